Source: an optimization exercise on an open RTL-to-GDS flow (aim: small area). Production flows keep margins and buffers that such runs may drop. In this exercise RTL edits were held to simulation tests only and were not proved equivalent to the original. Order is by start time. A run may have started before the one above it ended, and the first run may already hold edits. Some runs may be left out. An edit can pass the tests and still lose a function that they never use. In runs 4 to 8 the design's own scripts or RTL, not TritonCTS, make the clock network. No driver is modelled on the clock port, so clock power and skew are understated where the tree is cut down; a real chip needs a root buffer or a tree. Power figures rest on the tool's default switching activity, not on a simulated workload.

==> flow/design.v <==
`timescale 1ns / 1ps
module clock_divider(
    input wire clk,
    input wire rst,
    output reg clkTime,
    output reg clkAdj,
    output reg clkLED,
    output reg clkDis,
    output wire tickTime,
    output wire tickAdj,
    output wire tickLED,
    output wire tickDis
    );
    reg [31:0] countTime;
    reg [31:0] countAdj;
    reg [31:0] countLED;
    reg [31:0] countDis;
    assign tickDis  = (countDis  == 10)   & ~clkDis;
    assign tickLED  = (countLED  == 1000) & ~clkLED;
    assign tickAdj  = (countAdj  == 2500) & ~clkAdj;
    assign tickTime = (countTime == 5000) & ~clkTime;
    always@(posedge clk)
    begin
        if (rst)
        begin
            countTime <= 0;
            countAdj <= 0;
            countLED <= 0;
            countDis <= 0;
            clkTime <= 0;
            clkAdj <= 0;
            clkLED <= 0;
            clkDis <= 0;
        end
        else
        begin
        if (countDis == 10)
        begin
            clkDis <= ~clkDis;
            countDis <= 0;
        end
        else
        begin
            countDis <= countDis + 1;
        end
        if (countLED == 1000)
        begin
            clkLED <= ~clkLED;
            countLED <= 0;
        end
        else
        begin
            countLED <= countLED + 1;
        end
        if (countAdj == 2500)
        begin
            clkAdj <= ~clkAdj;
            countAdj <= 0;
        end
        else
        begin
            countAdj <= countAdj + 1;
        end
        if (countTime == 5000)
        begin
            clkTime <= ~clkTime;
            countTime <= 0;
        end
        else
        begin
            countTime <= countTime + 1;           
        end
        end
    end
endmodule
`timescale 1ns / 1ps
module adjust_led(
    input wire clk,
    input wire rst,
    input wire tickLED,
    input wire adj,
    output reg adjLED
    );
    always @(posedge clk) begin
        if (rst)
        begin
            adjLED <= 0;
        end
        else if (tickLED)
        begin
        if(adj)
        begin
            adjLED <= ~adjLED;
        end
        else
        begin
            adjLED <= 0;
        end
        end
    end
endmodule
`timescale 1ns / 1ps
module counter(
    input wire clk,
    input wire sys_rst,
    input wire tickAdj,  
    output reg pause,
    output reg reset,
    input wire sel,
    input wire adj,
    input wire tickDis,  
    input wire rstB,    
    input wire pauseB,  
    output reg [2:0] m10,
    output reg [3:0] m1,
    output reg [2:0] s10,
    output reg [3:0] s1
    );
    reg clk1;
    reg rst;
    reg [2:0] stepRst, stepPause;
    reg pauseFlip;
    always @(posedge clk) 
    begin
    if (sys_rst)
    begin
        m10 <= 3'b000;
        m1 <= 4'b0000;
        s10 <= 3'b000;
        s1 <= 4'b0000;
        clk1 <= 1'b1;
    end
    else if (tickAdj)
    begin
        if(pause)
        begin
        end
        else if(reset) 
        begin
             m10 <= 3'b000;
             m1 <= 4'b0000;
             s10 <= 3'b000;
             s1 <= 4'b0000;
        end
        else if(adj)
        begin
            if(sel)  
            begin
                s1 <= s1 +1;
                if(s1 == 9)
                begin
                    s10 <= s10+1;
                    s1 <= 0;
                    if(s10 == 5)
                    begin
                        s10 <= 0;
                    end
                end
            end 
            else
            begin
                m1 <= m1 +1;
                if(m1 == 9)
                begin
                    m10 <= m10+1;
                    m1 <= 0;
                    if(m10 == 5)
                    begin
                        m10 <= 0;
                    end
                end
            end
        end
        else if (clk1)
        begin
            s1 <= s1 + 1;
            if (s1 == 9)
            begin
                s10 <= s10 + 1;
                s1 <= 0;
                if (s10 == 5)
                begin
                    m1 <= m1 + 1;
                    s10 <= 0;
                    if (m1 == 9)
                    begin
                        m10 <= m10 + 1;
                        m1 <= 0;
                        if (m10 == 5)
                        begin
                            m10 <= 0;
                        end
                    end
                end
            end
        end 
        clk1 <= ~clk1;
    end
    end
    always @(posedge clk)
    begin
        if (sys_rst)
        begin
            stepRst   <= 3'b000;
            stepPause <= 3'b000;
            reset <= 1'b0;
        end
        else if (tickDis)
        begin
        if (rst) 
        begin
            stepRst   <= 3'b000;
            stepPause <= 3'b000;
        end
        else 
        begin
            stepRst   <= {rstB, stepRst[2:1]};
            reset <= rstB;
            stepPause <= {pauseB, stepPause[2:1]};
        end
        end
    end
    always @(posedge clk)
    begin
        if (sys_rst)
        begin
            rst   <= 1'b0;
            pause <= 1'b0;
            pauseFlip <= 1'b0;
        end
        else if (tickDis)
        begin
        if (rst == 1) 
        begin
            rst   <= 1'b0;
            pause <= 1'b0;
            pauseFlip <= 0;
        end 
        else if (pauseFlip)
        begin
            pause <= ~pause;
            pauseFlip <= 1'b0;
        end
        else 
        begin
            rst   <= ~stepRst[0]   & stepRst[1];
            pauseFlip <= ~stepPause[0] & stepPause[1];
        end
        end
    end
endmodule
`timescale 1ns / 1ps
module display(
    input wire clk,
    input wire rst,
    input wire tickDis,  
    input wire clkAdj,
    input wire [2:0] m10,
    input wire [3:0] m1,
    input wire [2:0] s10,
    input wire [3:0] s1,
    input wire adj,
    input wire sel,
    output reg [6:0] seg,
    output reg [3:0] an
);
    reg [1:0] digit_select;   
    reg [8:0] blink_counter;   
    reg blink_state;   
    always @(posedge clk) begin
        if (rst) begin
            blink_counter <= 0;
            blink_state <= 0;
        end else if (tickDis) begin
        blink_counter <= blink_counter + 1;   
        if (blink_counter == 125) begin
            blink_counter <= 0;   
            blink_state <= ~blink_state;   
        end
        end
    end
    always @(posedge clk) begin
        if (rst) begin
            seg <= 7'b1111111;
            an <= 4'b1111;
            digit_select <= 2'b00;
        end else if (tickDis) begin
        case (digit_select)
            2'b00: begin
                an <= 4'b0111;   
                if (adj && ~sel) begin
                    if (~blink_state) begin
                        seg <= 7'b1111111;   
                    end else begin
                        case (m10)
                            3'b000: seg <= 7'b1000000;
                            3'b001: seg <= 7'b1111001;
                            3'b010: seg <= 7'b0100100;
                            3'b011: seg <= 7'b0110000;
                            3'b100: seg <= 7'b0011001;
                            3'b101: seg <= 7'b0010010;
                            default: seg <= 7'b1111111;  
                        endcase
                    end
                end else begin
                    case (m10)
                        3'b000: seg <= 7'b1000000;
                        3'b001: seg <= 7'b1111001;
                        3'b010: seg <= 7'b0100100;
                        3'b011: seg <= 7'b0110000;
                        3'b100: seg <= 7'b0011001;
                        3'b101: seg <= 7'b0010010;
                        default: seg <= 7'b1111111;  
                    endcase   
                end
            end
            2'b01: begin
                an <= 4'b1011;   
                if (adj && ~sel) begin
                    if (~blink_state) begin
                        seg <= 7'b1111111;   
                    end else begin
                        case (m1)
                            4'b0000: seg <= 7'b1000000;
                            4'b0001: seg <= 7'b1111001;
                            4'b0010: seg <= 7'b0100100;
                            4'b0011: seg <= 7'b0110000;
                            4'b0100: seg <= 7'b0011001;
                            4'b0101: seg <= 7'b0010010;
                            4'b0110: seg <= 7'b0000010;
                            4'b0111: seg <= 7'b1111000;
                            4'b1000: seg <= 7'b0000000;
                            4'b1001: seg <= 7'b0010000;
                            default: seg <= 7'b1111111;  
                        endcase
                    end
                end else begin
                    case (m1)
                        4'b0000: seg <= 7'b1000000;
                        4'b0001: seg <= 7'b1111001;
                        4'b0010: seg <= 7'b0100100;
                        4'b0011: seg <= 7'b0110000;
                        4'b0100: seg <= 7'b0011001;
                        4'b0101: seg <= 7'b0010010;
                        4'b0110: seg <= 7'b0000010;
                        4'b0111: seg <= 7'b1111000;
                        4'b1000: seg <= 7'b0000000;
                        4'b1001: seg <= 7'b0010000;
                        default: seg <= 7'b1111111;  
                    endcase   
                end
            end
            2'b10: begin
                an <= 4'b1101;   
                if (adj && sel) begin
                    if (~blink_state) begin
                        seg <= 7'b1111111;   
                    end else begin
                        case (s10)
                            3'b000: seg <= 7'b1000000;
                            3'b001: seg <= 7'b1111001;
                            3'b010: seg <= 7'b0100100;
                            3'b011: seg <= 7'b0110000;
                            3'b100: seg <= 7'b0011001;
                            3'b101: seg <= 7'b0010010;
                            default: seg <= 7'b1111111;  
                        endcase
                    end
                end else begin
                    case (s10)
                        3'b000: seg <= 7'b1000000;
                        3'b001: seg <= 7'b1111001;
                        3'b010: seg <= 7'b0100100;
                        3'b011: seg <= 7'b0110000;
                        3'b100: seg <= 7'b0011001;
                        3'b101: seg <= 7'b0010010;
                        default: seg <= 7'b1111111;  
                    endcase   
                end
            end
            2'b11: begin
                an <= 4'b1110;   
                if (adj && sel) begin
                    if (~blink_state) begin
                        seg <= 7'b1111111;   
                    end else begin
                        case (s1)
                            4'b0000: seg <= 7'b1000000;
                            4'b0001: seg <= 7'b1111001;
                            4'b0010: seg <= 7'b0100100;
                            4'b0011: seg <= 7'b0110000;
                            4'b0100: seg <= 7'b0011001;
                            4'b0101: seg <= 7'b0010010;
                            4'b0110: seg <= 7'b0000010;
                            4'b0111: seg <= 7'b1111000;
                            4'b1000: seg <= 7'b0000000;
                            4'b1001: seg <= 7'b0010000;
                            default: seg <= 7'b1111111;  
                        endcase
                    end
                end else begin
                    case (s1)
                        4'b0000: seg <= 7'b1000000;
                        4'b0001: seg <= 7'b1111001;
                        4'b0010: seg <= 7'b0100100;
                        4'b0011: seg <= 7'b0110000;
                        4'b0100: seg <= 7'b0011001;
                        4'b0101: seg <= 7'b0010010;
                        4'b0110: seg <= 7'b0000010;
                        4'b0111: seg <= 7'b1111000;
                        4'b1000: seg <= 7'b0000000;
                        4'b1001: seg <= 7'b0010000;
                        default: seg <= 7'b1111111;  
                    endcase    
                end
            end
        endcase
        digit_select <= digit_select + 1;
        if (digit_select > 2'b11) digit_select <= 2'b00;   
        end
    end
endmodule
`timescale 1ns / 1ps
module main(
    input clk,
    input rst,
    input btnR,
    input btnC,
    input selSwitch,
    input adjSwitch,
    output adjLED,
    output pauseLED,
    output rstLED,
    output [6:0] seg,
    output [3:0] an
);
    wire clkTime;
    wire clkAdj;
    wire clkLED;
    wire clkDis;
    wire tickTime;
    wire tickAdj;
    wire tickLED;
    wire tickDis;
    wire [2:0] m10;
    wire [3:0] m1;
    wire [2:0] s10;
    wire [3:0] s1;
    wire reset;
    wire pause;
    assign pauseLED = pause;
    assign rstLED = reset;
    clock_divider my_cd(clk, rst, clkTime, clkAdj, clkLED, clkDis, tickTime, tickAdj, tickLED, tickDis);
    adjust_led my_adjust_led(clk, rst, tickLED, adjSwitch, adjLED);
    counter my_counter(clk, rst, tickAdj, pause, reset, selSwitch, adjSwitch, tickDis, btnR, btnC, m10, m1, s10, s1);
    display my_display(clk, rst, tickDis, clkAdj, m10, m1, s10, s1, adjSwitch, selSwitch, seg, an);
endmodule
==> flow/run.sh <==
#!/bin/bash
# synth_recipe.tcl (not shown) runs the flow's synth.tcl, then flattens the netlist and writes it again
# the make line also repeats each setting of config.mk as NAME=value (left out here)
make -C /OpenROAD-flow-scripts/flow DESIGN_CONFIG=/design/flow/config.mk WORK_HOME=/design/flow/orfs CLKGATE_MAP_FILE= SYNTH_SCRIPT=/design/flow/synth_recipe.tcl finish
==> flow/config.mk <==
export PLATFORM = sky130hd
export DESIGN_NAME = main
export DESIGN_NICKNAME = main
export VERILOG_FILES = /design/flow/design.v
export SDC_FILE = /design/flow/constraint.sdc
export NUM_CORES = 4
export LEC_CHECK = 0
export CAP_MARGIN = 20
export CORE_MARGIN = 2
export CORE_UTILIZATION = 40
export SLEW_MARGIN = 20
==> flow/constraint.sdc <==
create_clock -name core_clock -period 10.0 [get_ports {clk}]
set_input_delay 2.0000 -clock core_clock [delete_from_list [all_inputs] [get_ports {clk}]]
set_output_delay 2.0000 -clock core_clock [all_outputs]
set_load 0.01 [all_outputs]
==> summary.txt, run 1 <==
Placement
  – Routability Congestion: about 0.84
  – # port buffers: 19
  – Hpwl dp: ~11000 um
  – Placed Cells: between 1000 and 1500

Pwr
  – Power Dens Cells: about 150 nW/um2
  – Combinational share of power: 2.7%
  – Peak supply drop: 0.109 mV
  – Leakage: 3.28 nW
  – Clock power share: between 40% and 50%
  – Internal: 1.05 mW
  – Seq pwr share: about half
  – Switching Fraction: a little over a fifth
  – Switch Pwr: 0.297 mW

Cells and area
  – Layout cells sized above 1: under 10%
  – Ant. Diodes: 0
  – Nets: between 900 and 1000
  – P&R area growth vs syn: 12.4%
  – Commonest non-fill, non-tap cells in the layout: 162 x dfxtp_1, 135 x nor2_1, 73 x nand2_1
  – Layout Cells excl Fill: 1217
  – Commonest non-fill, non-tap cell in the layout: dfxtp_1

Die
  – Die Ht: between 100 and 150 um
  – Die ar.: roughly 21000 um2
  – IO Count: 20
  – Initial Util: around 40%
  – Total core area: 19500 um2
  – Die Wd: around 150 um
  – Num rows: between 50 and 60

Flow run
  – Max Cap Violations: 0

Clock tree
  – Number of buffers created by CTS: 17
  – Root Driver: clkbuf_16
  – CTS tree: done
  – Clock-pin slew on the worst setup and hold paths: 70 ps
  – H-Tree Depth: 4
  – Setup Buffers After CTS: 0
  – Clk buf depth: 2
  – Clock latency (worst-skew pair): between 400 and 500 ps
  – Sink Count: approximately 160
  – Hold_buf cts: 0
  – Post-CTS sizing: 0

Worst setup path
  – R2R Path Start: my_counter.reset
  – Reg2Reg Setup Slack: 6550 ps
  – Critical-path maximum fanout: 6
  – Required @ worst endpoint: approximately 10000 ps
  – R2r worst-path depth: 9
  – Crit path kind: input port to flop
  – Critical Path Source Type: input port
  – Crit path DAT: ~5000 ps
  – CP Launch Point: adjSwitch
  – Endpoint type of the worst setup path: flop

STA
  – Setup violators final: 0
  – Final hold viol count: 0
  – Crit path time final: about 4700 ps
  – Final max-slew violation count: 0
  – Worst rel slew slack: ~36%
  – Actual transition at the worst max-transition pin: ~960 ps
  – Setup TNS: 0 ps
  – RSZ-0062 raised after global routing: false
  – Max Clk Rate: around 210 MHz
  – Share of the clock period used by the worst path: a little under half
  – Worst Skew: about 11 ps

GRT
  – Gr ovfl total: 0
  – Met2 Use GR: ~24%
  – Vias in the first global route: between 5000 and 6000
  – First-pass GRT wire length: between 20000 and 30000 um
  – GR Util All Layers: between 10% and 20%
  – Met1 Use GR: about a fifth
  – Largest net degree at the start of global routing: 43
  – Busiest metal layer after global routing: met2
  – Antenna violations before repair: 1
  – M3 GR Usage: 3.99%

Yosys
  – Cell variety after synth: between 60 and 70
  – Syn. warnings: 4
  – Mean Syn Cell Area: ~8.5 um2
  – Ys async rst share: 0%
  – Synthesized flop and latch total: around 160
  – Sequential share of the synthesized area: between 40% and 50%
  – Syn Inst Count: 940
  – Synth Flop Type: dfxtp_1
  – Post-Syn Area: 7950 um2
  – Post-synth EDFFs: 0
  – Syn nets: between 900 and 1000

Outcome
  – Status: timing/DRC/antenna clean

Drt
  – Total routed wirelength: 15900 um
  – DR vias/cell: 5.15
  – Drt drc: 0
  – Initial DRC count: 388
  – DRT antenna net count: 0
  – Wire length per cell: 13.1 um
  – Vias: between 6000 and 7000
  – First-pass DRT Iterations: 5

Min path
  – Hold Path Origin: my_counter.stepPause[2]
  – Hold WC Path Type: flop to flop
  – Cell depth of the worst hold path: 2
layout make-up:
class,instances,area (um2)
clock inverter,13,161
timing repair buffer,22,205
fill,1911,10500
sequential,162,3240
inverter,42,158
clock buffer,18,429
tap,265,332
multi-input combinational,695,4410
through the flow:
stage,util (%),power (mW),hold WS [ps],cell area (um2),setup WS (ps)
after floorplan,-,0.693,432,7950,5830
after global routing,45.9,1.40,472,8940,4980
after detailed placement,42.8,0.704,446,8330,4870
after global placement,42.8,0.704,441,8330,4950
final,45.9,1.35,452,8940,5260
after CTS,45.8,1.36,455,8920,5320
sequential cells by signal, summed over array words and instances (netlist names), 3 cells and up, named ones only:
register                  cells
my_cd.countAdj               32
my_counter.stepRst            3
my_counter.s1                 4
my_display.seg                7
my_counter.stepPause          3
my_counter.s10                3
my_cd.countLED               32
my_display.an                 4
my_display.blink_counter      9
my_counter.m10                3
my_counter.m1                 4
my_cd.countDis               32
critical path: stages:
cell,delay [ps]
clkdlybuf4s50_1,560
nor3_1,100
or2_0,330
nor4_2,700
mux2i_1,290
nor2_1,240
inv_1,130
ha_1,210
a221oi_1,350
a22oi_1,120
routing by layer:
metal | wire [um] | up-vias
met1 | 8150 | 2906
li1 | - | 3278
met2 | 7130 | 68
met3 | 471 | 17
met4 | 142 | 2
met5 | 13 | -
power groups by stage:
stage / clock network (mW) / logic [mW] / registers [mW]
global route: 0.704 / 0.0412 / 0.653
CTS: 0.675 / 0.0370 / 0.653
floorplan: 0 / 0.0260 / 0.667
detailed placement: 0 / 0.0367 / 0.668
finish: 0.660 / 0.0364 / 0.653
global placement: 0 / 0.0366 / 0.668
logic make-up (layout without fill, tap and decap cells):
logic type / Yosys count / in the layout / synth area share, %
simple gates: 423 / 423 / 27.2
flops: 162 / 162 / 40.8
compound gates: 132 / 132 / 10.9
xor+xnor: 96 / 96 / 10.6
buf+inv: 83 / 95 / 4.07
fa+ha+maj: 31 / 31 / 4.88
mux: 13 / 13 / 1.67
worst min-delay path by stage:
stage	to
after floorplan	my_counter.stepPause[0]
after global placement	my_counter.stepRst[0]
after detailed placement	my_counter.stepRst[2]
after CTS	my_counter.stepRst[2]
after global routing	my_counter.stepPause[0]
final	my_counter.stepPause[2]
cells in the mapped netlist (8+ instances only):
master | number | area (um2)
nand2_1 | 73 | 274
nor3_1 | 22 | 110
o21ai_0 | 38 | 190
xor2_1 | 60 | 526
a21oi_1 | 35 | 175
nor4_1 | 24 | 150
xnor2_1 | 36 | 315
ha_1 | 31 | 388
clkbuf_1 | 36 | 135
nand4_1 | 25 | 156
or3_1 | 15 | 93.8
mux2i_1 | 11 | 110
dfxtp_1 | 162 | 3240
nor2b_1 | 8 | 50.1
nand3_1 | 45 | 225
nor2_1 | 135 | 507
and2_1 | 8 | 50.1
and4_1 | 12 | 105
and3_1 | 16 | 100
a22oi_1 | 8 | 60.1
inv_1 | 41 | 154
nor4b_1 | 8 | 70.1
==> inputs of run 2 (changes only) <==
==> flow/design.v (replaced) <==
`timescale 1ns / 1ps
module clock_divider(
    input wire clk,
    input wire rst,
    output wire tickDis,
    output wire tickAdj,
    output wire tickLED,
    output wire d7b,       
    output wire d9         
    );
    reg p;               
    reg [3:0] r11;
    reg [11:0] r2501;
    reg [2:0] r7;
    reg [3:0] r9;
    reg [3:0] r13;
    wire [3:0] c11    = r11   ^ 4'h5;    
    wire [11:0] c2501 = r2501 ^ 12'h555;  
    wire [2:0] c7     = r7    ^ 3'h5;    
    wire [3:0] c9     = r9    ^ 4'h5;    
    wire [3:0] c13    = r13   ^ 4'h5;    
    wire w11   = (c11 & 4'h3) == 4'h0;            
    wire w2501 = (c2501 & 12'h7b3) == 12'h400;    
    wire w9    = (c9 & 4'h9) == 4'h0;             
    wire w13   = (c13 & 4'hd) == 4'h0;            
    wire w7    = (c7 & 3'h3) == 3'h0;             
    assign tickDis = ~p & w11;
    assign tickAdj = ~p & w2501;
    assign tickLED = tickDis & w7 & w13;
    assign d7b = (c7 == 3'h7);
    assign d9 = (c9 & 4'ha) == 4'h0;
    always @(posedge clk) begin
        p     <= ~rst & ~p;
        r11   <= 4'h5   ^ ((rst | w11)   ? 4'h1    : {c11[2:0], c11[3] ^ c11[0]});
        r2501 <= 12'h555 ^ ((rst | w2501) ? 12'he59 : {c2501[10:0], c2501[11] ^ c2501[10]});
        r7    <= 3'h5   ^ (rst           ? 3'h1    : {c7[1:0], c7[2] ^ c7[0]});
        r9    <= 4'h5   ^ ((rst | w9)    ? 4'h3    : {c9[2:0], c9[3] ^ c9[0]});
        r13   <= 4'h5   ^ ((rst | w13)   ? 4'h1    : {c13[2:0], c13[3] ^ c13[0]});
    end
endmodule
`timescale 1ns / 1ps
module adjust_led(
    input wire clk,
    input wire rst,
    input wire tickLED,
    input wire adj,
    output reg adjLED
    );
    always @(posedge clk) begin
        if (rst)
            adjLED <= 0;
        else if (tickLED)
            adjLED <= adj & ~adjLED;
    end
endmodule
`timescale 1ns / 1ps
module counter(
    input wire clk,
    input wire sys_rst,
    input wire tickAdj,
    output reg pause,
    output reg reset,
    input wire sel,
    input wire adj,
    input wire tickDis,
    input wire rstB,
    input wire pauseB,
    output reg [2:0] m10,
    output reg [3:0] m1,
    output reg [2:0] s10,
    output reg [3:0] s1
    );
    reg clk1;
    reg rst;
    reg [2:0] stepRst, stepPause;
    reg pauseFlip;
    wire s1w  = (s1 == 9);
    wire s10w = (s10 == 5);
    wire m1w  = (m1 == 9);
    wire m10w = (m10 == 5);
    wire run  = tickAdj & ~pause & ~reset;
    wire clr  = tickAdj & ~pause & reset;
    wire incS = run & (adj ? sel : clk1);
    wire incM = run & (adj ? ~sel : (clk1 & s1w & s10w));
    always @(posedge clk) begin
        if (sys_rst | clr) begin
            s1 <= 0; s10 <= 0;
        end else if (incS) begin
            s1 <= s1w ? 4'd0 : s1 + 1;
            if (s1w) s10 <= s10w ? 3'd0 : s10 + 1;
        end
        if (sys_rst | clr) begin
            m1 <= 0; m10 <= 0;
        end else if (incM) begin
            m1 <= m1w ? 4'd0 : m1 + 1;
            if (m1w) m10 <= m10w ? 3'd0 : m10 + 1;
        end
        if (sys_rst)
            clk1 <= 1'b1;
        else if (tickAdj)
            clk1 <= ~clk1;
    end
    always @(posedge clk) begin
        if (sys_rst) begin
            stepRst   <= 3'b000;
            stepPause <= 3'b000;
            reset <= 1'b0;
        end else if (tickDis) begin
            if (rst) begin
                stepRst   <= 3'b000;
                stepPause <= 3'b000;
            end else begin
                stepRst   <= {rstB, stepRst[2:1]};
                reset <= rstB;
                stepPause <= {pauseB, stepPause[2:1]};
            end
        end
    end
    always @(posedge clk) begin
        if (sys_rst) begin
            rst   <= 1'b0;
            pause <= 1'b0;
            pauseFlip <= 1'b0;
        end else if (tickDis) begin
            if (rst) begin
                rst   <= 1'b0;
                pause <= 1'b0;
                pauseFlip <= 1'b0;
            end else if (pauseFlip) begin
                pause <= ~pause;
                pauseFlip <= 1'b0;
            end else begin
                rst   <= ~stepRst[0] & stepRst[1];
                pauseFlip <= ~stepPause[0] & stepPause[1];
            end
        end
    end
endmodule
`timescale 1ns / 1ps
module display(
    input wire clk,
    input wire rst,
    input wire tickDis,
    input wire d7b,
    input wire d9,
    input wire [2:0] m10,
    input wire [3:0] m1,
    input wire [2:0] s10,
    input wire [3:0] s1,
    input wire adj,
    input wire sel,
    output reg [6:0] seg,
    output reg [3:0] an
);
    reg blink_state;
    reg [3:0] code;
    wire selM10 = an[3] & an[2] & an[1];
    wire selMin = an[2] & an[1];
    wire even = ~an[3] | ~an[1];
    wire [3:0] digit = selM10 ? {1'b0, m10} :
                       ~an[3] ? m1 :
                       ~an[2] ? {1'b0, s10} : s1;
    wire blank = adj & (sel ^ selMin) & ~blink_state;
    always @(posedge clk) begin
        if (rst) begin
            blink_state <= 0;
            code <= 4'hf;
            an <= 4'b1111;
        end else if (tickDis) begin
            if (even & d7b & d9) blink_state <= ~blink_state;
            code <= blank ? 4'hf : digit;
            an <= {~selM10, an[3:1]};
        end
    end
    localparam [111:0] SEGTAB = 112'b1111111111111111111111111111111111111111110010000000000011110000000010001001000110010110000010010011110011000000;
    always @(*) seg = SEGTAB[code*7 +: 7];
endmodule
`timescale 1ns / 1ps
module main(
    input clk,
    input rst,
    input btnR,
    input btnC,
    input selSwitch,
    input adjSwitch,
    output adjLED,
    output pauseLED,
    output rstLED,
    output [6:0] seg,
    output [3:0] an
);
    wire tickAdj, tickLED, tickDis, d7b, d9;
    wire [2:0] m10;
    wire [3:0] m1;
    wire [2:0] s10;
    wire [3:0] s1;
    wire reset;
    wire pause;
    assign pauseLED = pause;
    assign rstLED = reset;
    clock_divider my_cd(clk, rst, tickDis, tickAdj, tickLED, d7b, d9);
    adjust_led my_adjust_led(clk, rst, tickLED, adjSwitch, adjLED);
    counter my_counter(clk, rst, tickAdj, pause, reset, selSwitch, adjSwitch, tickDis, btnR, btnC, m10, m1, s10, s1);
    display my_display(clk, rst, tickDis, d7b, d9, m10, m1, s10, s1, adjSwitch, selSwitch, seg, an);
endmodule
==> run 2 against run 1 <==
Against the previous run:
- register-to-register slack better by 1100 ps
- hold slack got worse by 70 ps
- worst setup slack better by 700 ps
- critical path depth fell by 4
- via count is 67% lower
==> summary.txt, run 2 <==
Pwr
  – Peak supply drop: around 0.14 mV
  – Switching Fraction: between 20% and 30%
  – Final Power: approximately 0.52 mW
  – Combinational share of power: approximately 5%
  – Seq pwr share: between 50 and 60%
  – Power Dens Cells: about 170 nW/um2
  – Internal: roughly 0.4 mW
  – Leakage: between 1 and 1.5 nW
  – Clock power share: 43.3%
  – Switch Pwr: 0.122 mW

Yosys
  – Synthesized flop and latch total: 63
  – Synth Flop Type: dfxtp_1
  – Ys async rst share: 0%
  – Largest area contributor in the netlist: dfxtp_1
  – Cell variety after synth: 41
  – Post-Syn Area: between 2000 and 3000 um2
  – Mean Syn Cell Area: 8.71 um2
  – Syn. warnings: 4
  – Synth Area in Compound Gates: a little under an eighth
  – List of most frequent post-synthesis cells: 63 x dfxtp_1, 41 x nor2_1, 38 x nand2_1, 23 x a21oi_1
  – Largest family of logic cells by synthesized area: simple AND/OR/NAND/NOR gates
  – Count leader, synth: dfxtp_1
  – Synth area leaders: dfxtp_1 47%, nor2_1 5.8%, nand2_1 5.3%, a21oi_1 4.3%, nand3b_1 3.1%
  – Synth Area in XOR/XNOR: a little under 3%
  – Post-synthesis mux area share: 3.52%
  – Syn Inst Count: 306
  – Share of the synthesized area in the top cell type: 47.3%
  – Synth Area in Adders: approximately 2.8%
  – Post-synth EDFFs: 0
  – Post-Synth Simple-Gate Area: between 20% and 30%
  – Sequential share of the synthesized area: between 40% and 50%
  – Syn nets: approximately 320

GRT
  – GR Util All Layers: between 15 and 20%
  – First-pass GRT wire length: just over 9000 um
  – Largest net degree at the start of global routing: 44
  – Gr ovfl total: 0
  – Vias in the first global route: ~2000
  – Antenna violations before repair: 0

STA
  – Final max-slew violation count: 0
  – WHS: between 300 and 400 ps
  – Worst rel slew slack: about 46%
  – Final setup margin: 5960 ps
  – Setup TNS: 0 ps
  – Share of the clock period used by the worst path: 40.4%
  – Max Clk Rate: between 200 and 250 MHz
  – Setup violators final: 0
  – RSZ-0062 raised after global routing: false
  – Worst Skew: roughly 12 ps
  – Crit path time final: 4040 ps
  – Final hold viol count: 0
  – Actual transition at the worst max-transition pin: roughly 800 ps

Drt
  – DR vias/cell: a little over 5
  – Total routed wirelength: around 5300 um
  – Initial DRC count: approximately 120
  – First-pass DRT Iterations: 4
  – Drt drc: 0
  – DRT antenna net count: 0
  – Vias: 2081
  – Wire length per cell: between 10 and 15 um

Clock tree
  – Hold_buf cts: 0
  – Sink Count: 63
  – Number of buffers created by CTS: 9
  – Clk buf depth: 2
  – Root Driver: clkbuf_8
  – CTS tree: done
  – Clock-pin slew on the worst setup and hold paths: around 70 ps
  – H-Tree Depth: 3
  – Clock latency (worst-skew pair): between 300 and 400 ps
  – Post-CTS sizing: 0
  – Setup Buffers After CTS: 0

Die
  – IO Count: 20
  – Die Wd: about 86 um
  – Die ar.: 7340 um2
  – Total core area: between 6000 and 7000 um2
  – Die Ht: around 86 um
  – Initial Util: between 40% and 50%
  – Num rows: 29

Placement
  – Routability Congestion: about 0.83
  – # port buffers: 19
  – Placed Cells: 389
  – Setup WS pre-CTS: 6240 ps
  – Hpwl dp: 3540 um
  – Dpl cell area: a little under 3000 um2

Cells and area
  – Commonest non-fill, non-tap cell in the layout: dfxtp_1
  – Post-layout util: between 40 and 50%
  – P&R area growth vs syn: 16.7%
  – Nets: roughly 340
  – Final instance area: 3110 um2
  – Commonest non-fill, non-tap cells in the layout: 63 x dfxtp_1, 41 x nor2_1, 38 x nand2_1
  – Layout Cells excl Fill: between 400 and 500
  – Layout cells sized above 1: 8.54%
  – Top reg by flops: my_cd.r2501
  – Ant. Diodes: 0
  – Max reg flops: 12

Flow run
  – Max Cap Violations: 0

Min path
  – Hold WC Path Type: flop to flop

Worst setup path
  – CP max stage delay: slightly below 500 ps
  – Crit path DAT: a little over 2000 ps
  – Crit path kind: flop to output pin
  – Slowest stage cell, crit path: clkdlybuf4s50_1
  – Endpoint type of the worst setup path: output pin
  – Critical-path maximum fanout: 6
  – CP cell instances: inv_1, ha_1, or2_2, a21oi_1, a31oi_1, clkdlybuf4s50_1
  – Reg2Reg Setup Slack: ~7700 ps
  – Required @ worst endpoint: 8000 ps
  – Critical Path Source Type: flop

Outcome
  – Status: timing/DRC/antenna clean
run 2: worst max-delay path: cells and delay by family (launching register included):
family	cells	cell delay (ps)
and+or+nand+nor	1	260
DFF	1	400
AOI/OAI and AO/OA	2	240
buffers and inverters	2	620
adders and majority gates	1	190
run 2: power by group through the flow:
stage	Combinational [mW]	Clock [mW]	Sequential, mW
4_1_cts	0.0262	0.230	0.268
3_5_place_dp	0.0260	0	0.273
3_3_place_gp	0.0258	0	0.273
2_1_floorplan	0.0189	0	0.271
6_report	0.0257	0.224	0.268
5_1_grt	0.0294	0.242	0.269
run 2: layout make-up:
class	instances	area [um2]
repair buffers	21	205
well taps	77	96.3
flip-flops and latches	63	1260
inverters	7	26.3
clock inverters	6	70.1
clock buffers	10	138
fillers	629	3270
multi-input cells	221	1320
run 2: metal layers:
metal	routed length, um	track usage, %	vias up
li1	-	-	1091
met1	2610	20.4	958
met2	2430	25.1	22
met3	123	3.46	10
met4	99	7.79	0
met5	0	0	-
run 2: final timing paths:
kind / startpoint / end / cells past startpoint
worst max-delay path: my_display.code[1] / seg[3] / 6
worst min register to register: my_cd.r2501[2] / my_cd.r2501[3] / 1
worst min-delay path: my_cd.r2501[2] / my_cd.r2501[3] / 1
worst max register to register: my_cd.r2501[5] / my_counter.m1[3] / 5
run 2: logic make-up after synthesis:
group | Yosys count
simple gates | 146
flops | 63
compound gates | 51
buf+inv | 22
xor+xnor | 9
mux | 9
fa+ha+maj | 6
==> inputs of run 3 (changes only) <==
--- a/flow/design.v
+++ b/flow/design.v
@@ -173,6 +173,16 @@
         end
     end
-    localparam [111:0] SEGTAB = 112'b1111111111111111111111111111111111111111110010000000000011110000000010001001000110010110000010010011110011000000;
-    always @(*) seg = SEGTAB[code*7 +: 7];
+    always @(*) seg =
+        (code == 4'd0) ? 7'b1000000 :
+        (code == 4'd1) ? 7'b1111001 :
+        (code == 4'd2) ? 7'b0100100 :
+        (code == 4'd3) ? 7'b0110000 :
+        (code == 4'd4) ? 7'b0011001 :
+        (code == 4'd5) ? 7'b0010010 :
+        (code == 4'd6) ? 7'b0000010 :
+        (code == 4'd7) ? 7'b1111000 :
+        (code == 4'd8) ? 7'b0000000 :
+        (code == 4'd9) ? 7'b0010000 :
+        7'b1111111;
 endmodule
 `timescale 1ns / 1ps
--- a/flow/config.mk
+++ b/flow/config.mk
@@ -9,3 +9,6 @@
 export CORE_MARGIN = 2
 export CORE_UTILIZATION = 40
+export CTS_BUF_LIST = sky130_fd_sc_hd__clkbuf_16
+export CTS_CLUSTER_DIAMETER = 500
+export CTS_CLUSTER_SIZE = 100
 export SLEW_MARGIN = 20
==> run 3 against run 2 <==
Against the previous run:
- still clean
- register-to-register slack improved by 40 ps
- hold slack got worse by 17 ps
- synthesized cell count up 4.9%
- routed wire length is 4.8% higher
- cell area rose by 3.1%
- critical path depth shrank 1
- highest routed layer unchanged
==> summary.txt, run 3 <==
Outcome
  – Status: timing/DRC/antenna clean

GRT
  – Vias in the first global route: 2039
  – First-pass GRT wire length: 9630 um
  – Antenna violations before repair: 0
  – Largest net degree at the start of global routing: 36
  – Gr ovfl total: 0
  – GR Util All Layers: about 16%

Pwr
  – Combinational share of power: 4.5%
  – Internal: 0.466 mW
  – Leakage: ~1.2 nW
  – Switch Pwr: between 0.1 and 0.15 mW
  – Peak supply drop: 0.120 mV
  – Seq pwr share: between 40 and 50%
  – Clock power share: 50.9%
  – Switching Fraction: a little under a quarter
  – Power Dens Cells: around 190 nW/um2

Die
  – Die ar.: approximately 7400 um2
  – Initial Util: around two fifths
  – Num rows: 29
  – Die Ht: around 86 um
  – IO Count: 20
  – Die Wd: between 80 and 90 um
  – Total core area: approximately 6500 um2

Placement
  – Hpwl dp: roughly 3700 um
  – Placed Cells: roughly 400
  – # port buffers: 19
  – Routability Congestion: about 0.8

Yosys
  – Post-synth EDFFs: 0
  – Share of the synthesized area in the top cell type: between 40% and 50%
  – Synth Flop Type: dfxtp_1
  – Sequential share of the synthesized area: roughly 47%
  – Cell variety after synth: about 50
  – Syn. warnings: 4
  – Count leader, synth: dfxtp_1
  – Synth area leaders: dfxtp_1 47%, a21oi_1 6.5%, nor2_1 6.0%, nand2_1 4.2%, o21ai_0 3.5%
  – Ys async rst share: 0%
  – Mean Syn Cell Area: around 8.4 um2
  – Largest area contributor in the netlist: dfxtp_1
  – Syn Inst Count: 321
  – Post-Syn Area: approximately 2700 um2
  – Synthesized flop and latch total: 63
  – List of most frequent post-synthesis cells: 63 x dfxtp_1, 43 x nor2_1, 35 x a21oi_1, 30 x nand2_1, 19 x o21ai_0
  – Syn nets: between 300 and 400

STA
  – Share of the clock period used by the worst path: between 30% and 40%
  – RSZ-0062 raised after global routing: false
  – Actual transition at the worst max-transition pin: around 800 ps
  – Setup violators final: 0
  – Worst rel slew slack: 45.5%
  – Worst Skew: 3.39 ps
  – Final hold viol count: 0
  – Final max-slew violation count: 0
  – Setup TNS: 0 ps
  – Max Clk Rate: between 200 and 300 MHz
  – Crit path time final: 3840 ps

Cells and area
  – FILL cells: 621
  – Post-layout util: 49.7%
  – Nets: 339
  – Layout Cells excl Fill: 414
  – Max reg flops: 12
  – Ant. Diodes: 0
  – Layout cells sized above 1: about 8.6%
  – P&R area growth vs syn: 18.4%
  – Top reg by flops: my_cd.r2501
  – Commonest non-fill, non-tap cell in the layout: dfxtp_1
  – Commonest non-fill, non-tap cells in the layout: 63 x dfxtp_1, 43 x nor2_1, 35 x a21oi_1

Clock tree
  – Setup Buffers After CTS: 0
  – Clk buf depth: 2
  – Post-CTS sizing: 0
  – Sink Count: between 60 and 70
  – H-Tree Depth: 3
  – Number of buffers created by CTS: 9
  – Clock latency (worst-skew pair): 320 ps
  – Hold_buf cts: 0
  – Clock-pin slew on the worst setup and hold paths: 60 ps
  – Root Driver: clkbuf_16
  – CTS tree: done

Worst setup path
  – Crit path DAT: 1840 ps
  – R2r worst-path depth: 4
  – Critical-path maximum fanout: 14
  – Reg2Reg Setup Slack: between 7000 and 8000 ps
  – Crit path kind: flop to output pin
  – Critical Path Source Type: flop
  – Required @ worst endpoint: 8000 ps
  – Endpoint type of the worst setup path: output pin

Min path
  – Cell depth of the worst hold path: 1
  – Hold WC Path Type: flop to flop

Drt
  – DR vias/cell: between 5 and 6
  – Initial DRC count: ~150
  – DRT antenna net count: 0
  – Total routed wirelength: between 5000 and 6000 um
  – Wire length per cell: ~13 um
  – Vias: around 2300
  – Drt drc: 0
  – First-pass DRT Iterations: 4

Flow run
  – Max Cap Violations: 0
run 3: cell count changes after synthesis, moves of 6 or more:
| cell | before | now |
|---|---|---|
| a21oi_1 | 23 | 35 |
| nand3b_1 | 11 | 1 |
| nand2_1 | 38 | 30 |
| nand2b_1 | 9 | 2 |
| nor2b_1 | 5 | 11 |
run 3: cell families after synthesis:
family	after synthesis	synth area share, %
flops	63	46.6
buf+inv	29	4.71
fa+ha+maj	1	0.462
xor+xnor	6	1.94
compound gates	77	16.7
simple gates	137	26.6
mux	8	3.00
run 3: final timing paths:
check	start	endpoint
max	my_display.code[2]	seg[3]
min	my_cd.r2501[2]	my_cd.r2501[3]
max reg2reg	my_cd.r2501[5]	my_counter.s10[2]
min reg2reg	my_cd.r2501[2]	my_cd.r2501[3]
run 3: final cells by class:
class	count	area (um2)	share of cell area, %
Clock inverter	7	73.8	2.30
Timing Repair Buffer	20	198	6.16
Inverter	9	33.8	1.05
Multi-Input combinational cell	229	1320	41.1
Tap cell	77	96.3	3.00
Clock buffer	9	225	7.02
Sequential cell	63	1260	39.3
run 3: metrics by stage:
stage / instance area, um2 / hold WS [ps] / power [mW] / setup WS [ps]
floorplan: 2710 / 343 / 0.291 / 6650
global placement: 2910 / 348 / 0.300 / 6010
detailed placement: 2910 / 360 / 0.301 / 5950
CTS: 3210 / 369 / 0.608 / 6170
global route: 3210 / 392 / 0.622 / 6040
finish: 3210 / 364 / 0.601 / 6160
run 3: per-layer routing:
metal | up-vias | wire [um] | GRT usage [%] | share of wire, %
met5 | - | 0 | 0 | 0
met4 | 0 | 86 | 7.39 | 1.6
met3 | 7 | 262 | 4.76 | 4.8
met2 | 47 | 2480 | 24.5 | 45
met1 | 1044 | 2680 | 22.1 | 49
li1 | 1168 | - | - | -
run 3: worst max-delay path, stage by stage, from the launching register on:
cell	delay (ps)
dfxtp_1	560
inv_1	130
nor2_1	100
o21ai_0	80
nand3_1	110
clkdlybuf4s50_1	530
run 3: power by group through the flow:
| stage | Clock (mW) | Sequential, mW | Combinational [mW] |
|---|---|---|---|
| after floorplan | 0 | 0.271 | 0.0205 |
| after global routing | 0.322 | 0.270 | 0.0307 |
| after CTS | 0.312 | 0.268 | 0.0271 |
| final | 0.306 | 0.268 | 0.0268 |
| after detailed placement | 0 | 0.274 | 0.0269 |
| after global placement | 0 | 0.274 | 0.0266 |
==> inputs of run 4 (changes only) <==
==> flow/flow/run.sh (new file) <==
#!/bin/bash
# Own layout flow: the standard flow (standard.sh) with three changes,
# made in a copy of the ORFS scripts folder:
#  - synthesis maps with an area-oriented ABC script (flow/abc_area.script);
#    the Yosys steps, and so the registers and their names, are unchanged;
#  - the ports are buffered with buf_1;
#  - clock tree synthesis is replaced by four clock buffers (flow/clock_buffer.tcl).
set -euo pipefail
W=$PWD
rm -rf "$W/scripts"
cp -r "$FLOW_HOME/scripts" "$W/scripts"
cp "$W/flow/abc_area.script" "$W/scripts/abc_area.script"
grep -q 'log_cmd clock_tree_synthesis {\*}$cts_args' "$W/scripts/cts.tcl"
sed -i 's|log_cmd clock_tree_synthesis {\*}$cts_args|source $::env(OWN_FLOW_DIR)/clock_buffer.tcl|' "$W/scripts/cts.tcl"
export OWN_FLOW_DIR="$W/flow"
export OWN_CLK_PORT=clk
export OWN_CLKBUF=${OWN_CLKBUF:-sky130_fd_sc_hd__clkbuf_8}
export OWN_CLK_NBUF=${OWN_CLK_NBUF:-4}
bash "$W/standard.sh" SCRIPTS_DIR="$W/scripts" ABC_AREA=1 \
  "BUFFER_PORTS_ARGS=-buffer_cell sky130_fd_sc_hd__buf_1" finish > "$W/orfs_make.log" 2>&1
==> flow/flow/abc_area.script (new file) <==
strash
&get -n
&deepsyn -T 10
&put
&get -n
&nf -R 1000
&put
topo
stime -c
==> flow/flow/clock_buffer.tcl (new file) <==
set block [ord::get_db_block]
set db [ord::get_db]
set clk_name [get_name [get_ports $::env(OWN_CLK_PORT)]]
set port_net [[$block findBTerm $clk_name] getNet]
set master [$db findMaster $::env(OWN_CLKBUF)]
set k $::env(OWN_CLK_NBUF)

set sinks {}
foreach it [$port_net getITerms] {
  set loc [[$it getInst] getLocation]
  lappend sinks [list $it [lindex $loc 0] [lindex $loc 1]]
}
set n [llength $sinks]
if { $k > $n } { set k $n }

# k-means, seeded with sinks spread through the list sorted by x
set sorted [lsort -integer -index 1 $sinks]
set cent {}
for { set c 0 } { $c < $k } { incr c } {
  set s [lindex $sorted [expr { int(($c + 0.5) * $n / $k) }]]
  lappend cent [list [lindex $s 1] [lindex $s 2]]
}
for { set iter 0 } { $iter < 50 } { incr iter } {
  set assign {}
  foreach s $sinks {
    set best 0
    set bd 1e30
    for { set c 0 } { $c < $k } { incr c } {
      set dx [expr { [lindex $s 1] - [lindex [lindex $cent $c] 0] }]
      set dy [expr { [lindex $s 2] - [lindex [lindex $cent $c] 1] }]
      set d [expr { double($dx) * $dx + double($dy) * $dy }]
      if { $d < $bd } { set bd $d; set best $c }
    }
    lappend assign $best
  }
  set newcent {}
  for { set c 0 } { $c < $k } { incr c } {
    set sx 0.0; set sy 0.0; set m 0
    foreach s $sinks a $assign {
      if { $a == $c } { set sx [expr { $sx + [lindex $s 1] }]; set sy [expr { $sy + [lindex $s 2] }]; incr m }
    }
    if { $m > 0 } { lappend newcent [list [expr { $sx / $m }] [expr { $sy / $m }]] } else { lappend newcent [lindex $cent $c] }
  }
  set cent $newcent
}

for { set c 0 } { $c < $k } { incr c } {
  set its {}
  foreach s $sinks a $assign { if { $a == $c } { lappend its [lindex $s 0] } }
  if { [llength $its] == 0 } { continue }
  set buf [odb::dbInst_create $block $master clkbuf_leaf_$c]
  set leaf [odb::dbNet_create $block clknet_leaf_$c]
  $leaf setSigType CLOCK
  foreach it $its { $it disconnect; $it connect $leaf }
  [$buf findITerm A] connect $port_net
  [$buf findITerm X] connect $leaf
  $buf setLocation [expr { int([lindex [lindex $cent $c] 0]) }] [expr { int([lindex [lindex $cent $c] 1]) }]
  $buf setPlacementStatus PLACED
  puts "clock_buffer.tcl: clkbuf_leaf_$c ($::env(OWN_CLKBUF)) drives [llength $its] clock pins"
}
global_connect
set_propagated_clock [all_clocks]
==> flow/standard.sh (new file) <==
#!/bin/bash
# synth_recipe.tcl (not shown) runs the flow's synth.tcl, then flattens the netlist and writes it again
# the make line also repeats each setting of config.mk as NAME=value (left out here)
make -C /OpenROAD-flow-scripts/flow DESIGN_CONFIG=/design/flow/config.mk WORK_HOME=/design/flow/orfs CLKGATE_MAP_FILE= SYNTH_SCRIPT=/design/flow/synth_recipe.tcl "${@:-finish}"
--- a/flow/config.mk
+++ b/flow/config.mk
@@ -9,6 +9,3 @@
 export CORE_MARGIN = 2
 export CORE_UTILIZATION = 40
-export CTS_BUF_LIST = sky130_fd_sc_hd__clkbuf_16
-export CTS_CLUSTER_DIAMETER = 500
-export CTS_CLUSTER_SIZE = 100
 export SLEW_MARGIN = 20
removed: flow/run.sh
==> run 4 against run 3 <==
Against the previous run:
- still clean on timing, DRC and antenna
- clock power fell by 68%
- global-route usage is 3.0 points lower
- critical path depth increased by 6
- area after synthesis shrank 17%
- worst setup slack improved by 180 ps
- sequential share of layout area is 12 points higher
- via count is 25% lower
- cell area decreased by 23%
- synthesized cell count down 23%
- register-to-register slack got worse by 490 ps
- routed wire length decreased by 25%
- hold slack improved by 9.2 ps
- critical path type is now input port to flop
- critical endpoint is now my_counter.m10[1]
==> summary.txt, run 4 <==
Worst setup path
  – Crit path DAT: 3740 ps
  – Required @ worst endpoint: roughly 10000 ps
  – CP max stage delay: approximately 270 ps
  – Slowest stage cell, crit path: and2_0
  – Endpoint type of the worst setup path: flop
  – CP delay by family, top: simple AND/OR/NAND/NOR gates
  – Crit path kind: input port to flop
  – Critical-path maximum fanout: 6
  – Critical Path Source Type: input port
  – CP cell instances: buf_1, nand4b_1, nor4_1, o21a_1, and2_0, nand2_1, nor3_1, nand2_1, nor3_1, nor2_1, a21oi_1
  – Buf/Inv on CP: 1

STA
  – Worst rel slew slack: between 60 and 70%
  – Final hold viol count: 0
  – Setup violators final: 0
  – Max Clk Rate: roughly 270 MHz
  – Share of the clock period used by the worst path: ~37%
  – Setup TNS: 0 ps
  – RSZ-0062 raised after global routing: false
  – Actual transition at the worst max-transition pin: 530 ps
  – Worst Skew: approximately 13 ps
  – Final max-slew violation count: 0
  – Crit path time final: roughly 3700 ps

Yosys
  – Share of the synthesized area in the top cell type: 56.0%
  – Synth Flop Type: dfxtp_1
  – Post-synthesis mux area share: 0%
  – Post-Synth Simple-Gate Area: approximately 28%
  – Cell variety after synth: 33
  – Synth Area in XOR/XNOR: under 10%
  – Synth area leaders: dfxtp_1 56%, nor2_1 7.5%, nand2_1 4.2%, nor3_1 4.0%, nor2b_1 2.5%
  – Post-synth EDFFs: 0
  – Synthesized flop and latch total: between 60 and 70
  – Ys async rst share: 0%
  – List of most frequent post-synthesis cells: 63 x dfxtp_1, 45 x nor2_1, 25 x nand2_1, 18 x nor3_1
  – Mean Syn Cell Area: between 9 and 10 um2
  – Syn nets: 253
  – Sequential share of the synthesized area: 56.0%
  – Syn. warnings: 4
  – Largest area contributor in the netlist: dfxtp_1
  – Largest family of logic cells by synthesized area: simple AND/OR/NAND/NOR gates
  – Count leader, synth: dfxtp_1
  – Synth Area in Compound Gates: roughly 12%
  – Post-Syn Area: about 2300 um2
  – Synth Area in Adders: less than 1%
  – Syn Inst Count: about 250

GRT
  – Largest net degree at the start of global routing: 28
  – GR Util All Layers: 13.4%
  – Gr ovfl total: 0
  – Antenna violations before repair: 0
  – First-pass GRT wire length: between 7000 and 8000 um
  – Vias in the first global route: around 1600

Die
  – Die Ht: between 70 and 80 um
  – Num rows: 27
  – Total core area: 5470 um2
  – Initial Util: between 40% and 50%
  – Die Wd: 79.0 um
  – Die ar.: between 6000 and 7000 um2
  – IO Count: 20

Cells and area
  – P&R area growth vs syn: 9.94%
  – Top reg by flops: my_cd.r2501
  – Ant. Diodes: 0
  – Commonest non-fill, non-tap cell in the layout: dfxtp_1
  – FILL cells: 566
  – Area of the multi-input gates: 972 um2
  – Nets: around 280
  – Reg area: between 1000 and 1500 um2
  – Max reg flops: 12
  – Layout cells sized above 1: approximately 1.9%
  – Layout Cells excl Fill: between 300 and 400
  – Commonest non-fill, non-tap cells in the layout: 63 x dfxtp_1, 45 x nor2_1, 25 x nand2_1

Flow run
  – Max Cap Violations: 0

Clock tree
  – Clock latency (worst-skew pair): 150 ps
  – Hold_buf cts: 0
  – Clock-pin slew on the worst setup and hold paths: 90 ps
  – Post-CTS sizing: 0
  – Setup Buffers After CTS: 0

Outcome
  – Status: timing/DRC/antenna clean

Drt
  – Total routed wirelength: between 4000 and 5000 um
  – Initial DRC count: 66
  – Wire length per cell: 12.1 um
  – Drt drc: 0
  – DR vias/cell: 4.97
  – Vias: between 1500 and 2000
  – DRT antenna net count: 0
  – First-pass DRT Iterations: 4

Pwr
  – Power Dens Cells: between 150 and 200 nW/um2
  – Leakage: between 0.9 and 1 nW
  – Peak supply drop: between 0.1 and 0.15 mV

Placement
  – Placed Cells: 338
  – Hpwl dp: slightly above 3000 um
  – Routability Congestion: slightly above 0.8
  – # port buffers: 19

Min path
  – Hold WC Path Type: flop to flop
-- run 4: area by class of cell --
type                       count  share of cell area [%]
tap                           72                    3.64
inverter                       5                   0.758
timing repair buffer          20                    3.18
buffer                         4                    2.22
sequential                    63                    50.9
multi-input combinational    178                    39.3
-- run 4: routing by layer --
layer	part of all wire, %	up-vias	global-route usage, %
li1	-	907	-
met4	0.99	0	1.21
met2	43	27	22.4
met3	5.4	3	2.05
met1	51	764	19.1
met5	0	-	0
-- run 4: cells by family (layout without fill, tap and decap cells) --
kind of cell | count (synthesis) | after routing
AND/OR/NAND/NOR | 129 | 129
buffers and inverters | 5 | 29
adder cells (fa/ha/maj) | 1 | 1
flip-flops | 63 | 63
XOR/XNOR | 7 | 7
AO/OA/AOI/OAI | 41 | 41
-- run 4: final timing paths --
kind / startpoint / to / slack, ps / depth (start not counted)
max: adjSwitch / my_counter.m10[1] / 6340 / 11
min: my_cd.r2501[2] / my_cd.r2501[3] / 370 / 1
max reg2reg: my_cd.r2501[5] / my_counter.s10[1] / 7230 / 8
min reg2reg: my_cd.r2501[2] / my_cd.r2501[3] / 370 / 1
-- run 4: stage by stage --
stage          power (mW)  setup slack, ps  cell area (um2)  hold slack (ps)  util (%)
2_1_floorplan       0.283             6580             2250              343         -
3_3_place_gp        0.290             6330             2420              347      44.2
3_5_place_dp        0.291             6210             2420              355      44.2
4_1_cts             0.385             6370             2480              378      45.2
5_1_grt             0.401             6150             2480              388      45.2
6_report            0.382             6340             2480              374      45.2
-- run 4: report_power, final --
group / leakage, nW / switching [mW] / internal [mW] / total, mW
clock network: 0.0288 / 0.0600 / 0.0370 / 0.0970
registers: 0.515 / 0.00555 / 0.260 / 0.266
logic: 0.369 / 0.0112 / 0.00799 / 0.0192
-- run 4: worst reg2reg max path: cells and delay by family, from the launching register on --
kind | cells | cell delay, ps
flip-flops | 1 | 320
AO/OA/AOI/OAI | 1 | 170
AND/OR/NAND/NOR | 7 | 2190
==> inputs of run 5 (changes only) <==
--- a/flow/design.v
+++ b/flow/design.v
@@ -75,24 +75,35 @@
     reg [2:0] stepRst, stepPause;
     reg pauseFlip;
-    wire s1w  = (s1 == 9);
-    wire s10w = (s10 == 5);
-    wire m1w  = (m1 == 9);
-    wire m10w = (m10 == 5);
+    wire s1w  = s1[3] & s1[0];       
+    wire s10w = s10[2] & s10[0];     
+    wire m1w  = m1[3] & m1[0];       
+    wire m10w = m10[2] & m10[0];     
     wire run  = tickAdj & ~pause & ~reset;
     wire clr  = tickAdj & ~pause & reset;
     wire incS = run & (adj ? sel : clk1);
     wire incM = run & (adj ? ~sel : (clk1 & s1w & s10w));
+    function [3:0] inc10(input [3:0] d);
+        inc10 = {d[3] ^ (d[0] & (d[3] | (d[2] & d[1]))),
+                 d[2] ^ (d[1] & d[0]),
+                 d[1] ^ (d[0] & ~d[3]),
+                 ~d[0]};
+    endfunction
+    function [2:0] inc6(input [2:0] d);
+        inc6 = {d[2] ^ (d[0] & (d[2] | d[1])),
+                d[1] ^ (d[0] & ~d[2]),
+                ~d[0]};
+    endfunction
     always @(posedge clk) begin
         if (sys_rst | clr) begin
             s1 <= 0; s10 <= 0;
         end else if (incS) begin
-            s1 <= s1w ? 4'd0 : s1 + 1;
-            if (s1w) s10 <= s10w ? 3'd0 : s10 + 1;
+            s1 <= inc10(s1);
+            if (s1w) s10 <= inc6(s10);
         end
         if (sys_rst | clr) begin
             m1 <= 0; m10 <= 0;
         end else if (incM) begin
-            m1 <= m1w ? 4'd0 : m1 + 1;
-            if (m1w) m10 <= m10w ? 3'd0 : m10 + 1;
+            m1 <= inc10(m1);
+            if (m1w) m10 <= inc6(m10);
         end
         if (sys_rst)
@@ -165,24 +176,26 @@
         if (rst) begin
             blink_state <= 0;
-            code <= 4'hf;
+            code <= 4'ha;
             an <= 4'b1111;
         end else if (tickDis) begin
             if (even & d7b & d9) blink_state <= ~blink_state;
-            code <= blank ? 4'hf : digit;
+            code <= {digit[3] | blank, digit[2], digit[1] | blank, digit[0]};
             an <= {~selM10, an[3:1]};
         end
     end
-    always @(*) seg =
-        (code == 4'd0) ? 7'b1000000 :
-        (code == 4'd1) ? 7'b1111001 :
-        (code == 4'd2) ? 7'b0100100 :
-        (code == 4'd3) ? 7'b0110000 :
-        (code == 4'd4) ? 7'b0011001 :
-        (code == 4'd5) ? 7'b0010010 :
-        (code == 4'd6) ? 7'b0000010 :
-        (code == 4'd7) ? 7'b1111000 :
-        (code == 4'd8) ? 7'b0000000 :
-        (code == 4'd9) ? 7'b0010000 :
-        7'b1111111;
+    always @(*)
+        if (code[3])
+            seg = code[1] ? 7'b1111111 : code[0] ? 7'b0010000 : 7'b0000000;
+        else
+            case (code[2:0])
+                3'd0: seg = 7'b1000000;
+                3'd1: seg = 7'b1111001;
+                3'd2: seg = 7'b0100100;
+                3'd3: seg = 7'b0110000;
+                3'd4: seg = 7'b0011001;
+                3'd5: seg = 7'b0010010;
+                3'd6: seg = 7'b0000010;
+                default: seg = 7'b1111000;
+            endcase
 endmodule
 `timescale 1ns / 1ps
==> run 5 against run 4 <==
Against the previous run:
- die area down 2.3%
- utilization is 1.1 points higher
- critical path depth decreased by 6
- combinational power increased by 58%
- sequential power is 2% higher
- first-iteration DRC count unchanged
- hold slack worse by 9.2 ps
- critical endpoint is now my_counter.rst
==> summary.txt, run 5 <==
Outcome
  – Status: timing/DRC/antenna clean

Worst setup path
  – Critical-path maximum fanout: 17
  – Reg2Reg Setup Slack: around 7600 ps
  – Endpoint type of the worst setup path: flop
  – FF-to-FF End: my_counter.m10[1]
  – R2r worst-path depth: 11
  – Crit path kind: input port to flop
  – Crit path DAT: about 4000 ps
  – Required @ worst endpoint: just over 10000 ps
  – R2R Path Start: my_cd.r2501[5]
  – Critical Path Source Type: input port

GRT
  – Largest net degree at the start of global routing: 20
  – First-pass GRT wire length: 7090 um
  – Antenna violations before repair: 0
  – Vias in the first global route: 1538
  – GR Util All Layers: 13.5%
  – Gr ovfl total: 0

Yosys
  – Synth area leaders: dfxtp_1 57%, nor2_1 6.5%, nand2_1 6.0%, a21oi_1 4.6%, o21ai_0 3.0%
  – List of most frequent post-synthesis cells: 63 x dfxtp_1, 38 x nor2_1, 35 x nand2_1, 20 x a21oi_1, 13 x o21ai_0
  – Syn nets: between 200 and 300
  – Synthesized flop and latch total: 63
  – Count leader, synth: dfxtp_1
  – Syn. warnings: 4
  – Syn Inst Count: 244
  – Largest area contributor in the netlist: dfxtp_1
  – Post-synth EDFFs: 0
  – Ys async rst share: 0%
  – Share of the synthesized area in the top cell type: a little under three fifths
  – Mean Syn Cell Area: around 9 um2
  – Sequential share of the synthesized area: between 50% and 60%
  – Synth Flop Type: dfxtp_1
  – Cell variety after synth: 32
  – Post-Syn Area: between 2000 and 2500 um2

Clock tree
  – Clock-pin slew on the worst setup and hold paths: approximately 110 ps
  – Hold_buf cts: 0
  – Setup Buffers After CTS: 0
  – Clock latency (worst-skew pair): 160 ps
  – Post-CTS sizing: 0

STA
  – Share of the clock period used by the worst path: 38.8%
  – Setup violators final: 0
  – Final max-slew violation count: 0
  – Final hold viol count: 0
  – Actual transition at the worst max-transition pin: 703 ps
  – Worst Skew: approximately 19 ps
  – Setup TNS: 0 ps
  – RSZ-0062 raised after global routing: false
  – Worst rel slew slack: between 50% and 60%
  – Max Clk Rate: 258 MHz
  – Crit path time final: between 3000 and 4000 ps

Cells and area
  – Commonest non-fill, non-tap cells in the layout: 63 x dfxtp_1, 38 x nor2_1, 35 x nand2_1
  – Post-layout util: between 40% and 50%
  – Commonest non-fill, non-tap cell in the layout: dfxtp_1
  – Ant. Diodes: 0
  – Nets: 276
  – Layout cells sized above 1: 1.50%
  – Max reg flops: 12
  – Top reg by flops: my_cd.r2501
  – Layout Cells excl Fill: approximately 340
  – P&R area growth vs syn: 9.73%
  – Final instance area: 2410 um2

Placement
  – Placed Cells: between 300 and 400
  – # port buffers: 19
  – Hpwl dp: between 2000 and 3000 um
  – Routability Congestion: ~0.75
  – Dpl cell area: ~2400 um2

Die
  – Die Wd: about 80 um
  – Die Ht: just under 80 um
  – Num rows: 26
  – IO Count: 20
  – Die ar.: 6110 um2
  – Initial Util: 42.2%
  – Total core area: about 5200 um2

Pwr
  – Internal: slightly above 0.3 mW
  – Switch Pwr: around 0.085 mW
  – Final Power: between 0.3 and 0.4 mW
  – Seq pwr share: 68.1%
  – Combinational share of power: 7.6%
  – Clock power share: between 20% and 30%
  – Peak supply drop: around 0.11 mV
  – Power Dens Cells: approximately 160 nW/um2
  – Switching Fraction: 21.6%
  – Leakage: approximately 0.87 nW

Min path
  – Cell depth of the worst hold path: 1
  – Hold WC Path Type: flop to flop
  – Hold Path End: my_cd.r2501[9]
  – Hold Path Origin: my_cd.r2501[8]

Drt
  – Vias: 1675
  – Drt drc: 0
  – DR vias/cell: 4.97
  – Initial DRC count: 66
  – Total routed wirelength: slightly above 4000 um
  – Wire length per cell: approximately 12 um
  – First-pass DRT Iterations: 4
  – DRT antenna net count: 0

Flow run
  – Max Cap Violations: 0
-- run 5: cell count changes after synthesis, moves of 4 or more --
cell and change:
nor3_1 -11, nor2_1 -7, nand2_1 +10, nor2b_1 -6
o21ai_0 +5, a21oi_1 +11, clkinv_1 +4
-- run 5: layout make-up --
cell class              instances  area (um2)
fillers                       533        2790
flip-flops and latches         63        1260
multi-input cells             172         903
well taps                      70        87.6
repair buffers                 19        71.3
plain buffers                   4        55.1
inverters                       9        33.8
-- run 5: power groups by stage --
stage          Combinational [mW]  Clock [mW]  Sequential [mW]
6_report                   0.0303      0.0962            0.270
3_5_place_dp               0.0308           0            0.275
2_1_floorplan              0.0218           0            0.274
3_3_place_gp               0.0305           0            0.275
4_1_cts                    0.0309       0.100            0.270
5_1_grt                    0.0352       0.110            0.271
-- run 5: worst max-delay path, cell delays in order --
cell and delay [ps]:
buf_1 520, clkinv_1 520, nand2_1 400, nor2_1 220, a32o_1 290
-- run 5: cells by family after synthesis --
family,Yosys count,synth area share (%)
simple gates,107,21.9
flops,63,57.4
compound gates,60,17.1
buf+inv,9,1.54
xor+xnor,4,1.59
fa+ha+maj,1,0.569
-- run 5: layer usage --
| metal | vias to the layer above | part of all wire [%] | GRT usage, % |
|---|---|---|---|
| li1 | 901 | - | - |
| met1 | 743 | 52 | 20.3 |
| met2 | 26 | 42 | 21.6 |
| met3 | 5 | 4.4 | 1.38 |
| met4 | 0 | 1.3 | 1.40 |
| met5 | - | 0 | 0 |
-- run 5: worst max-delay path by stage --
stage,cells past startpoint,to,startpoint
5_1_grt,6,my_counter.pauseFlip,rst
2_1_floorplan,10,my_counter.m10[1],adjSwitch
6_report,5,my_counter.rst,rst
4_1_cts,5,my_counter.rst,rst
3_3_place_gp,5,my_counter.rst,rst
3_5_place_dp,5,my_counter.rst,rst
-- run 5: stage by stage --
step / setup slack [ps] / hold WS (ps)
global placement: 5960 / 365
floorplan: 6800 / 343
global route: 5920 / 380
finish: 6120 / 364
CTS: 6110 / 369
detailed placement: 5900 / 365
==> inputs of run 6 (changes only) <==
--- a/flow/design.v
+++ b/flow/design.v
@@ -169,7 +169,6 @@
     wire selMin = an[2] & an[1];
     wire even = ~an[3] | ~an[1];
-    wire [3:0] digit = selM10 ? {1'b0, m10} :
-                       ~an[3] ? m1 :
-                       ~an[2] ? {1'b0, s10} : s1;
+    wire [3:0] digit = ({4{selM10}} & {1'b0, m10}) | ({4{~an[3]}} & m1) |
+                       ({4{~an[2]}} & {1'b0, s10}) | ({4{~an[1]}} & s1);
     wire blank = adj & (sel ^ selMin) & ~blink_state;
     always @(posedge clk) begin
==> run 6 against run 5 <==
Against the previous run:
- clock power hardly changed
- worst setup slack worse by 520 ps
- still clean
- hold slack improved by 21 ps
- largest cell class unchanged
- critical path type unchanged
- register-to-register slack got worse by 1400 ps
- total power is 0.82% lower
==> summary.txt, run 6 <==
Outcome
  – Status: timing/DRC/antenna clean

Yosys
  – Sequential share of the synthesized area: about 57%
  – Share of the synthesized area in the top cell type: roughly 57%
  – Cell variety after synth: 34
  – Synthesized flop and latch total: 63
  – Post-synth EDFFs: 0
  – Ys async rst share: 0%
  – Syn. warnings: 4
  – Post-Syn Area: between 2000 and 2500 um2
  – Syn Inst Count: 237
  – Largest area contributor in the netlist: dfxtp_1
  – Synth area leaders: dfxtp_1 57%, nor2_1 6.0%, nand2_1 5.0%, a21oi_1 3.9%, nor3_1 2.1%
  – Syn nets: roughly 240
  – Count leader, synth: dfxtp_1
  – Mean Syn Cell Area: between 9 and 10 um2
  – Synth Flop Type: dfxtp_1
  – List of most frequent post-synthesis cells: 63 x dfxtp_1, 35 x nor2_1, 29 x nand2_1, 17 x a21oi_1, 12 x clkinv_1

Pwr
  – Seq pwr share: roughly two thirds
  – Switching Fraction: a little over a fifth
  – Switch Pwr: between 0.08 and 0.09 mW
  – Power Dens Cells: 163 nW/um2
  – Leakage: between 0.8 and 0.9 nW
  – Combinational share of power: about 7.2%
  – Internal: between 0.3 and 0.4 mW
  – Peak supply drop: between 0.08 and 0.09 mV
  – Clock power share: around a quarter

Cells and area
  – Commonest non-fill, non-tap cells in the layout: 63 x dfxtp_1, 35 x nor2_1, 29 x nand2_1
  – Layout Cells excl Fill: 330
  – Max reg flops: 12
  – Reg area: ~1300 um2
  – FILL cells: around 510
  – Commonest non-fill, non-tap cell in the layout: dfxtp_1
  – P&R area growth vs syn: 9.74%
  – Top reg by flops: my_cd.r2501
  – Layout cells sized above 1: 1.54%
  – Area of the multi-input gates: 890 um2
  – Ant. Diodes: 0
  – Nets: between 200 and 300

STA
  – Final hold viol count: 0
  – Setup violators final: 0
  – RSZ-0062 raised after global routing: false
  – Share of the clock period used by the worst path: 44.0%
  – Actual transition at the worst max-transition pin: between 700 and 800 ps
  – Max Clk Rate: about 230 MHz
  – Worst rel slew slack: 46.7%
  – Final max-slew violation count: 0
  – Setup TNS: 0 ps
  – Crit path time final: between 4000 and 5000 ps
  – Worst Skew: 26.5 ps

Placement
  – Routability Congestion: around 0.75
  – Placed Cells: 326
  – Hpwl dp: approximately 2900 um
  – # port buffers: 19

Clock tree
  – Hold_buf cts: 0
  – Post-CTS sizing: 0
  – Setup Buffers After CTS: 0
  – Clock-pin slew on the worst setup and hold paths: 110 ps
  – Clock latency (worst-skew pair): between 150 and 200 ps

GRT
  – Antenna violations before repair: 0
  – GR Util All Layers: between 10% and 20%
  – Vias in the first global route: 1525
  – First-pass GRT wire length: 6890 um
  – Largest net degree at the start of global routing: 21
  – Gr ovfl total: 0

Die
  – Die ar.: approximately 6100 um2
  – Total core area: 5200 um2
  – Num rows: 26
  – Die Ht: slightly below 80 um
  – Die Wd: between 70 and 80 um
  – IO Count: 20
  – Initial Util: a little over two fifths

Drt
  – Wire length per cell: about 12 um
  – Drt drc: 0
  – Initial DRC count: 69
  – DR vias/cell: around 5.1
  – Vias: 1671
  – First-pass DRT Iterations: 4
  – Total routed wirelength: just over 4000 um
  – DRT antenna net count: 0

Worst setup path
  – Reg2Reg Setup Slack: between 6000 and 7000 ps
  – Endpoint type of the worst setup path: flop
  – Crit path kind: input port to flop
  – Critical Path Source Type: input port
  – Crit path DAT: 4420 ps
  – Required @ worst endpoint: approximately 10000 ps
  – Critical-path maximum fanout: 8

Min path
  – Hold WC Path Type: flop to flop

Flow run
  – Max Cap Violations: 0
[run 6: changes by cell type after synthesis, sizes merged, moves of 4 or more]
cell	previous run	this run
o22a	4	0
a22oi	0	5
nand2	35	29
o21ai	13	5
o22ai	7	1
nand3	4	8
nor3b	2	6
[run 6: cell type report]
cell class | count | share of cell area, %
inverters | 12 | 1.87
multi-input cells | 162 | 36.9
flip-flops and latches | 63 | 52.3
plain buffers | 4 | 2.28
well taps | 70 | 3.63
repair buffers | 19 | 2.96
[run 6: layer usage]
| metal | track usage (%) | vias to the layer above | wire length (um) |
|---|---|---|---|
| li1 | - | 885 | - |
| met1 | 19.2 | 759 | 2170 |
| met2 | 22.1 | 21 | 1650 |
| met3 | 1.26 | 6 | 153 |
| met4 | 1.93 | 0 | 63 |
| met5 | 0 | - | 0 |
[run 6: critical path: stages]
cell and delay, ps:
buf_1 140, nand2b_1 140, o211a_1 150, and2_0 310, nand3_1 180, or3b_1 370
a21boi_0 230, and2_0 370, nand3_1 160, nor2_1 150, nand2_1 80, nor3b_1 130
[run 6: power groups by stage]
stage	clock network, mW	logic (mW)	registers [mW]
after floorplan	0	0.0197	0.273
after CTS	0.100	0.0290	0.268
after global routing	0.108	0.0330	0.270
final	0.0962	0.0284	0.268
after detailed placement	0	0.0289	0.274
after global placement	0	0.0283	0.274
[run 6: kinds of logic after synthesis]
logic type	count (synthesis)	synth area share (%)
xor+xnor	3	1.20
fa+ha+maj	1	0.570
buf+inv	12	2.05
compound gates	51	15.7
simple gates	107	23.1
flops	63	57.4
[run 6: worst paths after layout]
kind	start	end	cells after the start
max	selSwitch	my_counter.m10[1]	12
min	my_cd.r2501[2]	my_cd.r2501[3]	1
max reg2reg	my_cd.r2501[5]	my_counter.m10[1]	13
min reg2reg	my_cd.r2501[2]	my_cd.r2501[3]	1
[run 6: through the flow]
stage / power [mW] / setup slack (ps) / instance area (um2) / hold slack (ps) / util (%)
after floorplan: 0.292 / 5920 / 2200 / 343 / -
after global placement: 0.302 / 5530 / 2350 / 364 / 45.2
after detailed placement: 0.303 / 5410 / 2350 / 353 / 45.2
after CTS: 0.397 / 5560 / 2410 / 388 / 46.3
after global routing: 0.411 / 5200 / 2410 / 396 / 46.3
final: 0.393 / 5600 / 2410 / 385 / 46.3
==> inputs of run 7 (changes only) <==
--- a/flow/config.mk
+++ b/flow/config.mk
@@ -8,4 +8,4 @@
 export CAP_MARGIN = 20
 export CORE_MARGIN = 2
-export CORE_UTILIZATION = 40
+export CORE_UTILIZATION = 70
 export SLEW_MARGIN = 20
==> run 7 against run 6 <==
Against the previous run:
- fmax decreased by 0.62%
- synthesized cell count unchanged
- via count increased by 0.48%
- hold slack got worse by 16 ps
- area after synthesis unchanged
- routed wire length decreased by 2.1%
- critical path type unchanged
- critical endpoint unchanged
==> summary.txt, run 7 <==
Yosys
  – Syn nets: 244
  – Mean Syn Cell Area: just over 9 um2
  – Cell variety after synth: 34
  – Syn. warnings: 4
  – Sequential share of the synthesized area: a little under three fifths
  – Synth area leaders: dfxtp_1 57%, nor2_1 6.0%, nand2_1 5.0%, a21oi_1 3.9%, nor3_1 2.1%
  – Ys async rst share: 0%
  – Synth Flop Type: dfxtp_1
  – Synthesized flop and latch total: between 60 and 70
  – Post-synth EDFFs: 0
  – Post-Syn Area: between 2000 and 2500 um2
  – Share of the synthesized area in the top cell type: 57.4%
  – Largest area contributor in the netlist: dfxtp_1
  – Count leader, synth: dfxtp_1
  – Syn Inst Count: between 200 and 250
  – List of most frequent post-synthesis cells: 63 x dfxtp_1, 35 x nor2_1, 29 x nand2_1, 17 x a21oi_1, 12 x clkinv_1

STA
  – Setup violators final: 0
  – Max Clk Rate: about 230 MHz
  – Final max-slew violation count: 0
  – Final setup margin: approximately 5600 ps
  – WHS: between 300 and 400 ps
  – RSZ-0062 raised after global routing: false
  – Actual transition at the worst max-transition pin: 765 ps
  – Share of the clock period used by the worst path: 44.3%
  – Worst Skew: 12.8 ps
  – Crit path time final: approximately 4400 ps
  – Setup TNS: 0 ps
  – Worst rel slew slack: 48.8%
  – Final hold viol count: 0

Cells and area
  – Top reg by flops: my_cd.r2501
  – P&R area growth vs syn: 8.26%
  – Ant. Diodes: 0
  – Max reg flops: 12
  – Layout cells sized above 1: 1.54%
  – Layout Cells excl Fill: a little over 300
  – Commonest non-fill, non-tap cell in the layout: dfxtp_1
  – Nets: between 200 and 300
  – Commonest non-fill, non-tap cells in the layout: 63 x dfxtp_1, 35 x nor2_1, 29 x nand2_1

Worst setup path
  – CP Launch Point: adjSwitch
  – Critical-path maximum fanout: 8
  – Slowest stage cell, crit path: and2_0
  – R2r worst-path depth: 13
  – CP Depth: 12
  – CP cell instances: buf_1, nand2b_1, o211a_1, and2_0, nand3_1, or3b_1, a21boi_0, and2_0, nand3_1, nor2_1, nand2_1, nor3b_1
  – Buf/Inv on CP: 1
  – Required @ worst endpoint: 10030 ps
  – Crit path kind: input port to flop
  – Endpoint type of the worst setup path: flop
  – Critical Path Source Type: input port
  – CP max stage delay: roughly 390 ps
  – CP delay by family, top: simple AND/OR/NAND/NOR gates
  – R2R Path Start: my_cd.r2501[5]
  – Crit path DAT: roughly 4500 ps

Clock tree
  – Post-CTS sizing: 0
  – Hold_buf cts: 0
  – Clock-pin slew on the worst setup and hold paths: roughly 100 ps
  – Setup Buffers After CTS: 0
  – Clock latency (worst-skew pair): roughly 150 ps

Placement
  – # port buffers: 19
  – Setup WS pre-CTS: 5420 ps
  – Placed Cells: 300
  – Routability Congestion: roughly 0.78
  – Hpwl dp: 2920 um

Min path
  – Cell depth of the worst hold path: 1
  – Hold WC Path Type: flop to flop
  – Hold Path Origin: my_cd.r2501[2]

Die
  – Num rows: 20
  – Die Ht: approximately 60 um
  – Die Wd: 60.0 um
  – IO Count: 20
  – Initial Util: around 73%
  – Die ar.: about 3600 um2
  – Total core area: between 3000 and 4000 um2

Pwr
  – Power Dens Cells: approximately 160 nW/um2
  – Peak supply drop: between 0.15 and 0.2 mV
  – Leakage: 0.860 nW

GRT
  – Vias in the first global route: approximately 1500
  – Antenna violations before repair: 0
  – GR Util All Layers: approximately 23%
  – First-pass GRT wire length: about 6400 um
  – Gr ovfl total: 0
  – Largest net degree at the start of global routing: 19

Drt
  – First-pass DRT Iterations: 4
  – Vias: about 1700
  – DRT antenna net count: 0
  – Drt drc: 0
  – Initial DRC count: between 80 and 90
  – Highest routing layer actually used: met4
  – Wire length per cell: around 13 um
  – Total routed wirelength: 3950 um
  – M1 WL: approximately 1900 um
  – Met2 routed wirelength: 1870 um
  – Met3 routed WL: approximately 120 um
  – DR vias/cell: approximately 5.5

Outcome
  – Status: timing/DRC/antenna clean

Flow run
  – Max Cap Violations: 0
[run 7: cell counts in the layout (fill, tap and decap cells not counted)]
No cell type changed its count.
[run 7: area by class of cell]
class,instances,area [um2]
inverters,12,45.0
fillers,218,651
multi-input cells,162,890
flip-flops and latches,63,1260
repair buffers,19,71.3
plain buffers,4,55.1
well taps,44,55.1
[run 7: logic make-up (layout without fill, tap and decap cells)]
logic type / after synthesis / count (layout) / share of synthesized area (%)
adder cells (fa/ha/maj): 1 / 1 / 0.570
flip-flops: 63 / 63 / 57.4
buffers and inverters: 12 / 35 / 2.05
AND/OR/NAND/NOR: 107 / 107 / 23.1
AO/OA/AOI/OAI: 51 / 51 / 15.7
XOR/XNOR: 3 / 3 / 1.20
[run 7: worst register-to-register path, stage by stage, from the launching register on]
cell and delay [ps]:
dfxtp_1 320, or4_1 570, or3_1 400, nor2_1 160, o211a_1 180, and2_0 310
nand3_1 190, or3b_1 370, a21boi_0 270, and2_0 390, nand3_1 180, nor2_1 150
nand2_1 80, nor3b_1 140
[run 7: final timing paths]
check | end | slack (ps)
setup reg to reg | my_counter.m10[1] | 6180
hold / removal | my_cd.r2501[3] | 370
setup / recovery | my_counter.m10[1] | 5570
hold reg to reg | my_cd.r2501[3] | 370
[run 7: metal layers]
layer	vias to the layer above	global-route usage [%]
li1	886	-
met1	758	31.0
met2	28	39.3
met3	7	2.81
met4	0	3.49
met5	-	0
[run 7: stage by stage]
step / power [mW] / cell area [um2] / util, %
after floorplan: 0.292 / 2200 / -
after global placement: 0.301 / 2320 / 76.7
after detailed placement: 0.303 / 2320 / 76.7
after CTS: 0.392 / 2380 / 78.5
after global routing: 0.409 / 2380 / 78.5
final: 0.392 / 2380 / 78.5
[run 7: power breakdown]
part	total [mW]	internal (mW)	switching (mW)	leakage, nW
Combinational	0.0285	0.0101	0.0184	0.316
Sequential	0.269	0.262	0.00719	0.515
Clock	0.0946	0.0369	0.0576	0.0288
==> inputs of run 8 (changes only) <==
--- a/flow/flow/run.sh
+++ b/flow/flow/run.sh
@@ -15,6 +15,6 @@
 export OWN_FLOW_DIR="$W/flow"
 export OWN_CLK_PORT=clk
-export OWN_CLKBUF=${OWN_CLKBUF:-sky130_fd_sc_hd__clkbuf_8}
-export OWN_CLK_NBUF=${OWN_CLK_NBUF:-4}
+export OWN_CLKBUF=${OWN_CLKBUF:-sky130_fd_sc_hd__clkbuf_16}
+export OWN_CLK_NBUF=${OWN_CLK_NBUF:-2}
 bash "$W/standard.sh" SCRIPTS_DIR="$W/scripts" ABC_AREA=1 \
   "BUFFER_PORTS_ARGS=-buffer_cell sky130_fd_sc_hd__buf_1" finish > "$W/orfs_make.log" 2>&1
--- a/flow/config.mk
+++ b/flow/config.mk
@@ -8,4 +8,4 @@
 export CAP_MARGIN = 20
 export CORE_MARGIN = 2
-export CORE_UTILIZATION = 70
+export CORE_UTILIZATION = 40
 export SLEW_MARGIN = 20
==> run 8 against run 7 <==
Against the previous run:
- total power is 0.21% higher
- cell count is 7.9% higher
- largest cell class unchanged
- register-to-register slack better by 90 ps
- sequential power hardly changed
- die area is 69% higher
- critical endpoint unchanged
- synthesized cell count stayed put
- clock skew is 7.1 ps higher
==> summary.txt, run 8 <==
Worst setup path
  – Required @ worst endpoint: 10060 ps
  – CP cell instances: buf_1, nand2b_1, o211a_1, and2_0, nand3_1, or3b_1, a21boi_0, and2_0, nand3_1, nor2_1, nand2_1, nor3b_1
  – Critical-path maximum fanout: 8
  – R2r worst-path depth: 13
  – Buf/Inv on CP: 1
  – R2R Path Start: my_cd.r2501[5]
  – Reg2Reg Setup Slack: 6270 ps
  – CP delay by family, top: simple AND/OR/NAND/NOR gates
  – FF-to-FF End: my_counter.m10[1]
  – Critical Path Sink: my_counter.m10[1]
  – Critical Path Source Type: input port
  – Crit path kind: input port to flop
  – Slowest stage cell, crit path: or3b_1
  – Crit path DAT: about 4400 ps
  – CP Depth: 12
  – CP max stage delay: 370 ps
  – Endpoint type of the worst setup path: flop
  – CP Launch Point: selSwitch

Cells and area
  – Commonest non-fill, non-tap cells in the layout: 63 x dfxtp_1, 35 x nor2_1, 29 x nand2_1
  – Ant. Diodes: 0
  – Top reg by flops: my_cd.r2501
  – Layout cells sized above 1: less than 1%
  – P&R area growth vs syn: 9.52%
  – Max reg flops: 12
  – Commonest non-fill, non-tap cell in the layout: dfxtp_1
  – Nets: roughly 270
  – Layout Cells excl Fill: 328
  – Post-layout util: 46.2%
  – Final instance area: roughly 2400 um2

Drt
  – Wire length per cell: 12.0 um
  – Vias: about 1700
  – First-pass DRT Iterations: 4
  – DR vias/cell: about 5
  – Drt drc: 0
  – Initial DRC count: 79
  – DRT antenna net count: 0
  – Total routed wirelength: slightly below 4000 um

Yosys
  – Count leader, synth: dfxtp_1
  – Synthesized flop and latch total: 63
  – Ys async rst share: 0%
  – Syn nets: roughly 240
  – Cell variety after synth: 34
  – Share of the synthesized area in the top cell type: roughly 57%
  – Sequential share of the synthesized area: a little under three fifths
  – Mean Syn Cell Area: 9.27 um2
  – Synth area leaders: dfxtp_1 57%, nor2_1 6.0%, nand2_1 5.0%, a21oi_1 3.9%, nor3_1 2.1%
  – Syn Inst Count: between 200 and 250
  – Largest area contributor in the netlist: dfxtp_1
  – Synth Flop Type: dfxtp_1
  – Post-Syn Area: approximately 2200 um2
  – Syn. warnings: 4
  – Post-synth EDFFs: 0
  – List of most frequent post-synthesis cells: 63 x dfxtp_1, 35 x nor2_1, 29 x nand2_1, 17 x a21oi_1, 12 x clkinv_1

Clock tree
  – Clock-pin slew on the worst setup and hold paths: 120 ps
  – Setup Buffers After CTS: 0
  – Clock latency (worst-skew pair): between 150 and 200 ps
  – Post-CTS sizing: 0
  – Hold_buf cts: 0

STA
  – Max Clk Rate: roughly 230 MHz
  – Crit path time final: roughly 4300 ps
  – Worst Skew: ~20 ps
  – Worst rel slew slack: around 48%
  – Setup violators final: 0
  – Share of the clock period used by the worst path: a little over two fifths
  – Final hold viol count: 0
  – Actual transition at the worst max-transition pin: 771 ps
  – Setup TNS: 0 ps
  – WHS: between 300 and 400 ps
  – RSZ-0062 raised after global routing: false
  – Final max-slew violation count: 0

Die
  – Die Ht: about 78 um
  – Die Wd: just under 80 um
  – IO Count: 20
  – Initial Util: between 40 and 50%
  – Total core area: around 5200 um2
  – Die ar.: slightly above 6000 um2
  – Num rows: 26

GRT
  – Antenna violations before repair: 0
  – First-pass GRT wire length: about 7000 um
  – Vias in the first global route: approximately 1500
  – Gr ovfl total: 0
  – Largest net degree at the start of global routing: 35
  – GR Util All Layers: 13.2%

Pwr
  – Peak supply drop: roughly 0.11 mV
  – Leakage: between 0.8 and 0.9 nW
  – Power Dens Cells: 163 nW/um2

Placement
  – Hpwl dp: 2940 um
  – # port buffers: 19
  – Routability Congestion: approximately 0.75
  – Placed Cells: about 330
  – Dpl cell area: 2350 um2

Min path
  – Hold WC Path Type: flop to flop
  – Cell depth of the worst hold path: 1

Outcome
  – Status: timing/DRC/antenna clean

Flow run
  – Max Cap Violations: 0
## run 8: cell counts after synthesis
No cell type changed its count.
## run 8: worst min-delay path by stage
| stage | start | endpoint | slack (ps) |
|---|---|---|---|
| finish | my_cd.r9[2] | my_cd.r9[3] | 370 |
| global route | my_cd.r9[2] | my_cd.r9[3] | 390 |
| CTS | my_cd.r9[2] | my_cd.r9[3] | 380 |
| detailed placement | my_cd.r2501[2] | my_cd.r2501[3] | 350 |
| global placement | my_cd.r2501[2] | my_cd.r2501[3] | 360 |
| floorplan | my_cd.r2501[2] | my_cd.r2501[3] | 340 |
## run 8: kinds of logic after synthesis
logic type / after synthesis / share of synthesized area, %
AND/OR/NAND/NOR: 107 / 23.1
buffers and inverters: 12 / 2.05
AO/OA/AOI/OAI: 51 / 15.7
adder cells (fa/ha/maj): 1 / 0.570
flip-flops: 63 / 57.4
XOR/XNOR: 3 / 1.20
## run 8: worst register-to-register path, delay by kind of cell, from the launching register on
family          cells  cell delay (ps)
compound gates      2              420
flops               1              330
simple gates       11             2890
## run 8: layout make-up
type	count	area, um2
buffer	2	50.0
fill	507	2800
inverter	12	45.0
multi-input combinational	162	890
sequential	63	1260
tap	70	87.6
timing repair buffer	19	71.3
## run 8: routing by layer
layer  track usage, %  wire, um  up-vias
li1                 -         -      880
met1             19.5      2130      762
met2             21.9      1640       19
met3             1.03       125        2
met4             1.23        43        0
met5                0         0        -
## run 8: metrics by stage
step	worst slack [ps]	power (mW)
6_report	5660	0.393
5_1_grt	5260	0.412
4_1_cts	5610	0.399
3_5_place_dp	5410	0.303
3_3_place_gp	5530	0.302
2_1_floorplan	5920	0.292
## run 8: report_power, final
group          internal (mW)  switching (mW)
registers              0.262         0.00650
clock network         0.0372          0.0589
logic                 0.0101          0.0183

==> static timing again, ports no longer ideal <==
How much do the figures lean on ideal ports? The routed layouts below were timed once more, with nothing changed but the port constraints. Step 1: set_driving_cell puts a clkbuf_16 on clk and a buf_2 on each other input, an assumption about the parent block. Step 2 adds t to the input delays and takes it off the output delays; t is the mean of the earliest and latest rising clock arrival at the registers after step 1. Input paths then give back, and output paths get back, about the clock's delay inside the block. a / b / c = ideal ports / drivers / drivers and shift; a / b = the first two.
run | shift t [ns] | setup WS [ns] | worst register clock-pin slew, ns
run 1 | 0.464 | 5.257 / 5.242 / 4.779 | 0.07 / 0.07
run 2 | 0.360 | 5.955 / 5.927 / 6.222 | 0.08 / 0.08
run 3 | 0.354 | 6.160 / 6.126 / 5.940 | 0.06 / 0.06
run 4 | 0.203 | 6.336 / 6.359 / 6.156 | 0.10 / 0.10
run 5 | 0.209 | 6.119 / 6.151 / 5.942 | 0.11 / 0.11
run 6 | 0.206 | 5.597 / 5.632 / 5.426 | 0.11 / 0.11
run 7 | 0.198 | 5.569 / 5.592 / 5.395 | 0.10 / 0.10
run 8 | 0.213 | 5.663 / 5.689 / 5.476 | 0.12 / 0.12
After both steps setup and hold are still met in every run listed. For run 1, which loses most, drivers alone change the setup slack by -0.015 ns; drivers and shift together by -0.478 ns.
